This is an optimization exercise on Yosys and OpenROAD, whose aim is small area, not a production implementation. The RTL was checked by simulation tests, not by an equivalence proof against the original design. Runs are listed by start time; runs that overlapped did not see each other's results, and the first one shown may already differ from the original design. Some runs may be left out. An edit can pass the tests and still lose a function that they never use. In runs 8 to 11 the design's own scripts or RTL, not TritonCTS, make the clock network. The flow treats the clock pin as an ideal source. Dropping or thinning the clock tree relies on that and would not hold on a real chip. Power and IR drop assume default switching activity.

### flow/config.mk
export PLATFORM = sky130hd
export DESIGN_NAME = diodController
export DESIGN_NICKNAME = diodController
export VERILOG_FILES = /design/flow/design.v
export SDC_FILE = /design/flow/constraint.sdc
export NUM_CORES = 4
export LEC_CHECK = 0
export CAP_MARGIN = 20
export CORE_MARGIN = 2
export CORE_UTILIZATION = 40
export SLEW_MARGIN = 20
### flow/constraint.sdc
create_clock -name core_clock -period 20.0 [get_ports {clk}]
set_input_delay 4.0000 -clock core_clock [delete_from_list [all_inputs] [get_ports {clk}]]
set_output_delay 4.0000 -clock core_clock [all_outputs]
set_load 0.01 [all_outputs]
### flow/design.v
module noise_latch (
    input  wire clk,
    input  wire reset,
    input  wire noise_in,
    output wire noise_out
);
    assign noise_out = noise_in;
endmodule
module mode_profile (
    input  [1:0]  mode,
    output reg [15:0] window_send_time,
    output reg [15:0] window_increase_time,
    output reg [15:0] window_pause_time,
    output reg [15:0] window_listen_time,
    output reg [7:0]  num_windows,
    output reg lfd_disable_before,
    output reg lfd_enable_after,
    output reg calibration_mode,
    output reg pause_action_required
);
localparam MODE_ENABLE    = 2'b00;
localparam MODE_CALIBRATE = 2'b01;
parameter CLK_FREQ_MHZ = 50;
parameter real DELAY_30mcrs = 30.0;
parameter real DELAY_350mcrs = 350.0;
parameter real DELAY_115mcrs = 115.0;
parameter real DELAY_5mcrs   = 5.0;
localparam integer DELAY_30  = DELAY_30mcrs  * CLK_FREQ_MHZ;
localparam integer DELAY_350 = DELAY_350mcrs * CLK_FREQ_MHZ;
localparam integer DELAY_115 = DELAY_115mcrs * CLK_FREQ_MHZ;
localparam integer DELAY_5   = DELAY_5mcrs   * CLK_FREQ_MHZ;
always @(*) begin
    case (mode)
        MODE_ENABLE: begin
            window_send_time     = DELAY_30;
            window_increase_time = DELAY_350;
            window_pause_time    = DELAY_5;
            window_listen_time   = DELAY_115;
            num_windows          = 3;
            lfd_disable_before     = 0;
            lfd_enable_after       = 0;
            calibration_mode       = 0;
            pause_action_required  = 0;
        end
        MODE_CALIBRATE: begin
            window_send_time     = DELAY_30;
            window_increase_time = DELAY_350;
            window_pause_time    = DELAY_5;
            window_listen_time   = DELAY_115;
            num_windows          = 20;
            lfd_disable_before     = 1;  
            lfd_enable_after       = 1; 
            calibration_mode       = 1;
            pause_action_required  = 1;
        end
        default: begin
            window_send_time     = 16'd0;
            window_increase_time = 16'd0;
            window_pause_time    = 16'd0;
            window_listen_time   = 16'd0;
            num_windows          = 8'd0;
            lfd_disable_before     = 0;
            lfd_enable_after       = 0;
            calibration_mode       = 0;
            pause_action_required  = 0;
        end
    endcase
end
endmodule
module spi_module(
    input clk,         
    input reset,       
    input start,       
    input [7:0] data,  
    output reg SCLK,  
    output reg MOSI,  
    output reg SS     
);
    parameter CLKS_PER_HALF_BIT = 2;   
    reg [7:0] clk_counter;
    reg [2:0] bit_index;  
    reg [7:0] tx_data;
    reg tx_active;
    always @(posedge clk or posedge reset) begin
        if (reset) begin
            SCLK <= 0;
            MOSI <= 0;
            SS <= 1;
            clk_counter <= 0;
            bit_index <= 0;
            tx_active <= 0;
        end else begin
            if (start && !tx_active) begin
                tx_active <= 1;
                SS <= 0;         
                tx_data <= data;  
                bit_index <= 7;   
                clk_counter <= 0;
                MOSI <= data[7];  
                SCLK <= 0;       
            end 
            else if (tx_active) begin
                clk_counter <= clk_counter + 1;
                if (clk_counter == CLKS_PER_HALF_BIT - 1) begin
                    SCLK <= ~SCLK;
                    clk_counter <= 0;
                    if (SCLK) begin
                        if (bit_index > 0) begin
                            bit_index <= bit_index - 1;
                            MOSI <= tx_data[bit_index - 1];
                        end else begin
                            tx_active <= 0;
                            SS <= 1;    
                            MOSI <= 0;
                        end
                    end
                end
            end
        end
    end
endmodule
module counter(
    input         clk,
    input         reset,
    input         start,
    input         noise_valid,
    output reg [7:0] voltage,
    output reg    spi_start,
    output reg    varu,
    output [1:0]  debug_window_count,
    output reg [2:0] debug_state
);
parameter IDLE       = 0;
parameter INIT       = 1;
parameter TRANSMIT   = 2;
parameter INCREASE   = 3;
parameter PAUSE      = 4;
parameter CHECK_NOISE = 5;
parameter CALIBRATE  = 6;
reg [2:0] state;
reg [15:0] timer;
reg [1:0] noise_check_count;
reg [1:0] window_count;
reg       noise_heard_in_window;
reg       prev_noise_valid;
reg [15:0] global_noise_count;
reg       prev_noise_heard_in_window;
assign debug_window_count = window_count;
wire [1:0] mode = 2'b00;   
wire [15:0] window_send_time;
wire [15:0] window_increase_time;
wire [15:0] window_pause_time;
wire [15:0] window_listen_time;
wire [7:0]  num_windows;
wire        lfd_disable_before;
wire        lfd_enable_after;
wire        calibration_mode;
wire        pause_action_required;
mode_profile profile_inst (
    .mode(mode),
    .window_send_time(window_send_time),
    .window_increase_time(window_increase_time),
    .window_pause_time(window_pause_time),
    .window_listen_time(window_listen_time),
    .num_windows(num_windows),
    .lfd_disable_before(lfd_disable_before),
    .lfd_enable_after(lfd_enable_after),
    .calibration_mode(calibration_mode),
    .pause_action_required(pause_action_required)
);
always @(posedge clk or posedge reset) begin
    if (reset) begin
        state <= IDLE;
        voltage <= 8'h00;
        timer <= 0;
        noise_check_count <= 0;
        spi_start <= 0;
        noise_heard_in_window <= 0;
        window_count <= 0;
        prev_noise_valid <= 0;
        prev_noise_heard_in_window <= 0;
        debug_state <= IDLE;
        varu <= 1;
    end else begin
        varu <= 0;
        spi_start <= 0;
        debug_state <= state;
        case (state)
            IDLE: begin
                if (start) begin
                    state <= INIT;
                    voltage <= 8'h00;
                end
            end
            INIT: begin
                timer <= 0;
                if (timer >= 3) begin
                    timer <= 0;
                    state <= TRANSMIT;
                end else begin
                    timer <= timer + 1;
                end
            end
            TRANSMIT: begin
                spi_start <= 1;
                if (timer >= window_send_time - 1) begin
                    spi_start <= 0;
                    timer <= 0;
                    state <= INCREASE;
                end else begin
                    timer <= timer + 1;
                end
            end
            INCREASE: begin
                if (timer >= window_increase_time - 1) begin
                    if (!prev_noise_heard_in_window) begin
                        voltage <= voltage + 1;
                    end
                    timer <= 0;
                    state <= PAUSE;
                end else begin
                    timer <= timer + 1;
                end
            end
            PAUSE: begin
                if (timer >= window_pause_time - 1) begin
                    timer <= 0;
                    state <= CHECK_NOISE;
                end else begin
                    timer <= timer + 1;
                end
            end
            CHECK_NOISE: begin
                spi_start <= 0;
                if (timer == 0) begin
                    noise_heard_in_window <= 0;
                    noise_check_count <= 0;
                end
                if (noise_valid) begin
                    noise_check_count <= noise_check_count + 1;
                    global_noise_count <= global_noise_count + 1;
                    noise_heard_in_window <= 1;
                end
                if (timer < window_listen_time - 1) begin
                    timer <= timer + 1;
                end else begin
                    timer <= 0;
                    if (noise_heard_in_window) begin
                        window_count <= window_count + 1;
                    end else begin
                        window_count <= 0;
                    end
                    prev_noise_heard_in_window <= noise_heard_in_window;
                    if (window_count >= num_windows) begin
                        varu <= 1;
                        state <= CALIBRATE;
                    end else begin
                        state <= TRANSMIT;
                    end
                end
            end
            CALIBRATE: begin
                varu <= 1;
            end
        endcase
    end
end
endmodule
module diodController(
    input clk,
    input reset,
    input start,
    input noise_valid,
    output spi_mosi,
    output spi_clk,
    output spi_ss,
    output [7:0] debug_voltage,
    output spi_start,
    output varu,
    output [1:0] debug_window_count,
    output [2:0] debug_state ,
		output 	 debug_noise_valid_filter
);
    wire [7:0] voltage;
    wire spi_start_int;
    wire varu_int;
    wire [1:0] debug_window_count_internal;
    wire [2:0] debug_state_internal; 
		wire noise_valid_filter;
	  noise_latch latch (
        .clk(clk),
        .reset(reset),
        .noise_in(noise_valid),
        .noise_out(noise_valid_filter)
    );
assign debug_noise_valid_filter = noise_valid_filter;
    counter cnt (
        .clk(clk),
        .reset(reset),
        .start(start),
        .noise_valid(noise_valid_filter),
        .voltage(voltage),
        .spi_start(spi_start_int),
        .varu(varu_int),
        .debug_window_count(debug_window_count_internal),
        .debug_state(debug_state_internal)  
    );
    spi_module spi (
        .clk(clk),
        .reset(reset),
        .start(spi_start_int),
        .data(voltage),
        .MOSI(spi_mosi),
        .SCLK(spi_clk),
        .SS(spi_ss)
    );
    assign debug_voltage = voltage;
    assign spi_start = spi_start_int;
    assign varu = varu_int;
    assign debug_window_count = debug_window_count_internal;
    assign debug_state = debug_state_internal; 
endmodule
### flow/run.sh
#!/bin/bash
# synth_recipe.tcl (not shown) runs the flow's synth.tcl, then flattens the netlist and writes it again
# the make line also repeats each setting of config.mk as NAME=value (left out here)
make -C /OpenROAD-flow-scripts/flow DESIGN_CONFIG=/design/flow/config.mk WORK_HOME=/design/flow/orfs CLKGATE_MAP_FILE= SYNTH_SCRIPT=/design/flow/synth_recipe.tcl finish
==> qor.yml, run 1 <==
cts:
  cts_made_buffers: 9
  hold_buffers: 0
  cts_buffer_depth: 2
  cts-resized-gates: 0
  htree_levels: 3
  cts_tree: "built"
  root_buffer: "clkbuf_8"
  postCtsSetupBuffers: 0
  clk_pin_slew_ns: 0.07
  cts_sinks: 59
  worst_skew_pair.late_latency_ns: 0.34
layout:
  postLayoutCellArea_sq_um: 3800
  syn_to_final_growth_pct: 14.0
  final_cell_mix: "49 x dfrtp_1, 35 x nand2_1, 26 x nor2_1"
  final-seq-area_sq_um: 1520
  fill_cells: 762
  nets: 365
  final_common_cell: "dfrtp_1"
  drive_gt1_share_pct: 11.5
  multi_input_area_sq_um: 1660
  diodes: 0
  post-route-util_pct: 46.7
die:
  die_w_um: 95.2
  io_pins: 23
  fp.coreArea_sq_um: 8130
  start_util_pct: 40.9
  rows: 33
  dieArea_sq_um: 9070
  fp.dieH_um: 95.2
drt:
  drt_iter0_markers: 127
  wirelength_um: 7180
  vias: 2563
  vias_per_cell: 5.55
  wl_per_cell_um: 15.5
  drc: 0
  drtAntennaViolNets: 0
  firstDrtPassIters: 4
sta:
  period_share_pct: 45.1
  fin_tns_setup_ns: 0
  finalClockSkew_ns: 0.00670
  worst_slew_pin_slew_ns: 1.00
  finalWorstSetupSlack_ns: 10.99
  rsz0062_at_grt: "no"
  max_freq_mhz: 111
  holdWs_ns: 0.503
  slew_viol_final: 0
  setup_viol: 0
  hold_viol: 0
  maxSlewHeadroom_pct: 32.4
  min_period_ns: 9.01
synthesis:
  synth_area_sq_um: 3330
  ys.flop_type: "dfrtp_1"
  ys_async_sr_fraction_pct: 86.4
  synth_cell_types: 68
  synthesis.area_per_instance_sq_um: 9.97
  synth_enable_flop_cells: 8
  yosys_warnings: 7
  seq_area_frac_synth_pct: 45.6
  synth_seq_cells: 59
  syn_inst: 334
placed_design:
  port_buffers: 22
  hpwlAfterDp_um: 5030
  dp_slack_ns: 10.99
  place_area_sq_um: 3590
  gp_congestion: 0.808
global_route:
  antenna_found_initial: 0
  grt_pass1_vias: 2434
  grt_start_max_net_pins: 30
  grt_pass1_wl_um: 12000
  grt_usage_pct: 17.3
  gr-total-overflow: 0
setup_path:
  cpLargestDelayFamily: "buffers and inverters"
  crit_chain: "clkdlybuf4s50_1 -> clkdlybuf4s50_1"
  crit_type: "primary input to primary output"
  cp_max_fo: 2
  crit_slowest_cell: "clkdlybuf4s50_1"
  required_ns: 16.00
  critPathCaptureType: "primary output"
  critPathMaxStageDelay_ns: 0.54
  crit_buf_inv: 2
  cp.arrival_ns: 5.01
  cp_common_cell: "clkdlybuf4s50_1"
  cp-start-kind: "primary input"
status:
  status: "no timing/DRC/antenna violations"
pwr:
  ir_drop_mv: 0.0741
  p_leak_nw: 1.56
  power_density_nw_per_um2: 138
run:
  drv_cap: 0
hold_path:
  hold_class: "flip-flop to flip-flop"
Yosys cell counts (8+ instances only):
master | number | area (sq um)
dfrtp_1 | 49 | 1230
nand2_1 | 35 | 131
nor2_1 | 26 | 97.6
nand3_1 | 17 | 85.1
o21ai_0 | 15 | 75.1
inv_1 | 12 | 45.0
o21ai_1 | 11 | 55.1
a21oi_1 | 10 | 50.1
ha_1 | 9 | 113
or3_1 | 9 | 56.3
edfxtp_1 | 8 | 240
nand4_1 | 8 | 50.1
xor2_1 | 8 | 70.1
layout make-up:
cell class                 instances  share of cell area, %
multi-input combinational        247                   43.6
timing repair buffer              23                   6.33
inverter                          12                   1.19
sequential                        59                   40.0
clock buffer                      12                   4.09
tap                              105                   3.46
clock inverter                     4                   1.32
sequential cells by signal, indices dropped and copies added (netlist names):
signal / cells
spi.bit_index: 3
cnt.window_count: 2
spi.clk_counter: 8
cnt.state: 3
spi.tx_data: 8
cnt.noise_heard_in_window: 1
spi.SS: 1
cnt.prev_noise_heard_in_window: 1
cnt.debug_state: 3
spi.MOSI: 1
cnt.timer: 16
spi.tx_active: 1
spi.SCLK: 1
cnt.varu: 1
cnt.voltage: 8
cnt.spi_start: 1
routing by layer:
| metal | wire length, um | vias to the layer above | GRT usage [%] | share of wire (%) |
|---|---|---|---|---|
| met5 | 0 | - | 0 | 0 |
| met4 | 87 | 0 | 6.28 | 1.2 |
| met3 | 195 | 9 | 4.90 | 2.7 |
| met2 | 3370 | 31 | 27.3 | 47 |
| met1 | 3520 | 1261 | 22.6 | 49 |
| li1 | - | 1262 | - | - |
per-stage QoR:
stage          cells  total power [mW]
5_1_grt          462             0.565
2_1_floorplan    334             0.355
4_1_cts          462             0.531
6_report         462             0.525
3_3_place_gp     445             0.413
3_5_place_dp     446             0.417
power breakdown:
part	total (mW)	internal [mW]	switching, mW
Sequential	0.188	0.149	0.0389
Combinational	0.226	0.0911	0.135
Clock	0.111	0.0641	0.0470
Total	0.525	0.304	0.221
final timing paths:
path	end	slack, ns	startpoint	cells past startpoint
setup reg to reg	cnt.timer[14]	17.12	cnt.timer[0]	7
hold / removal	cnt.prev_noise_heard_in_window	0.50	cnt.prev_noise_heard_in_window	1
setup / recovery	debug_noise_valid_filter	10.99	noise_valid	2
hold reg to reg	cnt.prev_noise_heard_in_window	0.50	cnt.prev_noise_heard_in_window	1
min in group asynchronous	spi.bit_index[0]	4.04	reset	2
max in group asynchronous	spi.SS	15.36	reset	3
cell families (layout without fill, tap and decap cells):
kind of cell    Yosys count  in the layout  share of synthesized area (%)
simple gates            144            144                           24.4
compound gates           77             77                           16.4
flops                    59             59                           45.6
buf+inv                  28             51                           4.66
xor+xnor                 11             11                           2.89
fa+ha+maj                 9              9                           3.38
mux                       6              6                           2.63
==> run 2: changes to the inputs <==
==> flow/design.v (replaced) <==
module noise_latch (
    input  wire clk,
    input  wire reset,
    input  wire noise_in,
    output wire noise_out
);
    assign noise_out = noise_in;
endmodule
module diodController(
    input clk,
    input reset,
    input start,
    input noise_valid,
    output spi_mosi,
    output spi_clk,
    output spi_ss,
    output [7:0] debug_voltage,
    output spi_start,
    output varu,
    output [1:0] debug_window_count,
    output [2:0] debug_state,
    output debug_noise_valid_filter
);
    localparam [2:0] IDLE        = 3'd0;
    localparam [2:0] INIT        = 3'd1;
    localparam [2:0] TRANSMIT    = 3'd2;
    localparam [2:0] INCREASE    = 3'd3;
    localparam [2:0] PAUSE       = 3'd4;
    localparam [2:0] CHECK_NOISE = 3'd5;
    localparam [2:0] CALIBRATE   = 3'd6;
    wire noise;
    noise_latch latch (
        .clk(clk),
        .reset(reset),
        .noise_in(noise_valid),
        .noise_out(noise)
    );
    assign debug_noise_valid_filter = noise;
    reg [2:0] state;
    reg [2:0] prev_state;
    reg       just_reset;
    reg [7:0] voltage;
    reg [1:0] window_count;
    reg       noise_heard;
    reg [5:0] lo;
    reg [9:0] hi;
    wire s_idle  = state == IDLE;
    wire s_init  = state == INIT;
    wire s_tx    = state == TRANSMIT;
    wire s_inc   = state == INCREASE;
    wire s_pause = state == PAUSE;
    wire s_check = state == CHECK_NOISE;
    wire p_tx    = prev_state == TRANSMIT;
    wire end_init  = lo[5] & lo[1];
    wire end_tx    = hi[5] & hi[3] & hi[2] & hi[1] & lo[3] & lo[2];
    wire end_inc   = hi[9] & hi[5] & hi[1] & lo[3];
    wire end_pause = hi[2] & hi[1] & hi[0] & lo[4] & lo[3];
    wire end_check = hi[7] & hi[5] & hi[4] & hi[1] & hi[0] & lo[4] & lo[2];
    wire to_tx     = (s_init & end_init) | (s_check & end_check & ~&window_count);
    wire to_inc    = s_tx & end_tx;
    wire to_pause  = s_inc & end_inc;
    wire to_check  = s_pause & end_pause;
    wire to_calib  = s_check & end_check & &window_count;
    wire load      = s_idle | to_tx | to_pause | to_check;
    wire       wrap   = lo[5] & s_tx;
    wire       carry  = &lo[4:0];
    wire [4:0] lo_inc = wrap ? lo[4:0] : lo[4:0] + 5'd1;
    wire       lo5    = carry | (lo[5] & ~s_tx);
    wire       hi_up  = wrap | (lo[5] & carry);
    always @(posedge clk) begin
        if (load) begin
            hi <= 10'd0;
            lo <= 6'd31;
        end else begin
            hi <= to_inc ? 10'd0 : hi + {9'd0, hi_up};
            lo <= {lo5, lo_inc};
        end
        noise_heard <= noise | (noise_heard & prev_state == CHECK_NOISE);
    end
    always @(posedge clk or posedge reset) begin
        if (reset) begin
            state <= IDLE;
            prev_state <= IDLE;
            just_reset <= 1'b1;
            voltage <= 8'h00;
            window_count <= 2'd0;
        end else begin
            just_reset <= 1'b0;
            prev_state <= state;
            if (s_idle & start) state <= INIT;
            if (to_tx)    state <= TRANSMIT;
            if (to_inc)   state <= INCREASE;
            if (to_pause) state <= PAUSE;
            if (to_check) state <= CHECK_NOISE;
            if (to_calib) state <= CALIBRATE;
            if (to_pause & window_count == 2'd0) voltage <= voltage + 8'd1;
            if (s_check & end_check)
                window_count <= noise_heard ? window_count + 2'd1 : 2'd0;
        end
    end
    wire active = ~lo[5] & (p_tx | s_inc);
    assign spi_ss    = ~active;
    assign spi_clk   = active & lo[1];
    assign spi_mosi  = active & voltage[~lo[4:2]];
    assign spi_start = s_tx & p_tx;
    assign varu      = just_reset | (state == CALIBRATE);
    assign debug_voltage      = voltage;
    assign debug_window_count = window_count;
    assign debug_state        = prev_state;
endmodule
==> qor.yml, run 2 <==
global_route:
  grt_usage_pct: 16.5  # was 17.3%
  antenna_found_initial: 0  # unchanged
  grt_start_max_net_pins: 18  # was 30
  gr-total-overflow: 0  # unchanged
  grt_pass1_wl_um: 6330  # was 12000 um
  grt_pass1_vias: 1295  # was 2434
layout:
  nets: 203  # was 365
  largest_registers: "hi (10), voltage (8), lo (6)"
  final_cell_mix: "22 x clkdlybuf4s50_1, 17 x dfxtp_1, 16 x dfrtp_1"  # was 49 x dfrtp_1, 35 x nand2_1, 26 x nor2_1
  largest_register_ffs: 10  # was 16
  drive_gt1_share_pct: 10.4  # was 11.5%
  postLayoutCellArea_sq_um: 2070  # was 3800 sq um
  post-route-util_pct: 48.3  # was 46.7%
  diodes: 0  # unchanged
  final_common_cell: "clkdlybuf4s50_1"  # was dfrtp_1
  max_flop_register: "hi"  # was cnt.timer
  final_cells: 245  # was 462
  syn_to_final_growth_pct: 17.4  # was 14.0%
drt:
  firstDrtPassIters: 4  # unchanged
  drt_iter0_markers: 57  # was 127
  vias: 1366  # was 2563
  vias_per_cell: 5.58  # was 5.55
  wl_per_cell_um: 15.7  # was 15.5 um
  drc: 0  # unchanged
  wirelength_um: 3840  # was 7180 um
  drtAntennaViolNets: 0  # unchanged
pwr:
  ir_drop_mv: 0.0394  # was 0.0741 mV
  power_density_nw_per_um2: 108  # was 138 nW/um^2
  p_leak_nw: 0.892  # was 1.56 nW
synthesis:
  synth_most_common_cell: "dfxtp_1"  # was dfrtp_1
  yosys_warnings: 1  # was 7
  synth_area_sq_um: 1770  # was 3330 sq um
  ys_async_sr_fraction_pct: 50.0  # was 86.4%
  synthTopCellsByArea: "dfrtp_1 23%, dfxtp_1 19%, ha_1 5.0%"  # was dfrtp_1 37%, edfxtp_1 7.2%, nand2_1 3.9%
  synth_top_area_share_pct: 22.7  # was 36.8%
  seq_area_frac_synth_pct: 43.4  # was 45.6%
  synth_cell_types: 49  # was 68
  ys.flop_type: "dfxtp_1"  # was dfrtp_1
  synth_enable_flop_cells: 0  # was 8
  synthesis.area_per_instance_sq_um: 10.1  # was 9.97 sq um
  syn_inst: 174  # was 334
  ys_top_cells_by_count: "17 x dfxtp_1, 16 x dfrtp_1, 14 x nand2_1"  # was 49 x dfrtp_1, 35 x nand2_1, 26 x nor2_1
  netlist.top_cell.by_area: "dfrtp_1"  # unchanged
  synth_seq_cells: 34  # was 59
setup_path:
  cp_common_cell: "clkdlybuf4s50_1"  # unchanged
  cp_max_fo: 2  # unchanged
  rrSetupSlack_ns: 17.42  # was 17.12 ns
  cp-start-kind: "primary input"  # unchanged
  crit_slowest_cell: "clkdlybuf4s50_1"  # unchanged
  crit_chain: "clkdlybuf4s50_1 -> clkdlybuf4s50_1"  # unchanged
  cpLargestDelayFamily: "buffers and inverters"  # unchanged
  critPathCaptureType: "primary output"  # unchanged
  required_ns: 16.00  # about the same
  cp.arrival_ns: 5.03  # was 5.01 ns
  crit_type: "primary input to primary output"  # unchanged
  critPathMaxStageDelay_ns: 0.54  # about the same
  crit_buf_inv: 2  # unchanged
hold_path:
  hold_class: "flip-flop to flip-flop"  # unchanged
cts:
  cts_made_buffers: 5  # was 9
  clk_pin_slew_ns: 0.07  # about the same
  cts_buffer_depth: 2  # unchanged
  cts_tree: "built"  # unchanged
  cts_sinks: 34  # was 59
  htree_levels: 2  # was 3
  cts-resized-gates: 0  # unchanged
  hold_buffers: 0  # unchanged
  worst_skew_pair.late_latency_ns: 0.28  # was 0.34 ns
  postCtsSetupBuffers: 0  # unchanged
  root_buffer: "clkbuf_8"  # unchanged
die:
  dieArea_sq_um: 4960  # was 9070 sq um
  start_util_pct: 41.1  # was 40.9%
  io_pins: 23  # unchanged
  fp.dieH_um: 70.4  # was 95.2 um
  rows: 24  # was 33
  die_w_um: 70.4  # was 95.2 um
  fp.coreArea_sq_um: 4290  # was 8130 sq um
sta:
  hold_viol: 0  # unchanged
  slew_viol_final: 0  # unchanged
  setup_viol: 0  # unchanged
  worst_slew_pin_slew_ns: 0.867  # was 1.00 ns
  period_share_pct: 45.2  # was 45.1%
  min_period_ns: 9.03  # was 9.01 ns
  maxSlewHeadroom_pct: 42.2  # was 32.4%
  max_freq_mhz: 111  # about the same
  fin_tns_setup_ns: 0  # unchanged
  rsz0062_at_grt: "no"  # unchanged
  finalClockSkew_ns: 0.0109  # was 0.00670 ns
placed_design:
  hpwlAfterDp_um: 2730  # was 5030 um
  dp_cells: 237  # was 446
  place_area_sq_um: 1960  # was 3590 sq um
  gp_congestion: 0.882  # was 0.808
  port_buffers: 22  # unchanged
run:
  drv_cap: 0  # unchanged
status:
  status: "no timing/DRC/antenna violations"  # unchanged
==> run 2: layout make-up <==
cell class                      count  area, sq um
Clock buffer                        7         86.3
Clock inverter                      1         30.0
Fill cell                         402         2220
Inverter                            9         33.8
Multi-Input combinational cell    120          870
Sequential cell                    34          767
Tap cell                           52         65.1
Timing Repair Buffer               22          220
==> run 2: through the flow <==
stage / power (mW) / hold slack, ns / worst slack, ns
6_report: 0.223 / 0.509 / 10.97
5_1_grt: 0.238 / 0.523 / 10.94
4_1_cts: 0.225 / 0.502 / 10.96
3_5_place_dp: 0.160 / 0.492 / 10.97
3_3_place_gp: 0.157 / 0.473 / 10.99
2_1_floorplan: 0.143 / 0.375 / 11.88
==> run 2: cell families (layout without fill, tap and decap cells) <==
group | count (synthesis) | in the layout | synth area share [%]
AO/OA/AOI/OAI | 14 | 14 | 5.88
XOR/XNOR | 18 | 18 | 8.93
flip-flops | 34 | 34 | 43.4
multiplexers | 5 | 5 | 4.32
adder cells (fa/ha/maj) | 7 | 7 | 4.96
other | 1 | 1 | 0.212
AND/OR/NAND/NOR | 75 | 75 | 24.9
buffers and inverters | 20 | 39 | 7.30
==> run 2: where the power goes <==
part / internal, mW / total, mW / switching, mW
Clock: 0.0406 / 0.0641 / 0.0235
Sequential: 0.0811 / 0.102 / 0.0204
Combinational: 0.0317 / 0.0579 / 0.0262
==> run 2: final timing paths <==
check | from | to | cells after the start
min in group asynchronous | reset | voltage[5] | 2
worst min register to register | voltage[7] | voltage[7] | 1
worst max-delay path | noise_valid | debug_noise_valid_filter | 2
worst min-delay path | voltage[7] | voltage[7] | 1
worst max register to register | state[1] | hi[9] | 7
max in group asynchronous | reset | voltage[6] | 2
==> run 2: per-layer routing <==
| layer | up-vias | wire (um) | global-route usage, % |
|---|---|---|---|
| met1 | 682 | 1610 | 19.7 |
| met4 | 0 | 48 | 5.13 |
| li1 | 649 | - | - |
| met3 | 5 | 135 | 4.33 |
| met5 | - | 0 | 0 |
| met2 | 30 | 2040 | 28.6 |
==> run 3: changes to the inputs <==
==> flow/flow/run.sh (new file) <==
#!/bin/bash
set -euo pipefail
export BUFFER_PORTS_ARGS="-buffer_cell sky130_fd_sc_hd__buf_1"
export CTS_ARGS="-sink_clustering_enable -repair_clock_nets -dont_use_dummy_load"
bash standard.sh > standard.log 2>&1
==> flow/standard.sh (new file) <==
#!/bin/bash
# synth_recipe.tcl (not shown) runs the flow's synth.tcl, then flattens the netlist and writes it again
# the make line also repeats each setting of config.mk as NAME=value (left out here)
make -C /OpenROAD-flow-scripts/flow DESIGN_CONFIG=/design/flow/config.mk WORK_HOME=/design/flow/orfs CLKGATE_MAP_FILE= SYNTH_SCRIPT=/design/flow/synth_recipe.tcl "${@:-finish}"
removed: flow/run.sh
==> qor.yml, run 3 <==
status:
  status: "no timing/DRC/antenna violations"  # unchanged
synthesis:
  synth_cell_types: 49  # unchanged
  synthesis.area_per_instance_sq_um: 10.1  # unchanged
  netlist.top_cell.by_area: "dfrtp_1"  # unchanged
  synth_top_area_share_pct: 22.7  # unchanged
  synth_seq_cells: 34  # unchanged
  synthTopCellsByArea: "dfrtp_1 23%, dfxtp_1 19%, ha_1 5.0%"  # unchanged
  yosys_warnings: 1  # unchanged
  ys_async_sr_fraction_pct: 50.0  # unchanged
  ys.flop_type: "dfxtp_1"  # unchanged
  syn_inst: 174  # unchanged
  synth_area_sq_um: 1770  # unchanged
  seq_area_frac_synth_pct: 43.4  # unchanged
  synth_enable_flop_cells: 0  # unchanged
  synth_most_common_cell: "dfxtp_1"  # unchanged
  ys_top_cells_by_count: "17 x dfxtp_1, 16 x dfrtp_1, 14 x nand2_1"  # unchanged
global_route:
  grt_start_max_net_pins: 18  # unchanged
  antenna_found_initial: 0  # unchanged
  grtUsageMet3_pct: 4.33  # unchanged
  gr-total-overflow: 0  # unchanged
  top_usage_layer: "met2"  # unchanged
  grt_use_met1_pct: 18.8  # was 19.7%
  grtUsageMet2_pct: 26.8  # was 28.6%
  grt_usage_pct: 15.5  # was 16.5%
  grt_pass1_vias: 1316  # was 1295
  grt_pass1_wl_um: 6130  # was 6330 um
cts:
  hold_buffers: 0  # unchanged
  worst_skew_pair.late_latency_ns: 0.29  # was 0.28 ns
  cts_tree: "built"  # unchanged
  clk_pin_slew_ns: 0.08  # was 0.07 ns
  postCtsSetupBuffers: 0  # unchanged
  cts_sinks: 34  # unchanged
  root_buffer: "clkbuf_8"  # unchanged
  cts_made_buffers: 5  # unchanged
  htree_levels: 2  # unchanged
  cts_buffer_depth: 2  # unchanged
  cts-resized-gates: 0  # unchanged
die:
  io_pins: 23  # unchanged
  dieArea_sq_um: 4960  # unchanged
  fp.dieH_um: 70.4  # unchanged
  fp.coreArea_sq_um: 4290  # unchanged
  start_util_pct: 41.1  # unchanged
  rows: 24  # unchanged
  die_w_um: 70.4  # unchanged
setup_path:
  required_ns: 16.00  # about the same
  crit_slowest_cell: "buf_1"  # was clkdlybuf4s50_1
  crit_type: "primary input to primary output"  # unchanged
  cp.depth: 2  # unchanged
  cp_common_cell: "buf_1"  # was clkdlybuf4s50_1
  cp.arrival_ns: 4.25  # was 5.03 ns
  crit_chain: "buf_1 -> buf_1"  # was clkdlybuf4s50_1 -> clkdlybuf4s50_1
  cp_max_fo: 2  # unchanged
  critPathMaxStageDelay_ns: 0.17  # was 0.54 ns
  crit_buf_inv: 2  # unchanged
  cp-start-kind: "primary input"  # unchanged
  reg2reg_depth: 7  # unchanged
  critPathCaptureType: "primary output"  # unchanged
  cpLargestDelayFamily: "buffers and inverters"  # unchanged
sta:
  period_share_pct: 41.3  # was 45.2%
  maxSlewHeadroom_pct: 43.7  # was 42.2%
  hold_viol: 0  # unchanged
  fin_tns_setup_ns: 0  # unchanged
  max_freq_mhz: 121  # was 111 MHz
  min_period_ns: 8.25  # was 9.03 ns
  setup_viol: 0  # unchanged
  rsz0062_at_grt: "no"  # unchanged
  slew_viol_final: 0  # unchanged
  finalWorstSetupSlack_ns: 11.75  # was 10.97 ns
  finalClockSkew_ns: 0.0293  # was 0.0109 ns
  worst_slew_pin_slew_ns: 0.845  # was 0.867 ns
run:
  drv_cap: 0  # unchanged
layout:
  diodes: 0  # unchanged
  largest_registers: "hi (10), voltage (8), lo (6)"  # unchanged
  drive_gt1_share_pct: 9.47  # was 10.4%
  final_cell_mix: "22 x buf_1, 17 x dfxtp_1, 16 x dfrtp_1"  # was 22 x clkdlybuf4s50_1, 17 x dfxtp_1, 16 x dfrtp_1
  max_flop_register: "hi"  # unchanged
  largest_register_ffs: 10  # unchanged
  nets: 203  # unchanged
  syn_to_final_growth_pct: 6.87  # was 17.4%
  final_common_cell: "buf_1"  # was clkdlybuf4s50_1
hold_path:
  hold_depth: 1  # unchanged
  hold_class: "flip-flop to flip-flop"  # unchanged
drt:
  vias_per_cell: 5.47  # was 5.58
  firstDrtPassIters: 4  # unchanged
  wirelength_um: 3510  # was 3840 um
  drc: 0  # unchanged
  drt_iter0_markers: 44  # was 57
  drtAntennaViolNets: 0  # unchanged
  wl_per_cell_um: 14.5  # was 15.7 um
  vias: 1324  # was 1366
placed_design:
  dp_slack_ns: 11.74  # was 10.97 ns
  gp_congestion: 0.879  # was 0.882
  port_buffers: 22  # unchanged
  hpwlAfterDp_um: 2620  # was 2730 um
pwr:
  ir_drop_mv: 0.0415  # was 0.0394 mV
  finalPower_mw: 0.195  # was 0.223 mW
  p_leak_nw: 0.816  # was 0.892 nW
  power_density_nw_per_um2: 103  # was 108 nW/um^2
[run 3: kinds of logic after synthesis]
| logic type | Yosys count | share of synthesized area, % |
|---|---|---|
| adders and majority gates | 7 | 4.96 |
| muxes | 5 | 4.32 |
| xor gates and xnor gates | 18 | 8.93 |
| buffers and inverters | 20 | 7.30 |
| DFF | 34 | 43.4 |
| and+or+nand+nor | 75 | 24.9 |
| other | 1 | 0.212 |
| AOI/OAI and AO/OA | 14 | 5.88 |
[run 3: per-stage QoR]
| stage | hold slack [ns] | utilization (%) | cells | cell area [sq um] |
|---|---|---|---|---|
| detailed placement | 0.488 | 42.3 | 237 | 1820 |
| global placement | 0.473 | 42.3 | 237 | 1820 |
| finish | 0.499 | 43.9 | 242 | 1890 |
| global route | 0.516 | 43.9 | 242 | 1890 |
| CTS | 0.499 | 43.9 | 242 | 1890 |
| floorplan | 0.375 | - | 174 | 1770 |
[run 3: worst paths after layout]
check | startpoint | slack [ns] | end
worst max-delay path | noise_valid | 11.75 | debug_noise_valid_filter
worst min-delay path | voltage[7] | 0.50 | voltage[7]
worst max register to register | state[1] | 17.48 | hi[9]
worst min register to register | voltage[7] | 0.50 | voltage[7]
max in group asynchronous | reset | 15.81 | window_count[0]
min in group asynchronous | reset | 3.76 | voltage[3]
[run 3: layout make-up]
cell class | count | area [sq um]
Fill cell | 417 | 2410
Multi-Input combinational cell | 120 | 870
Sequential cell | 34 | 767
Timing Repair Buffer | 22 | 82.6
Clock buffer | 5 | 68.8
Tap cell | 52 | 65.1
Inverter | 9 | 33.8
[run 3: layer usage]
metal | part of all wire (%) | routed length, um
met5 | 0 | 0
met4 | 1.3 | 44
met2 | 51 | 1780
met1 | 44 | 1560
met3 | 3.7 | 129
[run 3: report_power, final]
part           internal [mW]  switching, mW  total (mW)
combinational         0.0251         0.0250      0.0501
sequential            0.0812         0.0198       0.101
clock                 0.0223         0.0213      0.0436
==> run 4: changes to the inputs <==
==> flow/flow/run.sh (replaced) <==
#!/bin/bash
set -euo pipefail
export BUFFER_PORTS_ARGS="-buffer_cell sky130_fd_sc_hd__buf_1"
export CTS_ARGS="-sink_clustering_enable -repair_clock_nets -dont_use_dummy_load -buf_list sky130_fd_sc_hd__clkbuf_8 -sink_clustering_size 40 -sink_clustering_max_diameter 300"
bash standard.sh > standard.log 2>&1
==> qor.yml, run 4 <==
status:
  status: "no timing/DRC/antenna violations"  # unchanged
placed_design:
  hpwlAfterDp_um: 2620  # unchanged
  gp_congestion: 0.879  # unchanged
  dp_slack_ns: 11.74  # unchanged
  port_buffers: 22  # unchanged
  dp_cells: 237  # unchanged
cts:
  clk_pin_slew_ns: 0.08  # about the same
  cts-resized-gates: 0  # unchanged
  cts_buffer_depth: 2  # unchanged
  htree_levels: 2  # unchanged
  root_buffer: "clkbuf_8"  # unchanged
  hold_buffers: 0  # unchanged
  postCtsSetupBuffers: 0  # unchanged
  cts_made_buffers: 5  # unchanged
  cts_sinks: 34  # unchanged
  worst_skew_pair.late_latency_ns: 0.29  # about the same
  cts_tree: "built"  # unchanged
synthesis:
  synthSimpleGateAreaFrac_pct: 24.9  # unchanged
  netlist.top_cell.by_area: "dfrtp_1"  # unchanged
  ys_top_cells_by_count: "17 x dfxtp_1, 16 x dfrtp_1, 14 x nand2_1"  # unchanged
  synthesis.area_per_instance_sq_um: 10.1  # unchanged
  seq_area_frac_synth_pct: 43.4  # unchanged
  synth_compound_area_share_pct: 5.88  # unchanged
  synth_top_family_by_area: "simple AND/OR/NAND/NOR gates"  # unchanged
  synth_most_common_cell: "dfxtp_1"  # unchanged
  syn_inst: 174  # unchanged
  synth_enable_flop_cells: 0  # unchanged
  synthTopCellsByArea: "dfrtp_1 23%, dfxtp_1 19%, ha_1 5.0%"  # unchanged
  synthMuxAreaShare_pct: 4.32  # unchanged
  synthAdderAreaFrac_pct: 4.96  # unchanged
  synth_cell_types: 49  # unchanged
  ys.flop_type: "dfxtp_1"  # unchanged
  ys_async_sr_fraction_pct: 50.0  # unchanged
  synth_xor_area_share_pct: 8.93  # unchanged
  synth_seq_cells: 34  # unchanged
  synth_area_sq_um: 1770  # unchanged
  yosys_warnings: 1  # unchanged
  synth_top_area_share_pct: 22.7  # unchanged
sta:
  maxSlewHeadroom_pct: 43.7  # unchanged
  fin_tns_setup_ns: 0  # unchanged
  slew_viol_final: 0  # unchanged
  rsz0062_at_grt: "no"  # unchanged
  setup_viol: 0  # unchanged
  finalClockSkew_ns: 0.0293  # unchanged
  hold_viol: 0  # unchanged
  min_period_ns: 8.25  # unchanged
  max_freq_mhz: 121  # unchanged
  finalWorstSetupSlack_ns: 11.75  # unchanged
  worst_slew_pin_slew_ns: 0.845  # unchanged
  period_share_pct: 41.3  # unchanged
hold_path:
  min_from: "voltage[7]"  # unchanged
  whs_endpoint: "voltage[7]"  # unchanged
  hold_depth: 1  # unchanged
  hold_class: "flip-flop to flip-flop"  # unchanged
layout:
  drive_gt1_share_pct: 9.47  # unchanged
  nets: 203  # unchanged
  final_cells: 242  # unchanged
  largest_registers: "hi (10), voltage (8), lo (6)"  # unchanged
  max_flop_register: "hi"  # unchanged
  final_common_cell: "buf_1"  # unchanged
  syn_to_final_growth_pct: 6.87  # unchanged
  largest_register_ffs: 10  # unchanged
  diodes: 0  # unchanged
  final_cell_mix: "22 x buf_1, 17 x dfxtp_1, 16 x dfrtp_1"  # unchanged
drt:
  firstDrtPassIters: 4  # unchanged
  vias: 1324  # unchanged
  wl_per_cell_um: 14.5  # unchanged
  drt_iter0_markers: 44  # unchanged
  wirelength_um: 3510  # unchanged
  drtAntennaViolNets: 0  # unchanged
  vias_per_cell: 5.47  # unchanged
  drc: 0  # unchanged
setup_path:
  crit_buf_inv: 2  # unchanged
  r2r-end: "hi[9]"  # unchanged
  critPathCaptureType: "primary output"  # unchanged
  cpLargestDelayFamily: "buffers and inverters"  # unchanged
  crit_chain: "buf_1 -> buf_1"  # unchanged
  reg2reg_from: "state[1]"  # unchanged
  cp_common_cell: "buf_1"  # unchanged
  cp.arrival_ns: 4.25  # about the same
  critPathMaxStageDelay_ns: 0.17  # about the same
  cp-start-kind: "primary input"  # unchanged
  rrSetupSlack_ns: 17.48  # about the same
  reg2reg_depth: 7  # unchanged
  crit_slowest_cell: "buf_1"  # unchanged
  crit_type: "primary input to primary output"  # unchanged
  required_ns: 16.00  # about the same
  cp_max_fo: 2  # unchanged
die:
  fp.coreArea_sq_um: 4290  # unchanged
  start_util_pct: 41.1  # unchanged
  die_w_um: 70.4  # unchanged
  fp.dieH_um: 70.4  # unchanged
  rows: 24  # unchanged
  io_pins: 23  # unchanged
  dieArea_sq_um: 4960  # unchanged
global_route:
  gr-total-overflow: 0  # unchanged
  grt_pass1_vias: 1316  # unchanged
  grt_usage_pct: 15.5  # unchanged
  grt_start_max_net_pins: 18  # unchanged
  antenna_found_initial: 0  # unchanged
  grt_pass1_wl_um: 6130  # unchanged
pwr:
  power_density_nw_per_um2: 103  # unchanged
  ir_drop_mv: 0.0415  # unchanged
  p_leak_nw: 0.816  # unchanged
run:
  drv_cap: 0  # unchanged
[run 4: cell counts in the layout (fill, tap and decap cells not counted)]
No cell type changed its count.
[run 4: how the worst max path moves through the flow]
stage          slack, ns  depth (start not counted)                       end   startpoint
2_1_floorplan      11.88                          1  debug_noise_valid_filter  noise_valid
3_3_place_gp       11.76                          2  debug_noise_valid_filter  noise_valid
3_5_place_dp       11.74                          2  debug_noise_valid_filter  noise_valid
4_1_cts            11.74                          2  debug_noise_valid_filter  noise_valid
5_1_grt            11.74                          2  debug_noise_valid_filter  noise_valid
6_report           11.75                          2  debug_noise_valid_filter  noise_valid
[run 4: per-stage QoR]
step | util [%] | hold WS [ns] | power (mW) | instance area, sq um
2_1_floorplan | - | 0.375 | 0.143 | 1770
5_1_grt | 43.9 | 0.516 | 0.210 | 1890
3_3_place_gp | 42.3 | 0.473 | 0.150 | 1820
6_report | 43.9 | 0.499 | 0.195 | 1890
3_5_place_dp | 42.3 | 0.488 | 0.153 | 1820
4_1_cts | 43.9 | 0.499 | 0.198 | 1890
[run 4: layer usage]
metal  up-vias  global-route usage, %  part of all wire, %
li1        650                      -                    -
met1       648                   18.8                   44
met2        21                   26.8                   51
met3         5                   4.33                  3.7
met4         0                   4.49                  1.3
met5         -                      0                    0
[run 4: layout make-up]
class,count,area [sq um]
fillers,417,2410
multi-input cells,120,870
flip-flops and latches,34,767
repair buffers,22,82.6
clock buffers,5,68.8
well taps,52,65.1
inverters,9,33.8
[run 4: cell families after synthesis]
group / after synthesis
other cells: 1
simple gates: 75
flops: 34
buf+inv: 20
compound gates: 14
mux: 5
fa+ha+maj: 7
xor+xnor: 18
[run 4: where the power goes]
group	switching (mW)	leakage, nW	internal (mW)	total [mW]
combinational	0.0250	0.423	0.0251	0.0501
clock	0.0213	0.0359	0.0223	0.0436
sequential	0.0198	0.357	0.0812	0.101
==> run 5: changes to the inputs <==
==> flow/flow/run.sh (replaced) <==
#!/bin/bash
set -euo pipefail
export BUFFER_PORTS_ARGS="-buffer_cell sky130_fd_sc_hd__buf_1"
export CTS_ARGS="-sink_clustering_enable -repair_clock_nets -dont_use_dummy_load"
export RECOVER_POWER=100
bash standard.sh > standard.log 2>&1
==> qor.yml, run 5 <==
sta:
  rsz0062_at_grt: "no"  # unchanged
  finalClockSkew_ns: 0.0297  # was 0.0293 ns
  holdWs_ns: 0.499  # about the same
  hold_viol: 0  # unchanged
  max_freq_mhz: 121  # unchanged
  maxSlewHeadroom_pct: 43.8  # was 43.7%
  worst_slew_pin_slew_ns: 0.843  # was 0.845 ns
  fin_tns_setup_ns: 0  # unchanged
  finalWorstSetupSlack_ns: 11.75  # unchanged
  slew_viol_final: 0  # unchanged
  min_period_ns: 8.25  # unchanged
  setup_viol: 0  # unchanged
  period_share_pct: 41.3  # unchanged
layout:
  diodes: 0  # unchanged
  max_flop_register: "hi"  # unchanged
  final_cells: 242  # unchanged
  postLayoutCellArea_sq_um: 1880  # was 1890 sq um
  final_cell_mix: "22 x buf_1, 17 x dfxtp_1, 16 x dfrtp_1"  # unchanged
  largest_register_ffs: 10  # unchanged
  fill_cells: 421  # was 417
  nets: 203  # unchanged
  drive_gt1_share_pct: 7.89  # was 9.47%
  final_common_cell: "buf_1"  # unchanged
  largest_registers: "hi (10), voltage (8), lo (6)"  # unchanged
  post-route-util_pct: 43.8  # was 43.9%
  syn_to_final_growth_pct: 6.45  # was 6.87%
drt:
  vias: 1329  # was 1324
  wl_per_cell_um: 14.6  # was 14.5 um
  firstDrtPassIters: 4  # unchanged
  drtAntennaViolNets: 0  # unchanged
  vias_per_cell: 5.49  # was 5.47
  drc: 0  # unchanged
  wirelength_um: 3530  # was 3510 um
  drt_iter0_markers: 48  # was 44
synthesis:
  synth_enable_flop_cells: 0  # unchanged
  synth_area_sq_um: 1770  # unchanged
  synth_seq_cells: 34  # unchanged
  synth_most_common_cell: "dfxtp_1"  # unchanged
  synth_top_area_share_pct: 22.7  # unchanged
  ys_async_sr_fraction_pct: 50.0  # unchanged
  netlist.top_cell.by_area: "dfrtp_1"  # unchanged
  synthTopCellsByArea: "dfrtp_1 23%, dfxtp_1 19%, ha_1 5.0%"  # unchanged
  synth_compound_area_share_pct: 5.88  # unchanged
  synthMuxAreaShare_pct: 4.32  # unchanged
  seq_area_frac_synth_pct: 43.4  # unchanged
  synth_xor_area_share_pct: 8.93  # unchanged
  synthesis.area_per_instance_sq_um: 10.1  # unchanged
  yosys_warnings: 1  # unchanged
  syn_inst: 174  # unchanged
  synthSimpleGateAreaFrac_pct: 24.9  # unchanged
  synth_top_family_by_area: "simple AND/OR/NAND/NOR gates"  # unchanged
  synth_cell_types: 49  # unchanged
  synthAdderAreaFrac_pct: 4.96  # unchanged
  ys.flop_type: "dfxtp_1"  # unchanged
  ys_top_cells_by_count: "17 x dfxtp_1, 16 x dfrtp_1, 14 x nand2_1"  # unchanged
global_route:
  top_usage_layer: "met2"  # unchanged
  antenna_found_initial: 0  # unchanged
  grtUsageMet3_pct: 4.33  # unchanged
  grt_usage_pct: 15.5  # unchanged
  gr-total-overflow: 0  # unchanged
  grt_pass1_vias: 1316  # unchanged
  grtUsageMet2_pct: 26.8  # unchanged
  grt_start_max_net_pins: 18  # unchanged
  grt_pass1_wl_um: 6130  # unchanged
  grt_use_met1_pct: 18.8  # unchanged
status:
  status: "no timing/DRC/antenna violations"  # unchanged
setup_path:
  crit_type: "primary input to primary output"  # unchanged
  rrSetupSlack_ns: 17.45  # was 17.48 ns
  cpLargestDelayFamily: "buffers and inverters"  # unchanged
  critPathMaxStageDelay_ns: 0.17  # about the same
  critPathCaptureType: "primary output"  # unchanged
  cp_common_cell: "buf_1"  # unchanged
  crit_buf_inv: 2  # unchanged
  crit_slowest_cell: "buf_1"  # unchanged
  reg2reg_depth: 7  # unchanged
  r2r-end: "hi[9]"  # unchanged
  cp.arrival_ns: 4.25  # about the same
  crit_chain: "buf_1 -> buf_1"  # unchanged
  required_ns: 16.00  # about the same
  reg2reg_from: "state[1]"  # unchanged
  cp_max_fo: 2  # unchanged
  cp-start-kind: "primary input"  # unchanged
placed_design:
  place_area_sq_um: 1820  # unchanged
  dp_slack_ns: 11.74  # unchanged
  dp_cells: 237  # unchanged
  port_buffers: 22  # unchanged
  gp_congestion: 0.879  # unchanged
  hpwlAfterDp_um: 2620  # unchanged
run:
  drv_cap: 0  # unchanged
cts:
  cts_tree: "built"  # unchanged
  clk_pin_slew_ns: 0.08  # about the same
  cts_buffer_depth: 2  # unchanged
  hold_buffers: 0  # unchanged
  cts_sinks: 34  # unchanged
  root_buffer: "clkbuf_8"  # unchanged
  cts_made_buffers: 5  # unchanged
  cts-resized-gates: 0  # unchanged
  worst_skew_pair.late_latency_ns: 0.29  # about the same
  postCtsSetupBuffers: 0  # unchanged
  htree_levels: 2  # unchanged
die:
  fp.coreArea_sq_um: 4290  # unchanged
  die_w_um: 70.4  # unchanged
  dieArea_sq_um: 4960  # unchanged
  io_pins: 23  # unchanged
  start_util_pct: 41.1  # unchanged
  fp.dieH_um: 70.4  # unchanged
  rows: 24  # unchanged
pwr:
  finalPower_mw: 0.194  # was 0.195 mW
  p_leak_nw: 0.815  # was 0.816 nW
  ir_drop_mv: 0.0414  # was 0.0415 mV
  power_density_nw_per_um2: 103  # about the same
hold_path:
  min_from: "voltage[7]"  # unchanged
  hold_class: "flip-flop to flip-flop"  # unchanged
  hold_depth: 1  # unchanged
  whs_endpoint: "voltage[7]"  # unchanged
-- run 5: routing by layer --
metal	share of wire [%]	wire length, um
met5	0	0
met4	1.2	44
met3	4.8	168
met2	50	1780
met1	44	1530
-- run 5: report_power, final --
| group | internal, mW | switching [mW] |
|---|---|---|
| Clock | 0.0223 | 0.0212 |
| Sequential | 0.0812 | 0.0197 |
| Combinational | 0.0245 | 0.0250 |
| Total | 0.128 | 0.0659 |
-- run 5: cell type report --
cell class	instances	area, sq um	area share [%]
sequential	34	767	40.8
clock buffer	5	68.8	3.66
tap	52	65.1	3.46
timing repair buffer	22	82.6	4.39
inverter	9	33.8	1.80
multi-input combinational	120	862	45.9
-- run 5: cells by family (layout without fill, tap and decap cells) --
| logic type | after synthesis | in the layout |
|---|---|---|
| adders and majority gates | 7 | 7 |
| DFF | 34 | 34 |
| and+or+nand+nor | 75 | 75 |
| muxes | 5 | 5 |
| buffers and inverters | 20 | 36 |
| other | 1 | 1 |
| xor gates and xnor gates | 18 | 18 |
| AOI/OAI and AO/OA | 14 | 14 |
-- run 5: how the worst max path moves through the flow --
stage / from / slack, ns / to / cells past startpoint
global placement: noise_valid / 11.76 / debug_noise_valid_filter / 2
CTS: noise_valid / 11.74 / debug_noise_valid_filter / 2
floorplan: noise_valid / 11.88 / debug_noise_valid_filter / 1
finish: noise_valid / 11.75 / debug_noise_valid_filter / 2
detailed placement: noise_valid / 11.74 / debug_noise_valid_filter / 2
global route: noise_valid / 11.74 / debug_noise_valid_filter / 2
==> run 6: changes to the inputs <==
==> flow/flow/run.sh (replaced) <==
#!/bin/bash
# The standard layout, with smaller port buffers, no dummy clock loads,
# and OpenROAD's area restructuring of the logic after floorplan.
set -euo pipefail
here=$(pwd)
export BUFFER_PORTS_ARGS="-buffer_cell sky130_fd_sc_hd__buf_1"
export CTS_ARGS="-sink_clustering_enable -repair_clock_nets -dont_use_dummy_load"
export POST_FLOORPLAN_TCL=$here/flow/rmp.tcl
bash standard.sh > standard.log 2>&1
==> flow/flow/rmp.tcl (new file) <==
# Area recovery on the combinational logic of the standard synthesis
# (registers are left as they are), run at the end of floorplan.
set rmp_lib [lindex $::env(LIB_FILES) 0]
set rmp_dir $::env(OBJECTS_DIR)/rmp
file mkdir $rmp_dir
report_design_area
for {set i 0} {$i < 4} {incr i} {
  restructure -liberty_file $rmp_lib -target area \
    -tielo_port sky130_fd_sc_hd__conb_1/LO -tiehi_port sky130_fd_sc_hd__conb_1/HI \
    -work_dir $rmp_dir
  # Give this pass's tie cells unique names so the next pass can add its own.
  foreach inst [[ord::get_db_block] getInsts] {
    set n [$inst getName]
    if {[string match "rmp_const*" $n]} { $inst rename "rmp${i}_[string range $n 4 end]" }
  }
  report_design_area
}
==> qor.yml, run 6 <==
drt:
  drt_iter0_markers: 70  # was 48
  wirelength_um: 2900  # was 3530 um
  vias: 1225  # was 1329
  firstDrtPassIters: 4  # unchanged
  drc: 0  # unchanged
  vias_per_cell: 4.90  # was 5.49
  drtAntennaViolNets: 0  # unchanged
  wl_per_cell_um: 11.6  # was 14.6 um
setup_path:
  cp.arrival_ns: 4.24  # was 4.25 ns
  crit_chain: "buf_1 -> buf_1"  # unchanged
  cp.depth: 2  # unchanged
  crit_slowest_cell: "buf_1"  # unchanged
  critPathCaptureType: "primary output"  # unchanged
  r2r-end: "voltage[7]"  # was hi[9]
  cp_max_fo: 2  # unchanged
  crit_path_start: "noise_valid"  # unchanged
  critPathMaxStageDelay_ns: 0.15  # was 0.17 ns
  required_ns: 16.00  # about the same
  cpLargestDelayFamily: "buffers and inverters"  # unchanged
  crit_buf_inv: 2  # unchanged
  reg2reg_from: "lo[3]"  # was state[1]
  crit_type: "primary input to primary output"  # unchanged
  cp_common_cell: "buf_1"  # unchanged
  endpoint: "debug_noise_valid_filter"  # unchanged
  reg2reg_depth: 13  # was 7
  rrSetupSlack_ns: 17.59  # was 17.45 ns
  cp-start-kind: "primary input"  # unchanged
sta:
  finalWorstSetupSlack_ns: 11.76  # was 11.75 ns
  setup_viol: 0  # unchanged
  fin_tns_setup_ns: 0  # unchanged
  rsz0062_at_grt: "no"  # unchanged
  min_period_ns: 8.24  # was 8.25 ns
  period_share_pct: 41.2  # was 41.3%
  hold_viol: 0  # unchanged
  finalClockSkew_ns: 0.0107  # was 0.0297 ns
  maxSlewHeadroom_pct: 43.7  # was 43.8%
  worst_slew_pin_slew_ns: 0.836  # was 0.843 ns
  holdWs_ns: 0.434  # was 0.499 ns
  slew_viol_final: 0  # unchanged
  max_freq_mhz: 121  # about the same
layout:
  syn_to_final_growth_pct: -4.89  # was 6.45%
  drive_gt1_share_pct: 3.54  # was 7.89%
  final_cells: 250  # was 242
  largest_registers: "hi (10), voltage (8), lo (6)"  # unchanged
  diodes: 0  # unchanged
  postLayoutCellArea_sq_um: 1680  # was 1880 sq um
  max_flop_register: "hi"  # unchanged
  final_common_cell: "clkinv_1"  # was buf_1
  largest_register_ffs: 10  # unchanged
  final_cell_mix: "29 x clkinv_1, 22 x buf_1, 21 x nor2_1"  # was 22 x buf_1, 17 x dfxtp_1, 16 x dfrtp_1
  post-route-util_pct: 39.1  # was 43.8%
  nets: 204  # was 203
die:
  io_pins: 23  # unchanged
  dieArea_sq_um: 4960  # unchanged
  rows: 24  # unchanged
  start_util_pct: 41.1  # unchanged
  fp.coreArea_sq_um: 4290  # unchanged
  fp.dieH_um: 70.4  # unchanged
  die_w_um: 70.4  # unchanged
placed_design:
  place_area_sq_um: 1610  # was 1820 sq um
  dp_slack_ns: 11.75  # was 11.74 ns
  hpwlAfterDp_um: 2210  # was 2620 um
  dp_cells: 245  # was 237
  port_buffers: 22  # unchanged
  gp_congestion: 0.821  # was 0.879
cts:
  cts_tree: "built"  # unchanged
  worst_skew_pair.late_latency_ns: 0.28  # was 0.29 ns
  htree_levels: 2  # unchanged
  clk_pin_slew_ns: 0.05  # was 0.08 ns
  hold_buffers: 0  # unchanged
  cts_made_buffers: 5  # unchanged
  cts_sinks: 34  # unchanged
  cts-resized-gates: 0  # unchanged
  cts_buffer_depth: 2  # unchanged
  root_buffer: "clkbuf_8"  # unchanged
  postCtsSetupBuffers: 0  # unchanged
synthesis:
  seq_area_frac_synth_pct: 43.4  # unchanged
  synth_top_area_share_pct: 22.7  # unchanged
  yosys_warnings: 1  # unchanged
  synth_cell_types: 49  # unchanged
  syn_inst: 174  # unchanged
  ys_async_sr_fraction_pct: 50.0  # unchanged
  synth_enable_flop_cells: 0  # unchanged
  synthTopCellsByArea: "dfrtp_1 23%, dfxtp_1 19%, ha_1 5.0%"  # unchanged
  synth_area_sq_um: 1770  # unchanged
  ys.flop_type: "dfxtp_1"  # unchanged
  ys_top_cells_by_count: "17 x dfxtp_1, 16 x dfrtp_1, 14 x nand2_1"  # unchanged
  synth_seq_cells: 34  # unchanged
  synth_most_common_cell: "dfxtp_1"  # unchanged
  netlist.top_cell.by_area: "dfrtp_1"  # unchanged
  synthesis.area_per_instance_sq_um: 10.1  # unchanged
pwr:
  power_density_nw_per_um2: 115  # was 103 nW/um^2
  ir_drop_mv: 0.0316  # was 0.0414 mV
  finalPower_mw: 0.193  # was 0.194 mW
  p_leak_nw: 0.648  # was 0.815 nW
hold_path:
  hold_class: "flip-flop to flip-flop"  # unchanged
run:
  drv_cap: 0  # unchanged
status:
  status: "no timing/DRC/antenna violations"  # unchanged
global_route:
  gr-total-overflow: 0  # unchanged
  grt_pass1_wl_um: 4910  # was 6130 um
  antenna_found_initial: 0  # unchanged
  grt_pass1_vias: 1117  # was 1316
  grt_usage_pct: 12.7  # was 15.5%
  grt_start_max_net_pins: 18  # unchanged
-- run 6: worst min-delay path by stage --
stage | cells after the start | to | start
final | 2 | hi[6] | hi[6]
after detailed placement | 2 | hi[6] | hi[6]
after CTS | 2 | hi[6] | hi[6]
after global placement | 2 | hi[6] | hi[6]
after floorplan | 0 | prev_state[2] | state[2]
after global routing | 2 | hi[6] | hi[6]
-- run 6: report_power, final --
group / total [mW] / internal [mW] / leakage, nW / switching, mW
registers: 0.0965 / 0.0811 / 0.358 / 0.0153
clock network: 0.0435 / 0.0224 / 0.0359 / 0.0211
logic: 0.0529 / 0.0206 / 0.255 / 0.0324
total: 0.193 / 0.124 / 0.648 / 0.0688
-- run 6: layout make-up --
| cell class | count | area (sq um) |
|---|---|---|
| Fill cell | 451 | 2620 |
| Sequential cell | 34 | 767 |
| Multi-Input combinational cell | 107 | 579 |
| Inverter | 29 | 109 |
| Timing Repair Buffer | 23 | 90.1 |
| Clock buffer | 5 | 68.8 |
| Tap cell | 52 | 65.1 |
-- run 6: metal layers --
metal  vias to the layer above  GRT usage, %  part of all wire [%]
met1                       544          15.8                    50
met4                         0          5.13                   1.5
met5                         -             0                     0
met2                        24          19.8                    44
met3                         4          4.91                   4.8
li1                        653             -                     -
-- run 6: kinds of logic after synthesis --
group / after synthesis / synth area share, %
compound gates: 14 / 5.88
simple gates: 75 / 24.9
flops: 34 / 43.4
other cells: 1 / 0.212
mux: 5 / 4.32
fa+ha+maj: 7 / 4.96
buf+inv: 20 / 7.30
xor+xnor: 18 / 8.93
==> run 7: changes to the inputs <==
--- a/flow/design.v
+++ b/flow/design.v
@@ -43,7 +43,7 @@
     reg [1:0] window_count;
     reg       noise_heard;
     reg [5:0] lo;
-    reg [9:0] hi;
+    reg [8:0] hi;
     wire s_idle  = state == IDLE;
     wire s_init  = state == INIT;
     wire s_tx    = state == TRANSMIT;
@@ -53,9 +53,9 @@
     wire p_tx    = prev_state == TRANSMIT;
     wire end_init  = lo[5] & lo[1];
     wire end_tx    = hi[5] & hi[3] & hi[2] & hi[1] & lo[3] & lo[2];
-    wire end_inc   = hi[9] & hi[5] & hi[1] & lo[3];
-    wire end_pause = hi[2] & hi[1] & hi[0] & lo[4] & lo[3];
-    wire end_check = hi[7] & hi[5] & hi[4] & hi[1] & hi[0] & lo[4] & lo[2];
+    wire end_inc   = hi[8] & hi[4] & hi[0] & lo[5] & lo[3];
+    wire end_pause = hi[2] & lo[4] & lo[3];
+    wire end_check = hi[6] & hi[4] & hi[3] & hi[1] & lo[4] & lo[2];
     wire to_tx     = (s_init & end_init) | (s_check & end_check & ~&window_count);
     wire to_inc    = s_tx & end_tx;
     wire to_pause  = s_inc & end_inc;
@@ -65,14 +65,14 @@
     wire       wrap   = lo[5] & s_tx;
     wire       carry  = &lo[4:0];
     wire [4:0] lo_inc = wrap ? lo[4:0] : lo[4:0] + 5'd1;
-    wire       lo5    = carry | (lo[5] & ~s_tx);
+    wire       lo5    = s_tx ? carry : carry ^ lo[5];
     wire       hi_up  = wrap | (lo[5] & carry);
     always @(posedge clk) begin
         if (load) begin
-            hi <= 10'd0;
+            hi <= 9'd0;
             lo <= 6'd31;
         end else begin
-            hi <= to_inc ? 10'd0 : hi + {9'd0, hi_up};
+            hi <= to_inc ? 9'd0 : hi + {8'd0, hi_up};
             lo <= {lo5, lo_inc};
         end
         noise_heard <= noise | (noise_heard & prev_state == CHECK_NOISE);
@@ -98,7 +98,7 @@
                 window_count <= noise_heard ? window_count + 2'd1 : 2'd0;
         end
     end
-    wire active = ~lo[5] & (p_tx | s_inc);
+    wire active = ~lo[5] & (p_tx | (s_inc & ~|hi));
     assign spi_ss    = ~active;
     assign spi_clk   = active & lo[1];
     assign spi_mosi  = active & voltage[~lo[4:2]];
==> qor.yml, run 7 <==
global_route:
  grt_usage_pct: 13.0  # was 12.7%
  grt_pass1_vias: 1098  # was 1117
  gr-total-overflow: 0  # unchanged
  grt_pass1_wl_um: 5050  # was 4910 um
  antenna_found_initial: 0  # unchanged
  grt_start_max_net_pins: 18  # unchanged
synthesis:
  seq_area_frac_synth_pct: 44.2  # was 43.4%
  netlist.top_cell.by_area: "dfrtp_1"  # unchanged
  ys_async_sr_fraction_pct: 51.5  # was 50.0%
  yosys_warnings: 1  # unchanged
  synth_cell_types: 47  # was 49
  synth_enable_flop_cells: 0  # unchanged
  ys_top_cells_by_count: "16 x dfrtp_1, 16 x dfxtp_1, 16 x nand3_1"  # was 17 x dfxtp_1, 16 x dfrtp_1, 14 x nand2_1
  synthesis.area_per_instance_sq_um: 9.89  # was 10.1 sq um
  synth_area_sq_um: 1690  # was 1770 sq um
  synthTopCellsByArea: "dfrtp_1 24%, dfxtp_1 19%, ha_1 5.9%"  # was dfrtp_1 23%, dfxtp_1 19%, ha_1 5.0%
  syn_inst: 171  # was 174
  ys.flop_type: "dfxtp_1"  # unchanged
  synth_top_area_share_pct: 23.7  # was 22.7%
  synth_seq_cells: 33  # was 34
pwr:
  ir_drop_mv: 0.0558  # was 0.0316 mV
  finalPower_mw: 0.201  # was 0.193 mW
  p_leak_nw: 0.655  # was 0.648 nW
  power_density_nw_per_um2: 121  # was 115 nW/um^2
drt:
  wl_met2_um: 1220  # was 1270 um
  firstDrtPassIters: 4  # unchanged
  drt_iter0_markers: 51  # was 70
  routed-wl-met3_um: 148  # was 140 um
  wl_met1_um: 1630  # was 1450 um
  drtAntennaViolNets: 0  # unchanged
  highest_layer: "met4"  # unchanged
  drc: 0  # unchanged
  vias_per_cell: 5.18  # was 4.90
  wl_per_cell_um: 12.5  # was 11.6 um
  wirelength_um: 3050  # was 2900 um
  vias: 1258  # was 1225
sta:
  worst_slew_pin_slew_ns: 0.800  # was 0.836 ns
  max_freq_mhz: 121  # about the same
  finalClockSkew_ns: 0.00626  # was 0.0107 ns
  hold_viol: 0  # unchanged
  min_period_ns: 8.25  # was 8.24 ns
  rsz0062_at_grt: "no"  # unchanged
  setup_viol: 0  # unchanged
  period_share_pct: 41.3  # was 41.2%
  maxSlewHeadroom_pct: 46.1  # was 43.7%
  slew_viol_final: 0  # unchanged
  fin_tns_setup_ns: 0  # unchanged
  holdWs_ns: 0.455  # was 0.434 ns
die:
  dieArea_sq_um: 4760  # was 4960 sq um
  io_pins: 23  # unchanged
  fp.dieH_um: 69.0  # was 70.4 um
  rows: 23  # was 24
  die_w_um: 69.0  # was 70.4 um
  start_util_pct: 42.0  # was 41.1%
  fp.coreArea_sq_um: 4030  # was 4290 sq um
layout:
  largest_register_ffs: 9  # was 10
  final-seq-area_sq_um: 747  # was 767 sq um
  max_flop_register: "hi"  # unchanged
  drive_gt1_share_pct: 3.63  # was 3.54%
  nets: 199  # was 204
  final_cell_mix: "27 x clkinv_1, 23 x nor2_1, 22 x buf_1"  # was 29 x clkinv_1, 22 x buf_1, 21 x nor2_1
  final_cells: 243  # was 250
  syn_to_final_growth_pct: -1.26  # was -4.89%
  final_common_cell: "clkinv_1"  # unchanged
  postLayoutCellArea_sq_um: 1670  # was 1680 sq um
  fill_cells: 435  # was 451
  largest_registers: "hi (9), voltage (8), lo (6)"  # was hi (10), voltage (8), lo (6)
  multi_input_area_sq_um: 599  # was 579 sq um
  diodes: 0  # unchanged
cts:
  cts-resized-gates: 0  # unchanged
  cts_sinks: 33  # was 34
  cts_buffer_depth: 2  # unchanged
  htree_levels: 2  # unchanged
  worst_skew_pair.late_latency_ns: 0.28  # about the same
  hold_buffers: 0  # unchanged
  root_buffer: "clkbuf_8"  # unchanged
  cts_tree: "built"  # unchanged
  postCtsSetupBuffers: 0  # unchanged
  clk_pin_slew_ns: 0.05  # about the same
  cts_made_buffers: 5  # unchanged
status:
  status: "no timing/DRC/antenna violations"  # unchanged
placed_design:
  gp_congestion: 0.873  # was 0.821
  hpwlAfterDp_um: 2320  # was 2210 um
  port_buffers: 22  # unchanged
  dp_cells: 238  # was 245
  place_area_sq_um: 1600  # was 1610 sq um
setup_path:
  crit_type: "primary input to primary output"  # unchanged
  required_ns: 16.00  # about the same
  crit_slowest_cell: "buf_1"  # unchanged
  critPathMaxStageDelay_ns: 0.16  # was 0.15 ns
  crit_buf_inv: 2  # unchanged
  cp_max_fo: 2  # unchanged
  rrSetupSlack_ns: 17.27  # was 17.59 ns
  cp_common_cell: "buf_1"  # unchanged
  cpLargestDelayFamily: "buffers and inverters"  # unchanged
  cp.arrival_ns: 4.25  # was 4.24 ns
  crit_chain: "buf_1 -> buf_1"  # unchanged
  critPathCaptureType: "primary output"  # unchanged
  cp-start-kind: "primary input"  # unchanged
hold_path:
  hold_class: "flip-flop to flip-flop"  # unchanged
run:
  drv_cap: 0  # unchanged
-- run 7: report_power, final --
part	internal [mW]	switching [mW]	leakage (nW)	total [mW]
clock network	0.0224	0.0210	0.0359	0.0434
registers	0.0783	0.0130	0.350	0.0913
logic	0.0247	0.0421	0.269	0.0668
total	0.125	0.0761	0.655	0.201
-- run 7: layout make-up --
class | count | area share, %
sequential | 33 | 44.8
multi-input combinational | 105 | 35.9
inverter | 27 | 6.07
timing repair buffer | 23 | 5.40
clock buffer | 5 | 4.12
tap | 50 | 3.75
-- run 7: per-stage QoR --
stage	worst slack (ns)	util, %
final	11.75	41.4
after global routing	11.73	41.4
after CTS	11.75	41.4
after detailed placement	11.75	39.7
after global placement	11.76	39.7
after floorplan	11.88	-
-- run 7: cell families after synthesis --
logic type | Yosys count | share of synthesized area (%)
AND/OR/NAND/NOR | 76 | 25.7
flip-flops | 33 | 44.2
XOR/XNOR | 17 | 8.81
AO/OA/AOI/OAI | 16 | 7.03
buffers and inverters | 16 | 4.22
adder cells (fa/ha/maj) | 8 | 5.92
multiplexers | 4 | 3.92
other | 1 | 0.222
-- run 7: worst paths after layout --
| path | startpoint | to | cells past startpoint |
|---|---|---|---|
| setup reg to reg | lo[4] | hi[8] | 11 |
| min in group asynchronous | reset | voltage[0] | 2 |
| setup / recovery | noise_valid | debug_noise_valid_filter | 2 |
| hold / removal | state[1] | prev_state[1] | 0 |
| max in group asynchronous | reset | just_reset | 2 |
| hold reg to reg | state[1] | prev_state[1] | 0 |
-- run 7: routing by layer --
| layer | GRT usage, % | vias to the layer above |
|---|---|---|
| met4 | 4.58 | 0 |
| met1 | 19.0 | 574 |
| met5 | 0 | - |
| met3 | 3.95 | 5 |
| li1 | - | 647 |
| met2 | 18.2 | 32 |
==> run 8: changes to the inputs <==
--- a/flow/design.v
+++ b/flow/design.v
@@ -47,9 +47,9 @@
     wire s_idle  = state == IDLE;
     wire s_init  = state == INIT;
     wire s_tx    = state == TRANSMIT;
-    wire s_inc   = state == INCREASE;
+    wire s_inc   = state[1] & state[0];
     wire s_pause = state == PAUSE;
-    wire s_check = state == CHECK_NOISE;
+    wire s_check = state[2] & state[0];
     wire p_tx    = prev_state == TRANSMIT;
     wire end_init  = lo[5] & lo[1];
     wire end_tx    = hi[5] & hi[3] & hi[2] & hi[1] & lo[3] & lo[2];
@@ -64,7 +64,8 @@
     wire load      = s_idle | to_tx | to_pause | to_check;
     wire       wrap   = lo[5] & s_tx;
     wire       carry  = &lo[4:0];
-    wire [4:0] lo_inc = wrap ? lo[4:0] : lo[4:0] + 5'd1;
+    wire [4:0] lo_p1  = lo[4:0] + 5'd1;
+    wire [4:0] lo_inc = {lo_p1[4:1], ~lo[0] & ~wrap};
     wire       lo5    = s_tx ? carry : carry ^ lo[5];
     wire       hi_up  = wrap | (lo[5] & carry);
     always @(posedge clk) begin
@@ -75,7 +76,7 @@
             hi <= to_inc ? 9'd0 : hi + {8'd0, hi_up};
             lo <= {lo5, lo_inc};
         end
-        noise_heard <= noise | (noise_heard & prev_state == CHECK_NOISE);
+        noise_heard <= noise | (noise_heard & prev_state[2] & prev_state[0]);
     end
     always @(posedge clk or posedge reset) begin
         if (reset) begin
==> flow/flow/run.sh (replaced) <==
#!/bin/bash
# The standard layout (standard.sh) with these changes:
#  - port buffers are buf_1 cells;
#  - after floorplan, OpenROAD's restructure re-maps the combinational logic
#    for area (flow/rmp.tcl); the registers stay as synthesis made them;
#  - the clock is distributed by a few clkbuf_8 cells, one per group of
#    nearby flip-flops (flow/cts_pre.tcl).
set -euo pipefail
here=$(pwd)
export BUFFER_PORTS_ARGS="-buffer_cell sky130_fd_sc_hd__buf_1"
export POST_FLOORPLAN_TCL=$here/flow/rmp.tcl
export PRE_CTS_TCL=$here/flow/cts_pre.tcl
export CLK_SPLIT_N=2
export CLK_SPLIT_CELL=sky130_fd_sc_hd__clkbuf_8
bash standard.sh > standard.log 2>&1
==> flow/flow/clk_split.tcl (new file) <==
# Split the sinks of clock net $netname into k groups by position (k-means on
# the sink locations) and drive each group from its own buffer of master $cb,
# placed at the group's centre; the clock port then drives only the k buffers.
proc clk_split {netname k cb} {
  set block [ord::get_db_block]
  set clknet [$block findNet $netname]
  set master [[ord::get_db] findMaster $cb]
  set sinks {}
  foreach it [$clknet getITerms] {
    set loc [[$it getInst] getLocation]
    lappend sinks [list $it [lindex $loc 0] [lindex $loc 1]]
  }
  set sinks [lsort -integer -index 1 $sinks]
  set n [llength $sinks]
  # initial centres: spread along x
  set cs {}
  for {set j 0} {$j < $k} {incr j} {
    set s [lindex $sinks [expr {int(($j + 0.5) * $n / $k)}]]
    lappend cs [list [lindex $s 1] [lindex $s 2]]
  }
  for {set iter 0} {$iter < 20} {incr iter} {
    set grp {}
    foreach s $sinks {
      set best 0; set bd 1e18
      for {set j 0} {$j < $k} {incr j} {
        set c [lindex $cs $j]
        set d [expr {abs([lindex $s 1] - [lindex $c 0]) + abs([lindex $s 2] - [lindex $c 1])}]
        if {$d < $bd} { set bd $d; set best $j }
      }
      lappend grp $best
    }
    set ncs {}
    for {set j 0} {$j < $k} {incr j} {
      set sx 0; set sy 0; set m 0
      foreach s $sinks g $grp { if {$g == $j} { incr sx [lindex $s 1]; incr sy [lindex $s 2]; incr m } }
      if {$m == 0} { lappend ncs [lindex $cs $j] } else { lappend ncs [list [expr {$sx / $m}] [expr {$sy / $m}]] }
    }
    set cs $ncs
  }
  for {set j 0} {$j < $k} {incr j} {
    set inst [odb::dbInst_create $block $master "clkbuf_split_$j"]
    set nb [odb::dbNet_create $block "clknet_split_$j"]
    $nb setSigType CLOCK
    [$inst findITerm A] connect $clknet
    [$inst findITerm X] connect $nb
    set c [lindex $cs $j]
    $inst setLocation [lindex $c 0] [lindex $c 1]
    $inst setPlacementStatus PLACED
    set m 0
    foreach s $sinks g $grp { if {$g == $j} { [lindex $s 0] disconnect; [lindex $s 0] connect $nb; incr m } }
    puts "clock group $j: $m sinks"
  }
}
==> flow/flow/cts_pre.tcl (new file) <==
# Clock tree: the clock port drives a few clock buffers, each placed at the
# centre of a group of nearby flip-flops and driving that group. With so few
# flip-flops this replaces the H-tree that clock_tree_synthesis would build.
source [file dirname [info script]]/clk_split.tcl
clk_split clk $::env(CLK_SPLIT_N) $::env(CLK_SPLIT_CELL)
proc clock_tree_synthesis {args} {
  puts "clock_tree_synthesis skipped: clock buffers placed by flow/cts_pre.tcl"
}
==> qor.yml, run 8 <==
status:
  status: "no timing/DRC/antenna violations"  # unchanged
setup_path:
  rrSetupSlack_ns: 17.22  # was 17.27 ns
  crit_type: "primary input to primary output"  # unchanged
  required_ns: 16.00  # about the same
  cp-start-kind: "primary input"  # unchanged
  critPathMaxStageDelay_ns: 0.15  # was 0.16 ns
  crit_chain: "buf_1 -> buf_1"  # unchanged
  crit_slowest_cell: "buf_1"  # unchanged
  cp_common_cell: "buf_1"  # unchanged
  cp.arrival_ns: 4.24  # was 4.25 ns
  cpLargestDelayFamily: "buffers and inverters"  # unchanged
  cp_max_fo: 2  # unchanged
  crit_buf_inv: 2  # unchanged
  critPathCaptureType: "primary output"  # unchanged
layout:
  post-route-util_pct: 39.4  # was 41.4%
  largest_register_ffs: 9  # unchanged
  final-seq-area_sq_um: 747  # unchanged
  syn_to_final_growth_pct: -5.86  # was -1.26%
  fill_cells: 425  # was 435
  final_cell_mix: "24 x clkinv_1, 23 x nor2_1, 22 x buf_1"  # was 27 x clkinv_1, 23 x nor2_1, 22 x buf_1
  final_common_cell: "clkinv_1"  # unchanged
  drive_gt1_share_pct: 1.61  # was 3.63%
  postLayoutCellArea_sq_um: 1590  # was 1670 sq um
  largest_registers: "hi (9), voltage (8), lo (6)"  # unchanged
  max_flop_register: "hi"  # unchanged
  diodes: 0  # unchanged
  nets: 192  # was 199
  multi_input_area_sq_um: 579  # was 599 sq um
synthesis:
  ys.flop_type: "dfxtp_1"  # unchanged
  yosys_warnings: 1  # unchanged
  seq_area_frac_synth_pct: 44.3  # was 44.2%
  ys_top_cells_by_count: "16 x dfrtp_1, 16 x dfxtp_1, 14 x nand2_1, 14 x nor3_1, 11 x nand3_1"  # was 16 x dfrtp_1, 16 x dfxtp_1, 16 x nand3_1
  synth_top_area_share_pct: 23.7  # about the same
  ys_async_sr_fraction_pct: 51.5  # unchanged
  synth_area_sq_um: 1690  # about the same
  synth_cell_types: 40  # was 47
  synthesis.area_per_instance_sq_um: 10.2  # was 9.89 sq um
  synth_seq_cells: 33  # unchanged
  synthTopCellsByArea: "dfrtp_1 24%, dfxtp_1 19%, ha_1 5.9%"  # unchanged
  synth_enable_flop_cells: 0  # unchanged
  syn_inst: 165  # was 171
  netlist.top_cell.by_area: "dfrtp_1"  # unchanged
drt:
  vias: 1219  # was 1258
  drc: 0  # unchanged
  drt_iter0_markers: 51  # unchanged
  routed-wl-met3_um: 143  # was 148 um
  wl_met2_um: 1320  # was 1220 um
  drtAntennaViolNets: 0  # unchanged
  vias_per_cell: 5.17  # was 5.18
  firstDrtPassIters: 4  # unchanged
  wl_per_cell_um: 12.4  # was 12.5 um
  highest_layer: "met4"  # unchanged
  wirelength_um: 2920  # was 3050 um
  wl_met1_um: 1440  # was 1630 um
pwr:
  p_leak_nw: 0.608  # was 0.655 nW
  ir_drop_mv: 0.0608  # was 0.0558 mV
  power_density_nw_per_um2: 110  # was 121 nW/um^2
placed_design:
  hpwlAfterDp_um: 2320  # about the same
  gp_congestion: 0.870  # was 0.873
  port_buffers: 22  # unchanged
  place_area_sq_um: 1560  # was 1600 sq um
sta:
  hold_viol: 0  # unchanged
  fin_tns_setup_ns: 0  # unchanged
  max_freq_mhz: 121  # about the same
  period_share_pct: 41.2  # was 41.3%
  slew_viol_final: 0  # unchanged
  rsz0062_at_grt: "no"  # unchanged
  min_period_ns: 8.24  # was 8.25 ns
  holdWs_ns: 0.461  # was 0.455 ns
  setup_viol: 0  # unchanged
  maxSlewHeadroom_pct: 35.6  # was 46.1%
  worst_slew_pin_slew_ns: 0.953  # was 0.800 ns
  finalClockSkew_ns: 0.0243  # was 0.00626 ns
die:
  rows: 23  # unchanged
  start_util_pct: 41.9  # was 42.0%
  io_pins: 23  # unchanged
  die_w_um: 69.0  # about the same
  fp.coreArea_sq_um: 4030  # unchanged
  fp.dieH_um: 69.0  # about the same
  dieArea_sq_um: 4760  # about the same
global_route:
  grt_pass1_wl_um: 4950  # was 5050 um
  grt_pass1_vias: 1063  # was 1098
  gr-total-overflow: 0  # unchanged
  antenna_found_initial: 0  # unchanged
  grt_usage_pct: 13.0  # about the same
  grt_start_max_net_pins: 21  # was 18
cts:
  postCtsSetupBuffers: 0  # unchanged
  cts-resized-gates: 0  # unchanged
  worst_skew_pair.late_latency_ns: 0.16  # was 0.28 ns
  hold_buffers: 0  # unchanged
  clk_pin_slew_ns: 0.08  # was 0.05 ns
hold_path:
  hold_class: "flip-flop to flip-flop"  # unchanged
run:
  drv_cap: 0  # unchanged
[run 8: cell type report]
type	count	area share, %
flip-flops and latches	33	47.0
multi-input cells	105	36.5
inverters	24	5.67
repair buffers	22	5.20
well taps	50	3.94
plain buffers	2	1.73
[run 8: cells by family after synthesis]
kind of cell	share of synthesized area, %
DFF	44.3
adders and majority gates	5.93
AOI/OAI and AO/OA	7.26
buffers and inverters	6.30
and+or+nand+nor	23.7
other	0.222
xor gates and xnor gates	7.78
muxes	4.52
[run 8: layer usage]
metal | GRT usage (%) | up-vias
li1 | - | 629
met1 | 19.1 | 559
met2 | 21.5 | 28
met3 | 1.14 | 3
met4 | 1.47 | 0
met5 | 0 | -
[run 8: stage by stage]
step / setup slack, ns / power, mW / cells
after floorplan: 11.88 / 0.138 / 165
after global placement: 11.76 / 0.150 / 234
after detailed placement: 11.76 / 0.151 / 234
after CTS: 11.76 / 0.170 / 236
after global routing: 11.72 / 0.191 / 236
final: 11.76 / 0.175 / 236
[run 8: power by group]
| group | switching [mW] | internal (mW) |
|---|---|---|
| logic | 0.0351 | 0.0209 |
| registers | 0.0144 | 0.0793 |
| clock network | 0.0156 | 0.00927 |
[run 8: path summary, 6_finish.rpt]
path / from / end / cells past startpoint
worst max-delay path: noise_valid / debug_noise_valid_filter / 2
worst min-delay path: hi[8] / hi[8] / 1
worst max register to register: state[1] / hi[4] / 6
worst min register to register: hi[8] / hi[8] / 1
max in group asynchronous: reset / just_reset / 2
min in group asynchronous: reset / voltage[1] / 2
==> run 9: changes to the inputs <==
--- a/flow/flow/run.sh
+++ b/flow/flow/run.sh
@@ -10,6 +10,6 @@
 export BUFFER_PORTS_ARGS="-buffer_cell sky130_fd_sc_hd__buf_1"
 export POST_FLOORPLAN_TCL=$here/flow/rmp.tcl
 export PRE_CTS_TCL=$here/flow/cts_pre.tcl
-export CLK_SPLIT_N=2
+export CLK_SPLIT_N=3
 export CLK_SPLIT_CELL=sky130_fd_sc_hd__clkbuf_8
 bash standard.sh > standard.log 2>&1
==> qor.yml, run 9 <==
setup_path:
  crit_slowest_cell: "buf_1"  # unchanged
  critPathCaptureType: "primary output"  # unchanged
  cp_common_cell: "buf_1"  # unchanged
  crit_buf_inv: 2  # unchanged
  cp_max_fo: 2  # unchanged
  crit_chain: "buf_1 -> buf_1"  # unchanged
  cp.arrival_ns: 4.24  # about the same
  cpLargestDelayFamily: "buffers and inverters"  # unchanged
  crit_type: "primary input to primary output"  # unchanged
  required_ns: 16.00  # about the same
  cp-start-kind: "primary input"  # unchanged
  critPathMaxStageDelay_ns: 0.15  # about the same
die:
  fp.dieH_um: 69.0  # unchanged
  dieArea_sq_um: 4760  # unchanged
  rows: 23  # unchanged
  start_util_pct: 41.9  # unchanged
  fp.coreArea_sq_um: 4030  # unchanged
  io_pins: 23  # unchanged
  die_w_um: 69.0  # unchanged
global_route:
  grt_pass1_vias: 1083  # was 1063
  grt_start_max_net_pins: 18  # was 21
  grt_usage_pct: 13.3  # was 13.0%
  antenna_found_initial: 0  # unchanged
  gr-total-overflow: 0  # unchanged
  grt_pass1_wl_um: 5000  # was 4950 um
drt:
  drc: 0  # unchanged
  drtAntennaViolNets: 0  # unchanged
  wl_per_cell_um: 12.6  # was 12.4 um
  wirelength_um: 2980  # was 2920 um
  vias: 1231  # was 1219
  firstDrtPassIters: 4  # unchanged
  drt_iter0_markers: 72  # was 51
  vias_per_cell: 5.19  # was 5.17
pwr:
  clockPowerShare_pct: 16.6  # was 14.3%
  internal-power_mw: 0.114  # was 0.109 mW
  combPwrFrac_pct: 31.2  # was 32.1%
  p_leak_nw: 0.615  # was 0.608 nW
  power_density_nw_per_um2: 112  # was 110 nW/um^2
  swShare_pct: 36.5  # was 37.3%
  switchingPower_mw: 0.0655  # was 0.0652 mW
  ir_drop_mv: 0.0575  # was 0.0608 mV
  p_seq_share_pct: 52.2  # was 53.7%
synthesis:
  synthSimpleGateAreaFrac_pct: 23.7  # unchanged
  synth_top_family_by_area: "simple AND/OR/NAND/NOR gates"  # unchanged
  synthesis.area_per_instance_sq_um: 10.2  # unchanged
  ys.flop_type: "dfxtp_1"  # unchanged
  synth_enable_flop_cells: 0  # unchanged
  ys_async_sr_fraction_pct: 51.5  # unchanged
  synthMuxAreaShare_pct: 4.52  # unchanged
  seq_area_frac_synth_pct: 44.3  # unchanged
  syn_inst: 165  # unchanged
  ys_top_cells_by_count: "16 x dfrtp_1, 16 x dfxtp_1, 14 x nand2_1, 14 x nor3_1, 11 x nand3_1"  # unchanged
  netlist.top_cell.by_area: "dfrtp_1"  # unchanged
  synth_top_area_share_pct: 23.7  # unchanged
  synth_seq_cells: 33  # unchanged
  yosys_warnings: 1  # unchanged
  synth_compound_area_share_pct: 7.26  # unchanged
  synthTopCellsByArea: "dfrtp_1 24%, dfxtp_1 19%, ha_1 5.9%"  # unchanged
  synthAdderAreaFrac_pct: 5.93  # unchanged
  synth_area_sq_um: 1690  # unchanged
  synth_xor_area_share_pct: 7.78  # unchanged
  synth_cell_types: 40  # unchanged
layout:
  final_common_cell: "clkinv_1"  # unchanged
  post-route-util_pct: 39.8  # was 39.4%
  fill_cells: 424  # was 425
  final_cell_mix: "24 x clkinv_1, 23 x nor2_1, 22 x buf_1"  # unchanged
  nets: 193  # was 192
  largest_register_ffs: 9  # unchanged
  final-seq-area_sq_um: 747  # unchanged
  diodes: 0  # unchanged
  drive_gt1_share_pct: 2.14  # was 1.61%
  max_flop_register: "hi"  # unchanged
  largest_registers: "hi (9), voltage (8), lo (6)"  # unchanged
  multi_input_area_sq_um: 579  # unchanged
  final_cells: 237  # was 236
  syn_to_final_growth_pct: -5.04  # was -5.86%
status:
  status: "no timing/DRC/antenna violations"  # unchanged
hold_path:
  hold_class: "flip-flop to flip-flop"  # unchanged
cts:
  worst_skew_pair.late_latency_ns: 0.14  # was 0.16 ns
  postCtsSetupBuffers: 0  # unchanged
  hold_buffers: 0  # unchanged
  clk_pin_slew_ns: 0.07  # was 0.08 ns
  cts-resized-gates: 0  # unchanged
sta:
  worst_slew_pin_slew_ns: 0.987  # was 0.953 ns
  rsz0062_at_grt: "no"  # unchanged
  max_freq_mhz: 121  # unchanged
  finalClockSkew_ns: 0.0210  # was 0.0243 ns
  slew_viol_final: 0  # unchanged
  setup_viol: 0  # unchanged
  hold_viol: 0  # unchanged
  maxSlewHeadroom_pct: 33.2  # was 35.6%
  period_share_pct: 41.2  # unchanged
  fin_tns_setup_ns: 0  # unchanged
  min_period_ns: 8.24  # unchanged
run:
  drv_cap: 0  # unchanged
placed_design:
  gp_congestion: 0.870  # unchanged
  dp_cells: 234  # unchanged
  hpwlAfterDp_um: 2320  # unchanged
  port_buffers: 22  # unchanged
-- run 9: cell families after synthesis --
logic type               after synthesis
multiplexers                           5
adder cells (fa/ha/maj)                8
XOR/XNOR                              15
other                                  1
flip-flops                            33
AND/OR/NAND/NOR                       71
AO/OA/AOI/OAI                         15
buffers and inverters                 17
-- run 9: cell type report --
| type | count | share of cell area, % |
|---|---|---|
| Buffer | 3 | 2.58 |
| Sequential cell | 33 | 46.6 |
| Multi-Input combinational cell | 105 | 36.1 |
| Tap cell | 50 | 3.90 |
| Inverter | 24 | 5.62 |
| Timing Repair Buffer | 22 | 5.15 |
-- run 9: path summary, 6_finish.rpt --
path                            depth (start not counted)                        to   startpoint  slack, ns
worst max-delay path                                    2  debug_noise_valid_filter  noise_valid      11.76
worst min-delay path                                    1                     hi[8]        hi[8]       0.46
worst max register to register                          6                     hi[4]     state[1]      17.24
worst min register to register                          1                     hi[8]        hi[8]       0.46
max in group asynchronous                               2                just_reset        reset      15.84
min in group asynchronous                               2                voltage[1]        reset       3.81
-- run 9: stage by stage --
step	cell area [sq um]	hold slack (ns)	setup WS (ns)	power, mW
floorplan	1690	0.374	11.88	0.138
global placement	1560	0.445	11.76	0.150
detailed placement	1560	0.449	11.76	0.151
CTS	1600	0.449	11.76	0.175
global route	1600	0.505	11.72	0.195
finish	1600	0.460	11.76	0.179
-- run 9: layer usage --
metal / up-vias / routed length, um / track usage (%) / share of wire, %
met3: 5 / 181 / 1.14 / 6.1
met4: 0 / 59 / 2.94 / 2.0
met2: 35 / 1320 / 21.8 / 44
met1: 562 / 1420 / 19.0 / 48
met5: - / 0 / 0 / 0
li1: 629 / - / - / -
-- run 9: power by group through the flow --
stage / sequential (mW) / clock [mW] / combinational, mW
after global routing: 0.0961 / 0.0337 / 0.0656
after CTS: 0.0952 / 0.0235 / 0.0561
after detailed placement: 0.0951 / 0 / 0.0558
after global placement: 0.0951 / 0 / 0.0553
after floorplan: 0.0887 / 0 / 0.0489
final: 0.0937 / 0.0298 / 0.0559
==> run 10: changes to the inputs <==
==> flow/flow/run.sh (replaced) <==
#!/bin/bash
# The standard layout (standard.sh) with these changes:
#  - port buffers are buf_1 cells;
#  - after floorplan, OpenROAD's restructure re-maps the combinational logic
#    for area (flow/rmp.tcl); the registers stay as synthesis made them;
#  - the clock is distributed by two or three clkbuf_8 cells, one per group
#    of nearby flip-flops (flow/cts_pre.tcl).
# The ORFS logs stay under orfs/logs; make's output goes to standard.log.
set -euo pipefail
here=$(pwd)
export BUFFER_PORTS_ARGS="-buffer_cell sky130_fd_sc_hd__buf_1"
export POST_FLOORPLAN_TCL=$here/flow/rmp.tcl
export PRE_CTS_TCL=$here/flow/cts_pre.tcl
bash standard.sh > standard.log 2>&1
--- a/flow/flow/clk_split.tcl
+++ b/flow/flow/clk_split.tcl
@@ -51,3 +51,33 @@
     puts "clock group $j: $m sinks"
   }
 }
+
+# Undo clk_split: reconnect the k groups to the clock net and delete their
+# buffers and nets.
+proc clk_unsplit {netname k} {
+  set block [ord::get_db_block]
+  set clknet [$block findNet $netname]
+  for {set j 0} {$j < $k} {incr j} {
+    set inst [$block findInst "clkbuf_split_$j"]
+    set nb [$block findNet "clknet_split_$j"]
+    foreach it [$nb getITerms] {
+      if {[$it getInst] == $inst} continue
+      $it disconnect
+      $it connect $clknet
+    }
+    odb::dbInst_destroy $inst
+    odb::dbNet_destroy $nb
+  }
+}
+
+# Largest slew at a flip-flop clock pin, from placement parasitics.
+proc clk_max_slew {} {
+  set_propagated_clock [all_clocks]
+  estimate_parasitics -placement
+  set ms 0
+  foreach pin [get_pins -hierarchical */CLK] {
+    set s [get_property $pin slew_max]
+    if {$s > $ms} { set ms $s }
+  }
+  return [expr {$ms * 1e-9}]
+}
==> flow/flow/cts_pre.tcl (replaced) <==
source [file dirname [info script]]/clk_split.tcl
set cell sky130_fd_sc_hd__clkbuf_8
clk_split clk 2 $cell
if {[clk_max_slew] > 112e-12} {
  puts "clock: two groups give [clk_max_slew] s of slew; using three"
  clk_unsplit clk 2
  clk_split clk 3 $cell
}
puts "clock: estimated max clock-pin slew [clk_max_slew] s"
proc clock_tree_synthesis {args} {
  puts "clock_tree_synthesis skipped: clock buffers placed by flow/cts_pre.tcl"
}
==> flow/flow/rmp.tcl (replaced) <==
# Area recovery on the combinational logic of the standard synthesis
# (registers are left as they are), run at the end of floorplan. The result
# of repeated restructure runs goes up and down, so try 1 to 4 runs in child
# processes and apply the count that gives the smallest area.
source [file dirname [info script]]/rmp_pass.tcl
set rmp_lib [lindex $::env(LIB_FILES) 0]
set rmp_dir $::env(OBJECTS_DIR)/rmp
file mkdir $rmp_dir
write_db $rmp_dir/pre.odb
write_sdc $rmp_dir/pre.sdc
set ::env(RMP_DIR) $rmp_dir
set best_n 1
set best_a [rmp_cell_area]
puts "rmp: area before [expr {$best_a / 1e6}]"
set best_a 1e30
for {set n 1} {$n <= 4} {incr n} {
  set ::env(RMP_N) $n
  file mkdir $rmp_dir/t$n
  set out [exec [expr {[info exists ::env(OPENROAD_EXE)] ? $::env(OPENROAD_EXE) : "openroad"}] -no_init -exit [file dirname [info script]]/rmp_trial.tcl >& $rmp_dir/trial_$n.log]
  set a 1e30
  set fh [open $rmp_dir/trial_$n.log]
  foreach line [split [read $fh] "\n"] {
    if {[regexp {^RMP_AREA ([0-9.e+]+)} $line -> v]} { set a $v }
  }
  close $fh
  puts "rmp: $n runs -> area [expr {$a / 1e6}]"
  if {$a < $best_a} { set best_a $a; set best_n $n }
}
puts "rmp: applying $best_n runs"
file mkdir $rmp_dir/final
rmp_passes $best_n $rmp_lib $rmp_dir/final
puts "rmp: area after [expr {[rmp_cell_area] / 1e6}]"
==> flow/flow/rmp_pass.tcl (new file) <==
# One run of area restructuring: rmp_passes $n runs OpenROAD's restructure
# n times on the loaded design (tie cells renamed between runs so that
# each run can add its own).
proc rmp_passes {n lib dir} {
  for {set i 0} {$i < $n} {incr i} {
    restructure -liberty_file $lib -target area \
      -tielo_port sky130_fd_sc_hd__conb_1/LO -tiehi_port sky130_fd_sc_hd__conb_1/HI \
      -work_dir $dir
    foreach inst [[ord::get_db_block] getInsts] {
      set name [$inst getName]
      if {[string match "rmp_const*" $name]} {
        $inst rename "rmp${i}_[string range $name 4 end]"
      }
    }
  }
}
proc rmp_cell_area {} {
  set a 0
  foreach inst [[ord::get_db_block] getInsts] {
    set m [$inst getMaster]
    set a [expr {$a + [$m getWidth] * [$m getHeight]}]
  }
  return $a
}
==> flow/flow/rmp_trial.tcl (new file) <==
# Child process of rmp.tcl: load the saved design, restructure it
# $env(RMP_N) times and print the resulting area.
source [file dirname [info script]]/rmp_pass.tcl
read_db $::env(RMP_DIR)/pre.odb
foreach lib $::env(LIB_FILES) { read_liberty $lib }
read_sdc $::env(RMP_DIR)/pre.sdc
rmp_passes $::env(RMP_N) [lindex $::env(LIB_FILES) 0] $::env(RMP_DIR)/t$::env(RMP_N)
puts "RMP_AREA [rmp_cell_area]"
==> qor.yml, run 10 <==
status:
  status: "no timing/DRC/antenna violations"  # unchanged
synthesis:
  synthSimpleGateAreaFrac_pct: 23.7  # unchanged
  seq_area_frac_synth_pct: 44.3  # unchanged
  synth_enable_flop_cells: 0  # unchanged
  synth_top_area_share_pct: 23.7  # unchanged
  synthTopCellsByArea: "dfrtp_1 24%, dfxtp_1 19%, ha_1 5.9%"  # unchanged
  ys_top_cells_by_count: "16 x dfrtp_1, 16 x dfxtp_1, 14 x nand2_1, 14 x nor3_1, 11 x nand3_1"  # unchanged
  synth_seq_cells: 33  # unchanged
  synthAdderAreaFrac_pct: 5.93  # unchanged
  synth_area_sq_um: 1690  # unchanged
  ys.flop_type: "dfxtp_1"  # unchanged
  synth_cell_types: 40  # unchanged
  synth_compound_area_share_pct: 7.26  # unchanged
  netlist.top_cell.by_area: "dfrtp_1"  # unchanged
  synth_top_family_by_area: "simple AND/OR/NAND/NOR gates"  # unchanged
  synthMuxAreaShare_pct: 4.52  # unchanged
  synth_xor_area_share_pct: 7.78  # unchanged
  synthesis.area_per_instance_sq_um: 10.2  # unchanged
  yosys_warnings: 1  # unchanged
  syn_inst: 165  # unchanged
  ys_async_sr_fraction_pct: 51.5  # unchanged
layout:
  max_flop_register: "hi"  # unchanged
  diodes: 0  # unchanged
  final_cells: 231  # was 237
  final_cell_mix: "27 x clkinv_1, 22 x buf_1, 18 x nor2_1"  # was 24 x clkinv_1, 23 x nor2_1, 22 x buf_1
  fill_cells: 422  # was 424
  largest_registers: "hi (9), voltage (8), lo (6)"  # unchanged
  nets: 187  # was 193
  drive_gt1_share_pct: 1.66  # was 2.14%
  final_common_cell: "clkinv_1"  # unchanged
  syn_to_final_growth_pct: -6.52  # was -5.04%
  largest_register_ffs: 9  # unchanged
sta:
  fin_tns_setup_ns: 0  # unchanged
  rsz0062_at_grt: "no"  # unchanged
  slew_viol_final: 0  # unchanged
  finalWorstSetupSlack_ns: 11.76  # about the same
  period_share_pct: 41.2  # about the same
  max_freq_mhz: 121  # unchanged
  maxSlewHeadroom_pct: 33.9  # was 33.2%
  setup_viol: 0  # unchanged
  worst_slew_pin_slew_ns: 0.982  # was 0.987 ns
  min_period_ns: 8.24  # about the same
  hold_viol: 0  # unchanged
  finalClockSkew_ns: 0.0108  # was 0.0210 ns
drt:
  drc: 0  # unchanged
  vias: 1152  # was 1231
  wirelength_um: 2810  # was 2980 um
  vias_per_cell: 4.99  # was 5.19
  firstDrtPassIters: 4  # unchanged
  wl_per_cell_um: 12.1  # was 12.6 um
  drt_iter0_markers: 43  # was 72
  drtAntennaViolNets: 0  # unchanged
setup_path:
  cp_max_fo: 2  # unchanged
  crit_slowest_cell: "buf_1"  # unchanged
  cp_common_cell: "buf_1"  # unchanged
  cpLargestDelayFamily: "buffers and inverters"  # unchanged
  crit_buf_inv: 2  # unchanged
  cp.arrival_ns: 4.24  # about the same
  critPathMaxStageDelay_ns: 0.15  # about the same
  required_ns: 16.00  # about the same
  cp-start-kind: "primary input"  # unchanged
  crit_type: "primary input to primary output"  # unchanged
  critPathCaptureType: "primary output"  # unchanged
  crit_chain: "buf_1 -> buf_1"  # unchanged
global_route:
  gr-total-overflow: 0  # unchanged
  grt_pass1_wl_um: 4580  # was 5000 um
  antenna_found_initial: 0  # unchanged
  grt_pass1_vias: 1031  # was 1083
  grt_start_max_net_pins: 19  # was 18
  grt_usage_pct: 12.3  # was 13.3%
run:
  drv_cap: 0  # unchanged
cts:
  cts-resized-gates: 0  # unchanged
  worst_skew_pair.late_latency_ns: 0.16  # was 0.14 ns
  clk_pin_slew_ns: 0.09  # was 0.07 ns
  hold_buffers: 0  # unchanged
  postCtsSetupBuffers: 0  # unchanged
placed_design:
  gp_congestion: 0.784  # was 0.870
  hpwlAfterDp_um: 2200  # was 2320 um
  port_buffers: 22  # unchanged
  dp_cells: 229  # was 234
  dp_slack_ns: 11.76  # about the same
die:
  fp.coreArea_sq_um: 4030  # unchanged
  dieArea_sq_um: 4760  # unchanged
  start_util_pct: 41.9  # unchanged
  fp.dieH_um: 69.0  # unchanged
  io_pins: 23  # unchanged
  die_w_um: 69.0  # unchanged
  rows: 23  # unchanged
hold_path:
  hold_class: "flip-flop to flip-flop"  # unchanged
-- run 10: cell counts after synthesis --
No cell type changed its count.
-- run 10: worst paths after layout --
| kind | from | endpoint | slack [ns] | cells past startpoint |
|---|---|---|---|---|
| max | noise_valid | debug_noise_valid_filter | 11.76 | 2 |
| min | hi[8] | hi[8] | 0.47 | 1 |
| max reg2reg | state[1] | hi[4] | 17.26 | 6 |
| min reg2reg | hi[8] | hi[8] | 0.47 | 1 |
| max in group asynchronous | reset | just_reset | 15.87 | 2 |
| min in group asynchronous | reset | voltage[2] | 3.80 | 2 |
-- run 10: logic make-up after synthesis --
family	after synthesis
xor+xnor	15
compound gates	15
buf+inv	17
simple gates	71
other cells	1
fa+ha+maj	8
flops	33
mux	5
-- run 10: layer usage --
metal  global-route usage, %  wire length [um]  vias to the layer above
met4                    1.96                42                        0
met3                   0.974               146                        2
met1                    18.3              1440                      514
met2                    19.6              1180                       22
met5                       0                 0                        -
li1                        -                 -                      614
-- run 10: stage by stage --
stage               cell area (sq um)  hold slack (ns)  utilization [%]
CTS                              1580            0.468             39.2
global placement                 1550            0.449             38.5
finish                           1580            0.466             39.2
floorplan                        1690            0.374                -
detailed placement               1550            0.450             38.5
global route                     1580            0.492             39.2
-- run 10: final cells by class --
| cell class | count | area, sq um | share of cell area, % |
|---|---|---|---|
| Sequential cell | 33 | 747 | 47.3 |
| Multi-Input combinational cell | 97 | 557 | 35.3 |
| Inverter | 27 | 101 | 6.42 |
| Timing Repair Buffer | 22 | 82.6 | 5.23 |
| Tap cell | 50 | 62.6 | 3.97 |
| Buffer | 2 | 27.5 | 1.74 |
Power of run 10 is not shown: the default activity estimate is doubtful for this run.
==> run 11: changes to the inputs <==
--- a/flow/design.v
+++ b/flow/design.v
@@ -66,15 +66,14 @@
     wire       carry  = &lo[4:0];
     wire [4:0] lo_p1  = lo[4:0] + 5'd1;
     wire [4:0] lo_inc = {lo_p1[4:1], ~lo[0] & ~wrap};
-    wire       lo5    = s_tx ? carry : carry ^ lo[5];
-    wire       hi_up  = wrap | (lo[5] & carry);
+    wire [9:0] hl5    = {hi, lo[5]} + {9'd0, carry | wrap};
     always @(posedge clk) begin
         if (load) begin
             hi <= 9'd0;
             lo <= 6'd31;
         end else begin
-            hi <= to_inc ? 9'd0 : hi + {8'd0, hi_up};
-            lo <= {lo5, lo_inc};
+            hi <= to_inc ? 9'd0 : hl5[9:1];
+            lo <= {hl5[0], lo_inc};
         end
         noise_heard <= noise | (noise_heard & prev_state[2] & prev_state[0]);
     end
--- a/flow/flow/run.sh
+++ b/flow/flow/run.sh
@@ -8,6 +8,7 @@
 # The ORFS logs stay under orfs/logs; make's output goes to standard.log.
 set -euo pipefail
 here=$(pwd)
+export REMOVE_ABC_BUFFERS=1
 export BUFFER_PORTS_ARGS="-buffer_cell sky130_fd_sc_hd__buf_1"
 export POST_FLOORPLAN_TCL=$here/flow/rmp.tcl
 export PRE_CTS_TCL=$here/flow/cts_pre.tcl
==> qor.yml, run 11 <==
pwr:
  switchingPower_mw: 0.0562
  clockPowerShare_pct: 15.8
  p_leak_nw: 0.601
  internal-power_mw: 0.104
  ir_drop_mv: 0.0521
  swShare_pct: 35.0
  p_seq_share_pct: 57.8
  combPwrFrac_pct: 26.5
  power_density_nw_per_um2: 102
hold_path:
  hold_class: "flip-flop to flip-flop"  # unchanged
layout:
  drive_gt1_share_pct: 1.61  # was 1.66%
  diodes: 0  # unchanged
  nets: 192  # was 187
  largest_registers: "hi (9), voltage (8), lo (6)"  # unchanged
  largest_register_ffs: 9  # unchanged
  final_cell_mix: "26 x nor2_1, 22 x buf_1, 22 x clkinv_1"  # was 27 x clkinv_1, 22 x buf_1, 18 x nor2_1
  syn_to_final_growth_pct: -2.71  # was -6.52%
  max_flop_register: "hi"  # unchanged
  final_common_cell: "nor2_1"  # was clkinv_1
  final_cells: 236  # was 231
die:
  io_pins: 23  # unchanged
  start_util_pct: 40.9  # was 41.9%
  rows: 23  # unchanged
  fp.coreArea_sq_um: 3940  # was 4030 sq um
  die_w_um: 67.5  # was 69.0 um
  fp.dieH_um: 67.5  # was 69.0 um
  dieArea_sq_um: 4560  # was 4760 sq um
drt:
  vias_per_cell: 5.04  # was 4.99
  wirelength_um: 2930  # was 2810 um
  drc: 0  # unchanged
  wl_per_cell_um: 12.4  # was 12.1 um
  vias: 1190  # was 1152
  drt_iter0_markers: 39  # was 43
  firstDrtPassIters: 4  # unchanged
  drtAntennaViolNets: 0  # unchanged
global_route:
  gr-total-overflow: 0  # unchanged
  antenna_found_initial: 0  # unchanged
  grt_pass1_wl_um: 4870  # was 4580 um
  grt_pass1_vias: 1098  # was 1031
  grt_start_max_net_pins: 18  # was 19
  grt_usage_pct: 13.2  # was 12.3%
setup_path:
  endpoint: "debug_noise_valid_filter"  # unchanged
  crit_buf_inv: 2  # unchanged
  crit_slowest_cell: "buf_1"  # unchanged
  cp.depth: 2  # unchanged
  cp-start-kind: "primary input"  # unchanged
  crit_type: "primary input to primary output"  # unchanged
  cp_common_cell: "buf_1"  # unchanged
  critPathCaptureType: "primary output"  # unchanged
  reg2reg_from: "lo[2]"  # was state[1]
  cp.arrival_ns: 4.24  # about the same
  critPathMaxStageDelay_ns: 0.15  # about the same
  crit_chain: "buf_1 -> buf_1"  # unchanged
  cpLargestDelayFamily: "buffers and inverters"  # unchanged
  cp_max_fo: 2  # unchanged
  rrSetupSlack_ns: 17.20  # was 17.26 ns
  crit_path_start: "noise_valid"  # unchanged
  required_ns: 16.00  # about the same
  r2r-end: "hi[8]"  # was hi[4]
  reg2reg_depth: 16  # was 6
cts:
  cts-resized-gates: 0  # unchanged
  clk_pin_slew_ns: 0.10  # was 0.09 ns
  postCtsSetupBuffers: 0  # unchanged
  worst_skew_pair.late_latency_ns: 0.16  # about the same
  hold_buffers: 0  # unchanged
sta:
  slew_viol_final: 0  # unchanged
  hold_viol: 0  # unchanged
  fin_tns_setup_ns: 0  # unchanged
  maxSlewHeadroom_pct: 30.4  # was 33.9%
  finalClockSkew_ns: 0.00333  # was 0.0108 ns
  min_period_ns: 8.24  # about the same
  rsz0062_at_grt: "no"  # unchanged
  setup_viol: 0  # unchanged
  period_share_pct: 41.2  # about the same
  worst_slew_pin_slew_ns: 1.04  # was 0.982 ns
  max_freq_mhz: 121  # about the same
synthesis:
  ys_async_sr_fraction_pct: 51.5  # unchanged
  synth_top_area_share_pct: 24.8  # was 23.7%
  netlist.top_cell.by_area: "dfrtp_1"  # unchanged
  synthTopCellsByArea: "dfrtp_1 25%, dfxtp_1 20%, xnor2_1 6.0%"  # was dfrtp_1 24%, dfxtp_1 19%, ha_1 5.9%
  synth_cell_types: 42  # was 40
  synth_seq_cells: 33  # unchanged
  ys.flop_type: "dfxtp_1"  # unchanged
  synth_area_sq_um: 1610  # was 1690 sq um
  seq_area_frac_synth_pct: 46.3  # was 44.3%
  ys_top_cells_by_count: "16 x dfrtp_1, 16 x dfxtp_1, 13 x nor3_1"  # was 16 x dfrtp_1, 16 x dfxtp_1, 14 x nand2_1, 14 x nor3_1, 11 x nand3_1
  synth_enable_flop_cells: 0  # unchanged
  yosys_warnings: 1  # unchanged
  syn_inst: 157  # was 165
  synthesis.area_per_instance_sq_um: 10.3  # was 10.2 sq um
placed_design:
  dp_cells: 234  # was 229
  port_buffers: 22  # unchanged
  gp_congestion: 0.818  # was 0.784
  hpwlAfterDp_um: 2270  # was 2200 um
run:
  drv_cap: 0  # unchanged
status:
  status: "no timing/DRC/antenna violations"  # unchanged
## run 11: area by class of cell
class                   instances  area (sq um)
fillers                       391          2370
inverters                      22          82.6
flip-flops and latches         33           747
well taps                      50          62.6
repair buffers                 22          82.6
multi-input cells             107           568
plain buffers                   2          27.5
## run 11: cell families (layout without fill, tap and decap cells)
group	after synthesis	count (layout)	synth area share (%)
muxes	4	0	4.11
adders and majority gates	7	0	5.43
DFF	33	33	46.3
other	1	1	0.232
AOI/OAI and AO/OA	13	37	6.36
xor gates and xnor gates	17	0	9.22
and+or+nand+nor	68	69	24.2
buffers and inverters	14	46	4.19
## run 11: through the flow
step	hold slack [ns]	setup slack (ns)	power (mW)	area [sq um]	util, %
5_1_grt	0.522	11.74	0.172	1570	39.8
3_3_place_gp	0.471	11.76	0.136	1540	39.1
2_1_floorplan	0.434	12.00	0.135	1580	-
4_1_cts	0.495	11.76	0.162	1570	39.8
6_report	0.494	11.76	0.161	1570	39.8
3_5_place_dp	0.461	11.76	0.136	1540	39.1
## run 11: power groups by stage
| stage | sequential [mW] | clock (mW) | combinational (mW) |
|---|---|---|---|
| 6_report | 0.0927 | 0.0253 | 0.0425 |
| 3_3_place_gp | 0.0941 | 0 | 0.0420 |
| 4_1_cts | 0.0925 | 0.0265 | 0.0429 |
| 2_1_floorplan | 0.0953 | 0 | 0.0395 |
| 5_1_grt | 0.0943 | 0.0291 | 0.0485 |
| 3_5_place_dp | 0.0939 | 0 | 0.0426 |
## run 11: worst min path at each step
stage           startpoint         endpoint  slack, ns  cells after the start
6_report       noise_heard  window_count[1]       0.49                      2
2_1_floorplan     state[2]    prev_state[2]       0.43                      0
3_3_place_gp         hi[8]            hi[8]       0.47                      1
5_1_grt           state[0]    prev_state[0]       0.52                      0
3_5_place_dp      state[0]    prev_state[0]       0.46                      0
4_1_cts        noise_heard  window_count[1]       0.50                      2
## run 11: metal layers
metal | routed length, um | track usage [%] | part of all wire, %
met1 | 1480 | 18.4 | 51
met2 | 1330 | 23.2 | 45
met3 | 105 | 1.00 | 3.6
met4 | 17 | 1.02 | 0.58
met5 | 0 | 0 | 0

## separate check: timing with driven ports
No port has a modelled driver above. Below, the same layouts with a new extraction and two added sets of constraints.
Step 1 assumes that a clkbuf_16 drives the clock port and a buf_2 every other input.
Step 2 adds t to the input delays and takes it off the output delays; t is the mean of the earliest and latest rising clock arrival at the registers after step 1. Input paths then give back, and output paths get back, about the clock's delay inside the block.
a / b / c = ideal / step 1 / step 2; a / b = the first two.
run | shift t [ns] | setup slack, ns | worst setup path after step 2
run 1 | 0.365 | 10.987 / 10.965 / 10.965 | input to output
run 2 | 0.304 | 10.966 / 10.942 / 10.942 | input to output
run 3 | 0.301 | 11.747 / 11.720 / 11.720 | input to output
run 4 | 0.301 | 11.747 / 11.720 / 11.720 | input to output
run 5 | 0.300 | 11.747 / 11.720 / 11.720 | input to output
run 6 | 0.303 | 11.758 / 11.735 / 11.735 | input to output
run 7 | 0.301 | 11.747 / 11.725 / 11.725 | input to output
run 8 | 0.185 | 11.763 / 11.741 / 11.741 | input to output
run 9 | 0.179 | 11.763 / 11.741 / 11.741 | input to output
run 10 | 0.190 | 11.763 / 11.741 / 11.741 | input to output
run 11 | 0.190 | 11.759 / 11.736 / 11.736 | input to output
After both steps setup and hold are still met in every run listed.
